What follows belongs to an exercise in optimizing a design on an open flow for small area; a production flow would make more cautious choices. Function was checked by simulation only, so behaviour that the tests miss may differ from the original. The runs stand in the order in which they began. Some may have run side by side, so a run need not build on the results above it, and the first need not be the original design. Some runs may be left out. An edit can pass the tests and still lose a function that they never use. Power and IR drop assume default switching activity.

==> flow/design.v <==
module arbiter5(
	input	wire		clk,
	input	wire		rst_n,
	input	wire[4:0]	grant,
	output	wire[4:0]	arbitration
	);
	reg	prio4_3;	reg	prio4_2;	reg	prio4_1;	reg	prio4_0;
	reg	prio3_2;	reg	prio3_1;	reg	prio3_0;
	reg	prio2_1;	reg	prio2_0;
	reg	prio1_0;
	assign arbitration[4] = grant[4]& (~grant[3] | prio4_3) & (~grant[2] | prio4_2) &(~grant[1] | prio4_1)& (~grant[0] | prio4_0);
	assign arbitration[3] = grant[3]& (~grant[4] | ~prio4_3) & (~grant[2] | prio3_2) &(~grant[1] | prio3_1)& (~grant[0] | prio3_0);
	assign arbitration[2] = grant[2]& (~grant[4] | ~prio4_2) & (~grant[3] | ~prio3_2) &(~grant[1] | prio2_1)& (~grant[0] | prio2_0);
	assign arbitration[1] = grant[1]& (~grant[4] | ~prio4_1) & (~grant[3] | ~prio3_1) &(~grant[2] | ~prio2_1)& (~grant[0] | prio1_0);
	assign arbitration[0] = grant[0]& (~grant[4] | ~prio4_0) & (~grant[3] | ~prio3_0) &(~grant[2] | ~prio2_0)& (~grant[1] | ~prio1_0);
	always @(posedge clk or negedge rst_n) begin
		if (!rst_n) begin
			prio4_3		<=	1;
			prio4_2		<=	1;
			prio4_1		<=	1;
			prio4_0		<=	1;
			prio3_2		<=	1;
			prio3_1		<=	1;
			prio3_0		<=	1;
			prio2_1		<=	1;
			prio2_0		<=	1;
			prio1_0		<=	1;
		end
		else begin
			case(arbitration)
				5'b10000:begin
					prio4_3		<=	0;
					prio4_2		<=	0;
					prio4_1		<=	0;
					prio4_0		<=	0;
					prio3_2		<=	prio3_2;
					prio3_1		<=	prio3_1;
					prio3_0		<=	prio3_0;
					prio2_1		<=	prio2_1;
					prio2_0		<=	prio2_0;
					prio1_0		<=	prio1_0;
				end
				5'b01000:begin
					prio4_3		<=	1;
					prio4_2		<=	prio4_2;
					prio4_1		<=	prio4_1;
					prio4_0		<=	prio4_0;
					prio3_2		<=	0;
					prio3_1		<=	0;
					prio3_0		<=	0;
					prio2_1		<=	prio2_1;
					prio2_0		<=	prio2_0;
					prio1_0		<=	prio1_0;
				end
				5'b00100:begin
					prio4_3		<=	prio4_3;
					prio4_2		<=	1;
					prio4_1		<=	prio4_1;
					prio4_0		<=	prio4_0;
					prio3_2		<=	1;
					prio3_1		<=	prio3_1;
					prio3_0		<=	prio3_0;
					prio2_1		<=	0;
					prio2_0		<=	0;
					prio1_0		<=	prio1_0;
				end
				5'b00010:begin
					prio4_3		<=	prio4_3;
					prio4_2		<=	prio4_2;
					prio4_1		<=	1;
					prio4_0		<=	prio4_0;
					prio3_2		<=	prio3_2;
					prio3_1		<=	1;
					prio3_0		<=	prio3_0;
					prio2_1		<=	1;
					prio2_0		<=	prio2_0;
					prio1_0		<=	0;
				end
				5'b00001:begin
					prio4_3		<=	prio4_3;
					prio4_2		<=	prio4_2;
					prio4_1		<=	prio4_1;
					prio4_0		<=	1;
					prio3_2		<=	prio3_2;
					prio3_1		<=	prio3_1;
					prio3_0		<=	1;
					prio2_1		<=	prio2_1;
					prio2_0		<=	1;
					prio1_0		<=	1;
				end
				default: begin
					prio4_3		<=	prio4_3;
					prio4_2		<=	prio4_2;
					prio4_1		<=	prio4_1;
					prio4_0		<=	prio4_0;
					prio3_2		<=	prio3_2;
					prio3_1		<=	prio3_1;
					prio3_0		<=	prio3_0;
					prio2_1		<=	prio2_1;
					prio2_0		<=	prio2_0;
					prio1_0		<=	prio1_0;
				end
			endcase
		end
	end
endmodule
module fifo_sub #(
  parameter DEPTH = 8, 
  parameter WIDTH = 3,
  parameter DATASIZE=40
  ) (
  input wire[DATASIZE-1:0] wdata,
  output reg full,
  input wire wr_en,
  input wire rd_en,
  output reg[DATASIZE-1:0] rdata,
  output reg empty_n,
  output reg[WIDTH:0] count,  
  input wire fifo_clk,
  input wire rst_n
  );
  reg[DATASIZE-1:0] fifo[DEPTH-1:0];
  reg[WIDTH:0] r_ptr;
  reg[WIDTH:0] w_ptr;
  always@(posedge fifo_clk, negedge rst_n) begin
    if(!rst_n)
      r_ptr <= {(WIDTH+1){1'b0}};
    else if(empty_n && rd_en)
      r_ptr <= r_ptr+1'b1;
    else
      r_ptr <= r_ptr;
  end    
  always@(posedge fifo_clk, negedge rst_n) begin
    if(!rst_n)
      rdata <= 40'd0;
     else if(rd_en && !wr_en && !empty_n)
      rdata <= rdata;
    else if(wr_en && ((rd_en && w_ptr == r_ptr + 1'b1) ||(!empty_n && w_ptr == r_ptr)))
      rdata <= wdata;
    else if(rd_en)
      rdata <= fifo[r_ptr[WIDTH-1:0]+1'b1];
    else
      rdata <= rdata;
  end
  always@(posedge fifo_clk) begin
    if(rst_n && !full && wr_en)
      fifo[w_ptr[WIDTH-1:0]] <= wdata;
  end
  always@(posedge fifo_clk, negedge rst_n) begin
    if(!rst_n)
      w_ptr <= {(WIDTH+1){1'b0}};
    else if(!full & wr_en)
      w_ptr <= w_ptr+1'b1;
    else
      w_ptr <= w_ptr;
  end
  wire full_pre;
  wire full_hold;
  wire[WIDTH:0] r_ptr_add;
  wire[WIDTH:0] w_ptr_add;
  assign w_ptr_add = w_ptr +1'b1;
  assign r_ptr_add = r_ptr + 1'b1;
  assign full_pre = (!rd_en && w_ptr_add[WIDTH-1:0] == r_ptr[WIDTH-1:0] && w_ptr_add[WIDTH]^r_ptr[WIDTH]) || (rd_en && w_ptr[WIDTH-1:0] == r_ptr[WIDTH-1:0] && w_ptr[WIDTH]^r_ptr[WIDTH]);
  assign full_hold =(!rd_en && w_ptr[WIDTH-1:0] == r_ptr[WIDTH-1:0] && w_ptr[WIDTH]^r_ptr[WIDTH]) || (rd_en && w_ptr[WIDTH-1:0] == r_ptr_add[WIDTH-1:0] && w_ptr[WIDTH]^r_ptr_add[WIDTH]);
  always@(posedge fifo_clk, negedge rst_n) begin
    if(!rst_n)
      empty_n <= 1'b0;
    else if(rd_en && !wr_en && w_ptr == r_ptr_add)
      empty_n <= 1'b0;
    else if(!empty_n && !wr_en && w_ptr == r_ptr)
      empty_n <= 1'b0;
    else
      empty_n <= 1'b1;
  end
  always@(posedge fifo_clk, negedge rst_n) begin
    if(!rst_n)
      full <= 1'b0;
    else if(wr_en && full_pre)
      full <= 1'b1;
    else if(full && full_hold)
      full <=1'b1;
    else
      full <= 1'b0;
  end
  always@(posedge fifo_clk, negedge rst_n) begin
    if(!rst_n)begin
      count <= 4'b0;
    end
    else begin
        case({wr_en,rd_en})
          2'b10:begin
            if (count!=3'b100) begin
              count <= count +1;
            end
            else begin
              count <= count;
            end
          end
          2'b01:begin
            if(count!=3'b000)begin
              count <= count - 1;
            end
            else begin
              count <= count;
            end
          end
          default:begin
            count   <= count;
          end
        endcase
    end
  end
endmodule
module fifo_11#(
  parameter DEPTH=8,
  parameter WIDTH=3,
  parameter DATASIZE=40
  )(
  output wire[DATASIZE-1:0] N_data_out,
  output wire N_valid_out,
  output wire N_full_out,
  output wire[WIDTH:0] N_pressure_out,
  input wire[DATASIZE-1:0] N_data_in,
  input wire N_valid_in,
  input wire fifo_ready_N,
  output wire[DATASIZE-1:0] E_data_out,
  output wire E_valid_out,
  output wire E_full_out,
  output wire[WIDTH:0] E_pressure_out,
  input wire[DATASIZE-1:0] E_data_in,
  input wire E_valid_in,
  input wire fifo_ready_E,
  output wire[DATASIZE-1:0] S_data_out,
  output wire S_valid_out,
  output wire S_full_out,
  output wire[WIDTH:0] S_pressure_out,
  input wire[DATASIZE-1:0] S_data_in,
  input wire S_valid_in,
  input wire fifo_ready_S,
  output wire[DATASIZE-1:0] W_data_out,
  output wire W_valid_out,
  output wire W_full_out,
  output wire[WIDTH:0] W_pressure_out,
  input wire[DATASIZE-1:0] W_data_in,
  input wire W_valid_in,
  input wire fifo_ready_W,
  output wire[DATASIZE-1:0] L_data_out,
  output wire L_valid_out,
  output wire L_full_out,
  output wire[WIDTH:0] L_pressure_out,
  input wire[DATASIZE-1:0] L_data_in,
  input wire L_valid_in,
  input wire fifo_ready_L,
  input wire fifo_clk,
  input wire rst_n
  );
  fifo_sub #(
    .DEPTH(DEPTH),
    .WIDTH(WIDTH),
    .DATASIZE(DATASIZE)
    ) fifo_N_11 (
    .wdata(N_data_in),
    .full(N_full_out),
    .wr_en(N_valid_in),
    .rd_en(fifo_ready_N),
    .empty_n(N_valid_out),
    .rdata(N_data_out),
    .count(N_pressure_out),
    .fifo_clk(fifo_clk),
    .rst_n(rst_n)
    );
  fifo_sub #(
    .DEPTH(DEPTH),
    .WIDTH(WIDTH),
    .DATASIZE(DATASIZE)
    ) fifo_E_11 (
    .wdata(E_data_in),
    .full(E_full_out),
    .wr_en(E_valid_in),
    .rd_en(fifo_ready_E),
    .empty_n(E_valid_out),
    .rdata(E_data_out),
    .count(E_pressure_out),
    .fifo_clk(fifo_clk),
    .rst_n(rst_n)
    );
  fifo_sub #(
    .DEPTH(DEPTH),
    .WIDTH(WIDTH),
    .DATASIZE(DATASIZE)
    ) fifo_S_11 (
    .wdata(S_data_in),
    .full(S_full_out),
    .wr_en(S_valid_in),
    .rd_en(fifo_ready_S),
    .empty_n(S_valid_out),
    .rdata(S_data_out),
    .count(S_pressure_out),
    .fifo_clk(fifo_clk),
    .rst_n(rst_n)
    );
  fifo_sub #(
    .DEPTH(DEPTH),
    .WIDTH(WIDTH),
    .DATASIZE(DATASIZE)
    ) fifo_W_11 (
    .wdata(W_data_in),
    .full(W_full_out),
    .wr_en(W_valid_in),
    .rd_en(fifo_ready_W),
    .empty_n(W_valid_out),
    .rdata(W_data_out),
    .count(W_pressure_out),
    .fifo_clk(fifo_clk),
    .rst_n(rst_n)
    );
  fifo_sub #(
    .DEPTH(DEPTH),
    .WIDTH(WIDTH),
    .DATASIZE(DATASIZE)
    ) fifo_L_11 (
    .wdata(L_data_in),
    .full(L_full_out),
    .wr_en(L_valid_in),
    .rd_en(fifo_ready_L),
    .empty_n(L_valid_out),
    .rdata(L_data_out),
    .count(L_pressure_out),
    .fifo_clk(fifo_clk),
    .rst_n(rst_n)
    );
endmodule
module rc_11_sub#(
  parameter DEPTH=8,
  parameter WIDTH=3,
  parameter DATASIZE=40   
  )(
  output reg[DATASIZE-1:0] data_out,
  output reg[3:0] direction_out,
  input wire[DATASIZE-1:0] data_in,
  input wire valid_in,
  input wire rc_ready,
  input wire[WIDTH:0] N_pressure_in,
  input wire[WIDTH:0] E_pressure_in,
  input wire[WIDTH:0] S_pressure_in,
  input wire[WIDTH:0] W_pressure_in,
  input wire rc_clk,
  input wire rst_n
  );
  wire[3:0] dst;
  assign dst=data_in[35:32];
  reg[3:0] direction;
  always @ (*) begin
    case (dst)
      4'b0000:
        if (W_pressure_in<=N_pressure_in)
          direction=4'b1000;
        else
          direction=4'b0100;
      4'b0001:direction=4'b0100;
      4'b0010:
        if (E_pressure_in<=N_pressure_in)
          direction=4'b0010;
        else
          direction=4'b0100;
      4'b0100:direction=4'b1000;
      4'b0101:direction=4'b0000;
      4'b0110:direction=4'b0010;
      4'b1000:
        if (W_pressure_in<=S_pressure_in)
          direction=4'b1000;
        else
          direction=4'b0001;
      4'b1001:direction=4'b0001;
      4'b1010:
        if (E_pressure_in<=S_pressure_in)
          direction=4'b0010;
        else
          direction=4'b0001;
      default:direction=4'b1111;
      endcase
    end
  always@(posedge rc_clk, negedge rst_n) begin
    if(!rst_n)
      data_out<=40'b0;
    else if (rc_ready)
      data_out<=data_in;
    else
      data_out<=data_out;
  end
  always@(posedge rc_clk, negedge rst_n) begin
    if(!rst_n)
      direction_out<=4'b1111;
    else if(!valid_in & rc_ready)
      direction_out<=4'b1111;
    else if(!rc_ready)
      direction_out<=direction_out;
    else
      direction_out<=direction;
  end
endmodule
module rc_11#(
  parameter DEPTH=8,
  parameter WIDTH=3,
  parameter DATASIZE=40
  )(
  output wire[DATASIZE-1:0] data_out_1,
  output wire[3:0] direction_out_1,
  input wire[DATASIZE-1:0] N_data_in,
  input wire N_valid_in,
  input wire[WIDTH:0] N_pressure_in,
  input wire rc_ready_N,
  output wire[DATASIZE-1:0] data_out_2,
  output wire[3:0] direction_out_2,
  input wire[DATASIZE-1:0] E_data_in,
  input wire E_valid_in,
  input wire[WIDTH:0] E_pressure_in,
  input wire rc_ready_E,
  output wire[DATASIZE-1:0] data_out_3,
  output wire[3:0] direction_out_3,
  input wire[DATASIZE-1:0] W_data_in,
  input wire W_valid_in,
  input wire[WIDTH:0] W_pressure_in,
  input wire rc_ready_W,
  output wire[DATASIZE-1:0] data_out_4,
  output wire[3:0] direction_out_4,
  input wire[DATASIZE-1:0] S_data_in,
  input wire S_valid_in,
  input wire[WIDTH:0] S_pressure_in,
  input wire rc_ready_S,
  output wire[DATASIZE-1:0] data_out_5,
  output wire[3:0] direction_out_5,
  input wire[DATASIZE-1:0] L_data_in,
  input wire L_valid_in,
  input wire rc_ready_L,
  input wire rc_clk,
  input wire rst_n
  );
rc_11_sub #(
    .DEPTH(DEPTH),
    .WIDTH(WIDTH),
    .DATASIZE(DATASIZE)
    ) rc_11_N (
    .data_out(data_out_1),
    .direction_out(direction_out_1),
    .data_in(N_data_in),
    .valid_in(N_valid_in),
    .rc_ready(rc_ready_N),
    .N_pressure_in(N_pressure_in),
    .E_pressure_in(E_pressure_in),
    .S_pressure_in(S_pressure_in),
    .W_pressure_in(W_pressure_in),
    .rc_clk(rc_clk),
    .rst_n(rst_n)
    );
    rc_11_sub #(
    .DEPTH(DEPTH),
    .WIDTH(WIDTH),
    .DATASIZE(DATASIZE)
    ) rc_11_E (
    .data_out(data_out_2),
    .direction_out(direction_out_2),
    .data_in(E_data_in),
    .valid_in(E_valid_in),
    .rc_ready(rc_ready_E),
    .N_pressure_in(N_pressure_in),
    .E_pressure_in(E_pressure_in),
    .S_pressure_in(S_pressure_in),
    .W_pressure_in(W_pressure_in),
    .rc_clk(rc_clk),
    .rst_n(rst_n)
    );
    rc_11_sub #(
    .DEPTH(DEPTH),
    .WIDTH(WIDTH),
    .DATASIZE(DATASIZE)
    ) rc_11_W (
    .data_out(data_out_3),
    .direction_out(direction_out_3),
    .data_in(W_data_in),
    .valid_in(W_valid_in),
    .rc_ready(rc_ready_W),
    .N_pressure_in(N_pressure_in),
    .E_pressure_in(E_pressure_in),
    .S_pressure_in(S_pressure_in),
    .W_pressure_in(W_pressure_in),
    .rc_clk(rc_clk),
    .rst_n(rst_n)
    );
    rc_11_sub #(
    .DEPTH(DEPTH),
    .WIDTH(WIDTH),
    .DATASIZE(DATASIZE)
    ) rc_11_S (
    .data_out(data_out_4),
    .direction_out(direction_out_4),
    .data_in(S_data_in),
    .valid_in(S_valid_in),
    .rc_ready(rc_ready_S),
    .N_pressure_in(N_pressure_in),
    .E_pressure_in(E_pressure_in),
    .S_pressure_in(S_pressure_in),
    .W_pressure_in(W_pressure_in),
    .rc_clk(rc_clk),
    .rst_n(rst_n)
    );
    rc_11_sub #(
    .DEPTH(DEPTH),
    .WIDTH(WIDTH),
    .DATASIZE(DATASIZE)
    ) rc_11_L (
    .data_out(data_out_5),
    .direction_out(direction_out_5),
    .data_in(L_data_in),
    .valid_in(L_valid_in),
    .rc_ready(rc_ready_L),
    .N_pressure_in(N_pressure_in),
    .E_pressure_in(E_pressure_in),
    .S_pressure_in(S_pressure_in),
    .W_pressure_in(W_pressure_in),
    .rc_clk(rc_clk),
    .rst_n(rst_n)
    );
endmodule
module switch_alloc11#(
  parameter DEPTH=8,
  parameter WIDTH=3,
  parameter DATASIZE=40   
  )(
  input	wire	clk,
  input	wire	rst_n,
	input	wire[3:0]	L_label,
	input	wire[3:0]	N_label,
	input	wire[3:0]	E_label,
	input	wire[3:0]	S_label,
	input	wire[3:0]	W_label,
	input	wire[DATASIZE-1:0]	L_data_in,
	input	wire[DATASIZE-1:0]	E_data_in,
	input	wire[DATASIZE-1:0]	S_data_in,
	input	wire[DATASIZE-1:0]	W_data_in,
	input	wire[DATASIZE-1:0]	N_data_in,
	input	wire	N_full,
	input	wire	S_full,
	input	wire	E_full,
	input	wire	W_full,
	input 	wire[4:0]		L_arb_res,
	input		wire[4:0]		E_arb_res,
	input		wire[4:0]		S_arb_res,
	input 	wire[4:0]		W_arb_res,
	input 	wire[4:0]		N_arb_res,
	output	wire	[4:0]	grant_L,
	output	wire	[4:0]	grant_N,
	output	wire	[4:0]	grant_S,
	output	wire	[4:0]	grant_W,
	output	wire	[4:0]	grant_E,
	output	wire	N_ready,
	output	wire	S_ready,
	output	wire	E_ready,
	output	wire	W_ready,
	output	wire	L_ready,
	output	reg		L_data_valid,
	output	reg		E_data_valid,
	output	reg		S_data_valid,
	output	reg		W_data_valid,
	output	reg		N_data_valid,
	output	reg[DATASIZE-1:0]	L_data_out,
	output	reg[DATASIZE-1:0]	E_data_out,
	output	reg[DATASIZE-1:0]	S_data_out,
	output	reg[DATASIZE-1:0]	W_data_out,
	output	reg[DATASIZE-1:0]	N_data_out
	);
	wire	L_label_valid;
	wire	N_label_valid;
	wire	S_label_valid;
	wire	W_label_valid;
	wire	E_label_valid;
	assign  L_label_valid	= 	~(&L_label);
	assign  N_label_valid	= 	~(&N_label);
	assign  S_label_valid	= 	~(&S_label);
	assign  W_label_valid	= 	~(&W_label);
	assign  E_label_valid	= 	~(&E_label);
	assign grant_W = {L_label[3]&L_label_valid, W_label[3]&W_label_valid, N_label[3]&N_label_valid, E_label[3]&E_label_valid, S_label[3]&S_label_valid};	 
	assign grant_N = {L_label[2]&L_label_valid,W_label[2]&W_label_valid,N_label[2]&N_label_valid,E_label[2]&E_label_valid,S_label[2]&S_label_valid};	 
	assign grant_E = {L_label[1]&L_label_valid,W_label[1]&W_label_valid,N_label[1]&N_label_valid,E_label[1]&E_label_valid,S_label[1]&S_label_valid};	 
	assign grant_S = {L_label[0]&L_label_valid,W_label[0]&W_label_valid,N_label[0]&N_label_valid,E_label[0]&E_label_valid,S_label[0]&S_label_valid};	 
	assign grant_L = {~(|L_label),~(|W_label),~(|N_label),~(|E_label),~(|S_label)};	 
	reg[DATASIZE-1:0]	L_data_src;
	reg[DATASIZE-1:0]	E_data_src;
	reg[DATASIZE-1:0]	S_data_src;
	reg[DATASIZE-1:0]	W_data_src;
	reg[DATASIZE-1:0]	N_data_src;
	reg	L_port_valid;
	reg	N_port_valid;
	reg	E_port_valid;
	reg	W_port_valid;
	reg	S_port_valid;
	assign 	 L_ready =  ~L_label_valid | L_arb_res[4] | (W_arb_res[4] & ~W_full)| (E_arb_res[4] & ~E_full)| (N_arb_res[4] & ~N_full)| (S_arb_res[4] & ~S_full);
	assign 	 W_ready =  ~W_label_valid | L_arb_res[3] | (W_arb_res[3] & ~W_full)| (E_arb_res[3] & ~E_full)| (N_arb_res[3] & ~N_full)| (S_arb_res[3] & ~S_full);
	assign 	 N_ready =  ~N_label_valid | L_arb_res[2] | (W_arb_res[2] & ~W_full)| (E_arb_res[2] & ~E_full)| (N_arb_res[2] & ~N_full)| (S_arb_res[2] & ~S_full);
	assign 	 E_ready =  ~E_label_valid | L_arb_res[1] | (W_arb_res[1] & ~W_full)| (E_arb_res[1] & ~E_full)| (N_arb_res[1] & ~N_full)| (S_arb_res[1] & ~S_full);
	assign 	 S_ready =  ~S_label_valid | L_arb_res[0] | (W_arb_res[0] & ~W_full)| (E_arb_res[0] & ~E_full)| (N_arb_res[0] & ~N_full)| (S_arb_res[0] & ~S_full);
	always @(*) begin
		case(L_arb_res)
			5'b00001:begin
				L_data_src = S_data_in;
				L_port_valid = 1;
			end
			5'b00010:begin
				L_data_src= E_data_in;
				L_port_valid=1;
			end
			5'b00100:begin
				L_data_src=N_data_in;
				L_port_valid=1;
			end
			5'b01000:begin
				L_data_src=W_data_in;
				L_port_valid=1;
			end
			5'b10000:begin
				L_data_src=L_data_in;
				L_port_valid=1;
			end
			default:begin
				L_data_src	=	'hdeadface;
				L_port_valid=0;
			end
			endcase
	end
			always @(*) begin
		case(W_arb_res)
			5'b00001:begin
				W_data_src=S_data_in;
				W_port_valid=1;
			end
			5'b00010:begin
				W_data_src=E_data_in;
				W_port_valid=1;
			end
			5'b00100:begin
				W_data_src=N_data_in;
				W_port_valid=1;
			end
			5'b01000:begin
				W_data_src=W_data_in;
				W_port_valid=1;
			end
			5'b10000:begin
				W_data_src=L_data_in;
				W_port_valid=1;
			end
			default:begin
				W_data_src=	'hdeadface;
				W_port_valid=0;
			end
			endcase
	end
		always @(*) begin
		case(N_arb_res)
			5'b00001:begin
				N_data_src=S_data_in;
				N_port_valid=1;
			end
			5'b00010:begin
				N_data_src=E_data_in;
				N_port_valid=1;
			end
			5'b00100:begin
				N_data_src=N_data_in;
				N_port_valid=1;
			end
			5'b01000:begin
				N_data_src=W_data_in;
				N_port_valid=1;
			end
			5'b10000:begin
				N_data_src=L_data_in;
				N_port_valid=1;
			end
			default:begin
				N_data_src= 'hdeadface;
				N_port_valid=0;
			end
			endcase
	end
		always @(*) begin
		case(E_arb_res)
			5'b00001:begin
				E_data_src=S_data_in;
				E_port_valid=1;
			end
			5'b00010:begin
				E_data_src=E_data_in;
				E_port_valid=1;
			end
			5'b00100:begin
				E_data_src=N_data_in;
				E_port_valid=1;
			end
			5'b01000:begin
				E_data_src=W_data_in;
				E_port_valid=1;
			end
			5'b10000:begin
				E_data_src=L_data_in;
				E_port_valid=1;
			end
			default:begin
				E_data_src=	'hdeadface;
				E_port_valid=0;
			end
			endcase
	end
		always @(*) begin
		case(S_arb_res)
			5'b00001:begin
				S_data_src=S_data_in;
				S_port_valid=1;
			end
			5'b00010:begin
				S_data_src=E_data_in;
				S_port_valid=1;
			end
			5'b00100:begin
				S_data_src=N_data_in;
				S_port_valid=1;
			end
			5'b01000:begin
				S_data_src=W_data_in;
				S_port_valid=1;
			end
			5'b10000:begin
				S_data_src=L_data_in;
				S_port_valid=1;
			end
			default:begin
				S_data_src=	'hdeadface;
				S_port_valid=0;
			end
		endcase
		end
		always @(posedge clk or negedge rst_n) begin
			if (!rst_n) begin
					L_data_valid	<=		0;
					L_data_out	<=		0;
			end
			else begin
					L_data_valid	<=		L_port_valid;
					L_data_out	<=		L_data_src;
			end
		end
		always @(posedge clk or negedge rst_n) begin
			if (!rst_n) begin
					W_data_valid	<=		0;
					W_data_out	<=		0;
			end
			else if(!W_full)begin
					W_data_valid		<=		W_port_valid;
					W_data_out			<=		W_data_src;
			end
			else begin
					W_data_valid		<=		W_data_valid;
					W_data_out			<=		W_data_out;
			end
		end
		always @(posedge clk or negedge rst_n) begin
			if (!rst_n) begin
					E_data_valid	<=		0;
					E_data_out	<=		0;
			end
			else if(!E_full)begin
					E_data_valid		<=		E_port_valid;
					E_data_out			<=		E_data_src;
			end
			else begin
					E_data_valid		<=		E_data_valid;
					E_data_out			<=		E_data_out;
			end
		end
		always @(posedge clk or negedge rst_n) begin
			if (!rst_n) begin
					N_data_valid	<=		0;
					N_data_out	<=		0;
			end
			else if(!N_full)begin
					N_data_valid		<=		N_port_valid;
					N_data_out			<=		N_data_src;
			end
			else begin
					N_data_valid		<=		N_data_valid;
					N_data_out			<=		N_data_out;
			end
		end
		always @(posedge clk or negedge rst_n) begin
			if (!rst_n) begin
					S_data_valid	<=		0;
					S_data_out	<=		0;
			end
			else if(!S_full)begin
					S_data_valid		<=		S_port_valid;
					S_data_out			<=		S_data_src;
			end
			else begin
					S_data_valid		<=		S_data_valid;
					S_data_out			<=		S_data_out;
			end
		end
endmodule
module	SA11#(
  parameter DEPTH=8,
  parameter WIDTH=3,
  parameter DATASIZE=40   
  )(
  	input	wire	clk,
  	input	wire	rst_n,
  	input	wire[3:0]	L_label,
		input	wire[3:0]	N_label,
		input	wire[3:0]	E_label,
		input	wire[3:0]	S_label,
		input	wire[3:0]	W_label,
	input	wire[DATASIZE-1:0]	L_data_in,
	input	wire[DATASIZE-1:0]	E_data_in,
	input	wire[DATASIZE-1:0]	S_data_in,
	input	wire[DATASIZE-1:0]	W_data_in,
	input	wire[DATASIZE-1:0]	N_data_in,
	input	wire	N_full,
	input	wire	S_full,
	input	wire	E_full,
	input	wire	W_full,
	output	wire	N_ready,
	output	wire	S_ready,
	output	wire	E_ready,
	output	wire	W_ready,
	output	wire	L_ready,
	output	wire	L_data_valid,
	output	wire	E_data_valid,
	output	wire	S_data_valid,
	output	wire	W_data_valid,
	output	wire	N_data_valid,
	output	wire[DATASIZE-1:0]	L_data_out,
	output	wire[DATASIZE-1:0]	E_data_out,
	output	wire[DATASIZE-1:0]	S_data_out,
	output	wire[DATASIZE-1:0]	W_data_out,
	output	wire[DATASIZE-1:0]	N_data_out
  );
  wire[4:0]		L_arb_res;
	wire[4:0]		E_arb_res;
	wire[4:0]		S_arb_res;
	wire[4:0]		W_arb_res;
	wire[4:0]		N_arb_res;
	wire[4:0]		grant_L;
	wire[4:0]		grant_N;
	wire[4:0]		grant_S;
	wire[4:0]		grant_W;
	wire[4:0]		grant_E;
  	arbiter5 arbiterL(
		.clk(clk),
		.rst_n(rst_n),
		.grant(grant_L),
		.arbitration(L_arb_res)
		);
  	arbiter5 arbiterW(
		.clk(clk),
		.rst_n(rst_n),
		.grant(grant_W),
		.arbitration(W_arb_res)
		);
  	arbiter5 arbiterN(
		.clk(clk),
		.rst_n(rst_n),
		.grant(grant_N),
		.arbitration(N_arb_res)
		);
  	arbiter5 arbiterE(
		.clk(clk),
		.rst_n(rst_n),
		.grant(grant_E),
		.arbitration(E_arb_res)
		);
  	arbiter5 arbiterS(
		.clk(clk),
		.rst_n(rst_n),
		.grant(grant_S),
		.arbitration(S_arb_res)
		);
  	switch_alloc11	#(
    	.DEPTH(DEPTH),
    	.WIDTH(WIDTH),
    	.DATASIZE(DATASIZE)
    	) switch_alloc(
    	.clk(clk),
  		.rst_n(rst_n),
		.L_label(L_label),
		.N_label(N_label),
		.E_label(E_label),
		.S_label(S_label),
		.W_label(W_label),
		.L_data_in(L_data_in),
		.W_data_in(W_data_in),
		.N_data_in(N_data_in),
		.E_data_in(E_data_in),
		.S_data_in(S_data_in),
		.N_full(N_full),
		.S_full(S_full),
		.E_full(E_full),
		.W_full(W_full),
		.L_arb_res(L_arb_res),
		.E_arb_res(E_arb_res),
		.S_arb_res(S_arb_res),
		.W_arb_res(W_arb_res),
		.N_arb_res(N_arb_res),
		.grant_L(grant_L),
		.grant_N(grant_N),
		.grant_S(grant_S),
		.grant_W(grant_W),
		.grant_E(grant_E),
		.N_ready(N_ready),
		.L_ready(L_ready),
		.E_ready(E_ready),
		.S_ready(S_ready),
		.W_ready(W_ready),
		.L_data_valid(L_data_valid),
		.W_data_valid(W_data_valid),
		.N_data_valid(N_data_valid),
		.E_data_valid(E_data_valid),
		.S_data_valid(S_data_valid),
		.L_data_out(L_data_out),
		.W_data_out(W_data_out),
		.N_data_out(N_data_out),
		.E_data_out(E_data_out),
		.S_data_out(S_data_out)
    );
endmodule
module router11#(
  parameter DEPTH=4,
  parameter WIDTH=2,
  parameter DATASIZE=40   
  )(
	input 	wire	clk,
	input 	wire	rst_n,
  output  wire  full,
	input	wire	[DATASIZE-1:0]	L_data_in,
	input	wire	[DATASIZE-1:0]	W_data_in,
	input	wire	[DATASIZE-1:0]	N_data_in,
	input	wire	[DATASIZE-1:0]	E_data_in,
	input	wire	[DATASIZE-1:0]	S_data_in,
	output	wire	[DATASIZE-1:0]	L_data_out,
	output	wire	[DATASIZE-1:0]	W_data_out,
	output	wire	[DATASIZE-1:0]	N_data_out,
	output	wire	[DATASIZE-1:0]	E_data_out,
	output	wire	[DATASIZE-1:0]	S_data_out,
	input	wire	L_valid_in,
	input	wire	W_valid_in,
	input	wire	N_valid_in,
	input	wire	E_valid_in,
	input	wire	S_valid_in,
	output	wire	L_valid_out,
	output	wire	W_valid_out,
	output	wire	N_valid_out,
	output	wire	E_valid_out,
	output	wire	S_valid_out,
	input	wire[WIDTH:0]	W_prussure_in,
	input	wire[WIDTH:0]	N_prussure_in,
	input	wire[WIDTH:0]	E_prussure_in,
	input	wire[WIDTH:0]	S_prussure_in,
	output	wire[WIDTH:0]	W_prussure_out,
	output	wire[WIDTH:0]	N_prussure_out,
	output	wire[WIDTH:0]	E_prussure_out,
	output	wire[WIDTH:0]	S_prussure_out,
  output  wire[WIDTH:0] L_prussure_out,
	input	wire	W_full_in,
	input	wire	N_full_in,
	input	wire	E_full_in,
	input	wire	S_full_in,
	output	wire	W_full_out,
	output	wire	N_full_out,
	output	wire	E_full_out,
	output	wire	S_full_out
);
  wire	[DATASIZE-1:0]  L_data_out_fifo;
  wire	[DATASIZE-1:0]  W_data_out_fifo;
  wire	[DATASIZE-1:0]  N_data_out_fifo;
  wire	[DATASIZE-1:0]  E_data_out_fifo;
  wire	[DATASIZE-1:0]  S_data_out_fifo;
  wire	L_valid_out_fifo;
  wire	W_valid_out_fifo;
  wire	N_valid_out_fifo;
  wire	E_valid_out_fifo;
  wire	S_valid_out_fifo;
  wire  L_ready;
  wire  W_ready;
  wire  N_ready;
  wire  E_ready;
  wire  S_ready;
  fifo_11	#(
      .DEPTH(DEPTH),
      .WIDTH(WIDTH),
      .DATASIZE(DATASIZE)
      ) fifo(
  		.N_data_out(N_data_out_fifo),
  		.N_valid_out(N_valid_out_fifo),
  		.N_full_out(N_full_out),
  		.N_pressure_out(N_prussure_out),
  		.N_data_in(N_data_in),
  		.N_valid_in(N_valid_in),
  		.fifo_ready_N(N_ready),
      .E_data_out(E_data_out_fifo),
      .E_valid_out(E_valid_out_fifo),
      .E_full_out(E_full_out),
      .E_pressure_out(E_prussure_out),
      .E_data_in(E_data_in),
      .E_valid_in(E_valid_in),
      .fifo_ready_E(E_ready),
      .S_data_out(S_data_out_fifo),
      .S_valid_out(S_valid_out_fifo),
      .S_full_out(S_full_out),
      .S_pressure_out(S_prussure_out),
      .S_data_in(S_data_in),
      .S_valid_in(S_valid_in),
      .fifo_ready_S(S_ready),
      .W_data_out(W_data_out_fifo),
      .W_valid_out(W_valid_out_fifo),
      .W_full_out(W_full_out),
      .W_pressure_out(W_prussure_out),
      .W_data_in(W_data_in),
      .W_valid_in(W_valid_in),
      .fifo_ready_W(W_ready),
      .L_data_out(L_data_out_fifo),
      .L_valid_out(L_valid_out_fifo),
      .L_full_out(full),
      .L_pressure_out(L_prussure_out),
      .L_data_in(L_data_in),
      .L_valid_in(L_valid_in),
      .fifo_ready_L(L_ready),
      .fifo_clk(clk),
      .rst_n(rst_n)
  );
    wire[3:0] L_label;
    wire[3:0] N_label;
    wire[3:0] E_label;
    wire[3:0] S_label;
    wire[3:0] W_label;
    wire  [DATASIZE-1:0]  L_data_out_rc;
    wire  [DATASIZE-1:0]  W_data_out_rc;
    wire  [DATASIZE-1:0]  N_data_out_rc;
    wire  [DATASIZE-1:0]  E_data_out_rc;
    wire  [DATASIZE-1:0]  S_data_out_rc;
   rc_11#(
      .DEPTH(DEPTH),
      .WIDTH(WIDTH),
      .DATASIZE(DATASIZE)
      ) RC(
      .data_out_1(N_data_out_rc),
      .direction_out_1(N_label),
      .N_data_in(N_data_out_fifo),
      .N_valid_in(N_valid_out_fifo),
      .N_pressure_in(N_prussure_in),
      .rc_ready_N(N_ready),
      .data_out_2(E_data_out_rc),
      .direction_out_2(E_label),
      .E_data_in(E_data_out_fifo),
      .E_valid_in(E_valid_out_fifo),
      .E_pressure_in(E_prussure_in),
      .rc_ready_E(E_ready),
      .data_out_3(W_data_out_rc),
      .direction_out_3(W_label),
      .W_data_in(W_data_out_fifo),
      .W_valid_in(W_valid_out_fifo),
      .W_pressure_in(W_prussure_in),
      .rc_ready_W(W_ready),
      .data_out_4(S_data_out_rc),
      .direction_out_4(S_label),
      .S_data_in(S_data_out_fifo),
      .S_valid_in(S_valid_out_fifo),
      .S_pressure_in(S_prussure_in),
      .rc_ready_S(S_ready),
      .data_out_5(L_data_out_rc),
      .direction_out_5(L_label),
      .L_data_in(L_data_out_fifo),
      .L_valid_in(L_valid_out_fifo),
      .rc_ready_L(L_ready),
      .rc_clk(clk),
      .rst_n(rst_n)
  );
   SA11#(
      .DEPTH(DEPTH),
      .WIDTH(WIDTH),
      .DATASIZE(DATASIZE)
  ) SA(
    .clk(clk),
    .rst_n(rst_n),
    .L_label(L_label),
    .W_label(W_label),
    .N_label(N_label),
    .E_label(E_label),
    .S_label(S_label),
    .L_data_in(L_data_out_rc),
    .W_data_in(W_data_out_rc),
    .N_data_in(N_data_out_rc),
    .E_data_in(E_data_out_rc),
    .S_data_in(S_data_out_rc),
    .N_full(N_full_in),
    .S_full(S_full_in),
    .E_full(E_full_in),
    .W_full(W_full_in),
    .N_ready(N_ready),
    .W_ready(W_ready),
    .E_ready(E_ready),
    .S_ready(S_ready),
    .L_ready(L_ready),
    .L_data_valid(L_valid_out),
    .W_data_valid(W_valid_out),
    .N_data_valid(N_valid_out),
    .E_data_valid(E_valid_out),
    .S_data_valid(S_valid_out),
    .L_data_out(L_data_out),
    .E_data_out(E_data_out),
    .S_data_out(S_data_out),
    .W_data_out(W_data_out),
    .N_data_out(N_data_out)
  );
endmodule
==> flow/run.sh <==
#!/bin/bash
# synth_recipe.tcl (not shown) runs the flow's synth.tcl, then flattens the netlist and writes it again
# the make line also repeats each setting of config.mk as NAME=value (left out here)
make -C /OpenROAD-flow-scripts/flow DESIGN_CONFIG=/design/flow/config.mk WORK_HOME=/design/flow/orfs CLKGATE_MAP_FILE= SYNTH_SCRIPT=/design/flow/synth_recipe.tcl finish
==> flow/config.mk <==
export PLATFORM = sky130hd
export DESIGN_NAME = router11
export DESIGN_NICKNAME = router11
export VERILOG_FILES = /design/flow/design.v
export SDC_FILE = /design/flow/constraint.sdc
export NUM_CORES = 4
export LEC_CHECK = 0
export CAP_MARGIN = 20
export CELL_PAD_IN_SITES_DETAIL_PLACEMENT = 1
export CELL_PAD_IN_SITES_GLOBAL_PLACEMENT = 2
export CORE_MARGIN = 2
export CORE_UTILIZATION = 35
export PLACE_DENSITY = 0.45
export SLEW_MARGIN = 20
==> flow/constraint.sdc <==
create_clock -name core_clock -period 5.0 [get_ports {clk}]
set_input_delay 1.0000 -clock core_clock [delete_from_list [all_inputs] [get_ports {clk}]]
set_output_delay 1.0000 -clock core_clock [all_outputs]
set_load 0.01 [all_outputs]
==> results of run 1 <==
## cell usage in the layout (no fill, tap or decap), types with 23 or more instances in the layout
cell type | synthesis | routed
dfstp_2 | 70 | 70
a31oi_1 | 117 | 115
clkinv_2 | 0 | 23
o21a_1 | 31 | 31
a32oi_1 | 130 | 130
buf_12 | 0 | 27
clkbuf_1 | 251 | 58
mux2_1 | 24 | 24
nand3_1 | 114 | 111
xnor2_1 | 45 | 45
nor2_1 | 156 | 156
mux2_2 | 282 | 282
dfrtp_1 | 660 | 655
a22oi_1 | 206 | 204
buf_4 | 2 | 117
inv_1 | 199 | 199
o21ai_0 | 47 | 47
edfxtp_1 | 800 | 800
clkbuf_16 | 0 | 183
clkdlybuf4s50_1 | 0 | 442
mux4_2 | 200 | 200
a222oi_1 | 203 | 203
and3_2 | 0 | 24
clkbuf_8 | 0 | 34
nand2_1 | 578 | 577
a21o_1 | 28 | 28
ha_1 | 42 | 39
## kinds of logic after synthesis
logic type	synth area share, %
AO/OA/AOI/OAI	11.0
XOR/XNOR	0.894
adder cells (fa/ha/maj)	0.800
buffers and inverters	3.30
flip-flops	64.5
multiplexers	12.9
AND/OR/NAND/NOR	6.51
## worst paths after layout
| kind | to | cells after the start |
|---|---|---|
| worst max-delay path | SA.switch_alloc.W_data_out[25] | 8 |
| worst min-delay path | fifo.fifo_L_11.rdata[35] | 1 |
| worst max register to register | SA.switch_alloc.W_data_out[25] | 8 |
| worst min register to register | RC.rc_11_N.data_out[21] | 2 |
| max in group asynchronous | fifo.fifo_E_11.rdata[7] | 3 |
| min in group core_clock | RC.rc_11_N.data_out[21] | 2 |
## worst max-delay path, delay by kind of cell (launching register included)
kind                   cells  cell delay, ns
and+or+nand+nor            4            1.35
buffers and inverters      2            1.01
DFF                        1            0.69
AOI/OAI and AO/OA          2            0.62
## report_power, final
part,total (mW),switching (mW),internal (mW)
sequential,23.8,6.27,17.5
clock,13.2,5.42,7.76
combinational,30.5,17.3,13.2
total,67.5,28.9,38.5
## sequential cells by signal (all words and copies together), names as in the netlist, 160 cells and up
signal and count:
fifo.fifo_E_11.fifo 160, fifo.fifo_N_11.fifo 160, fifo.fifo_S_11.fifo 160, fifo.fifo_W_11.fifo 160, fifo.fifo_L_11.fifo 160
## synth_stat cells, types with 8 or more instances
cell,count
mux2i_1,20
a311oi_1,9
mux2_2,282
a222oi_1,203
dfstp_2,70
nand3_1,114
o21bai_1,21
o22ai_1,11
nand2_1,578
nor2_1,156
a21oi_1,18
buf_1,28
mux4_2,200
o21a_1,31
buf_2,59
nand2b_1,9
edfxtp_1,800
a22oi_1,206
mux2_4,22
dfrtp_1,660
xnor2_1,45
and3_1,38
nor3_1,22
ha_1,42
nor2b_1,13
mux2_1,24
a31oi_1,117
clkbuf_1,251
a21o_1,28
or3_1,12
o21ai_0,47
o311a_1,14
and4_1,8
inv_1,199
a32oi_1,130
xor2_1,22
## cell type report
| type | count | area (um^2) | share of cell area (%) |
|---|---|---|---|
| Multi-Input combinational cell | 2540 | 21400 | 26.9 |
| Clock inverter | 58 | 636 | 0.800 |
| Antenna cell | 4 | 10.0 | 0.0126 |
| Inverter | 203 | 762 | 0.959 |
| Timing Repair Buffer | 591 | 5880 | 7.40 |
| Clock buffer | 275 | 5270 | 6.63 |
| Tap cell | 2480 | 3100 | 3.91 |
| Sequential cell | 1530 | 42400 | 53.4 |
## layer usage
layer / vias up / global-route usage [%] / part of all wire [%]
li1: 18800 / - / -
met1: 23800 / 37.1 / 42
met2: 1588 / 45.9 / 49
met3: 361 / 4.43 / 5.5
met4: 0 / 9.35 / 3.5
met5: - / 0 / 0
==> impl_metrics.tcl, run 1 <==
set metrics [dict create \
    r2r_start "RC.rc_11_L.direction_out[2]" \
    wirelength_um 267000 \
    hold_buffers 0 \
    pin_count 448 \
    synth_edf_count 800 \
    grt_usage_pct 27.8 \
    fin_area_um2 79400 \
    setup_viol 0 \
    ctsHtreeMaxLevel 4 \
    cts-root-buf "clkbuf_16" \
    rsz0062_at_grt "false" \
    worstMarginPinSlew_ns 0.975 \
    cellLeakagePower_nw 29.5 \
    synthTopCellsByArea "edfxtp_1 37%, dfrtp_1 25%, mux4_2 6.9%, mux2_2 4.8%, nand2_1 3.3%" \
    grt_max_degree 110 \
    fin_setup_tns_ns 0 \
    pre_cts_ws_ns 0.828 \
    drt_iter0_markers 4911 \
    clockBufferDepth 3 \
    area_growth_pct 21.0 \
    crit_type "register to register" \
    regToRegSetupSlack_ns 1.09 \
    core_um2 186000 \
    cts_setup_buffers 0 \
    crit_required_ns 5.67 \
    clk_pin_slew_worst_paths_ns 0.06 \
    ys_warn_count 4 \
    first_pass_iters 14 \
    status "complete, no violations" \
    dp_cells 7344 \
    synth_seq_cells 1530 \
    ir_drop_uv 901 \
    maxCapViolCount 0 \
    setup_ws_ns 1.09 \
    synth.largest_area_cell "edfxtp_1" \
    syn-instance-count 4617 \
    p_per_area_nw_per_um2 849 \
    row_count 158 \
    fin_nets 5307 \
    grt_pass1_wl_um 376000 \
    grt_pass1_vias 46200 \
    cts_resized 0 \
    place_congestion 0.917 \
    cts_sinks 1530 \
    crit_path_cell_trace "nand3_1 > nand3_1 > and4_2 > buf_4 > nor4_1 > a21oi_4 > buf_4 > a32oi_1" \
    slew_headroom_pct 35.0 \
    max_stage_delay_ns 0.71 \
    synth_top_area_share_pct 36.6 \
    crit_slowest_cell "and4_2" \
    clk_latency_ns 0.83 \
    crit_fanout 24 \
    synthFlopType "edfxtp_1" \
    finalPower_mw 67.5 \
    dr_total_vias 44500 \
    die-area_um2 191000 \
    die_w_um 437 \
    fin_crit_sh_pct 78.1 \
    routed_via_density 5.79 \
    fillerInstances 18700 \
    drc 0 \
    hold_ws_ns 0.154 \
    synthArstFlopShare_pct 47.7 \
    postSynthAreaPerCell_um2 14.2 \
    antenna_found_initial 11 \
    max_freq_mhz 256 \
    place_area_um2 73500 \
    skew_ns 0.0296 \
    worstHoldPathType "input pin to asynchronous set/reset pin" \
    fin_util_pct 42.7 \
    crit_path_end_kind "register" \
    hpwl_um 182000 \
    ys_types 74 \
    start_kind "register" \
    hold_violations 0 \
    syn_area_um2 65700 \
    stdcell_count 7681 \
    grt-ovfl-total 0 \
    cts_buffers 176 \
    finalMaxSlewViolations 0 \
    start_util_pct 35.3 \
    cts_tree "built" \
    startpoint "RC.rc_11_L.direction_out[2]" \
    arrival_ns 4.57 \
    die_h_um 437 \
    wire_per_inst_um 34.8 \
    portBuffers 447 \
    period_needed_ns 3.91 \
    ant_nets 0 \
    drive_gt1_share_pct 20.5 \
    yosysSeqAreaShare_pct 64.5 \
]
==> inputs of run 2 (changes only) <==
--- a/flow/design.v
+++ b/flow/design.v
@@ -114,5 +114,5 @@
   input wire wr_en,
   input wire rd_en,
-  output reg[DATASIZE-1:0] rdata,
+  output wire[DATASIZE-1:0] rdata,
   output reg empty_n,
   output reg[WIDTH:0] count,  
@@ -128,21 +128,8 @@
     else if(empty_n && rd_en)
       r_ptr <= r_ptr+1'b1;
-    else
-      r_ptr <= r_ptr;
-  end    
-  always@(posedge fifo_clk, negedge rst_n) begin
-    if(!rst_n)
-      rdata <= 40'd0;
-     else if(rd_en && !wr_en && !empty_n)
-      rdata <= rdata;
-    else if(wr_en && ((rd_en && w_ptr == r_ptr + 1'b1) ||(!empty_n && w_ptr == r_ptr)))
-      rdata <= wdata;
-    else if(rd_en)
-      rdata <= fifo[r_ptr[WIDTH-1:0]+1'b1];
-    else
-      rdata <= rdata;
   end
+  assign rdata = fifo[r_ptr[WIDTH-1:0]];
   always@(posedge fifo_clk) begin
-    if(rst_n && !full && wr_en)
+    if(!full && wr_en)
       fifo[w_ptr[WIDTH-1:0]] <= wdata;
   end
@@ -381,8 +368,6 @@
       endcase
     end
-  always@(posedge rc_clk, negedge rst_n) begin
-    if(!rst_n)
-      data_out<=40'b0;
-    else if (rc_ready)
+  always@(posedge rc_clk) begin
+    if (rc_ready)
       data_out<=data_in;
     else
@@ -601,209 +586,48 @@
 	assign 	 S_ready =  ~S_label_valid | L_arb_res[0] | (W_arb_res[0] & ~W_full)| (E_arb_res[0] & ~E_full)| (N_arb_res[0] & ~N_full)| (S_arb_res[0] & ~S_full);
 	always @(*) begin
-		case(L_arb_res)
-			5'b00001:begin
-				L_data_src = S_data_in;
-				L_port_valid = 1;
-			end
-			5'b00010:begin
-				L_data_src= E_data_in;
-				L_port_valid=1;
-			end
-			5'b00100:begin
-				L_data_src=N_data_in;
-				L_port_valid=1;
-			end
-			5'b01000:begin
-				L_data_src=W_data_in;
-				L_port_valid=1;
-			end
-			5'b10000:begin
-				L_data_src=L_data_in;
-				L_port_valid=1;
-			end
-			default:begin
-				L_data_src	=	'hdeadface;
-				L_port_valid=0;
-			end
-			endcase
+		L_data_src = ({DATASIZE{L_arb_res[0]}} & S_data_in) | ({DATASIZE{L_arb_res[1]}} & E_data_in) | ({DATASIZE{L_arb_res[2]}} & N_data_in) | ({DATASIZE{L_arb_res[3]}} & W_data_in) | ({DATASIZE{L_arb_res[4]}} & L_data_in);
+		L_port_valid = |L_arb_res;
+	end
+	always @(*) begin
+		W_data_src = ({DATASIZE{W_arb_res[0]}} & S_data_in) | ({DATASIZE{W_arb_res[1]}} & E_data_in) | ({DATASIZE{W_arb_res[2]}} & N_data_in) | ({DATASIZE{W_arb_res[3]}} & W_data_in) | ({DATASIZE{W_arb_res[4]}} & L_data_in);
+		W_port_valid = |W_arb_res;
+	end
+	always @(*) begin
+		N_data_src = ({DATASIZE{N_arb_res[0]}} & S_data_in) | ({DATASIZE{N_arb_res[1]}} & E_data_in) | ({DATASIZE{N_arb_res[2]}} & N_data_in) | ({DATASIZE{N_arb_res[3]}} & W_data_in) | ({DATASIZE{N_arb_res[4]}} & L_data_in);
+		N_port_valid = |N_arb_res;
+	end
+	always @(*) begin
+		E_data_src = ({DATASIZE{E_arb_res[0]}} & S_data_in) | ({DATASIZE{E_arb_res[1]}} & E_data_in) | ({DATASIZE{E_arb_res[2]}} & N_data_in) | ({DATASIZE{E_arb_res[3]}} & W_data_in) | ({DATASIZE{E_arb_res[4]}} & L_data_in);
+		E_port_valid = |E_arb_res;
+	end
+	always @(*) begin
+		S_data_src = ({DATASIZE{S_arb_res[0]}} & S_data_in) | ({DATASIZE{S_arb_res[1]}} & E_data_in) | ({DATASIZE{S_arb_res[2]}} & N_data_in) | ({DATASIZE{S_arb_res[3]}} & W_data_in) | ({DATASIZE{S_arb_res[4]}} & L_data_in);
+		S_port_valid = |S_arb_res;
+	end
+	always @(posedge clk or negedge rst_n) begin
+		if (!rst_n) L_data_valid <= 0;
+		else L_data_valid <= L_port_valid;
+	end
+	always @(posedge clk) L_data_out <= L_data_src;
+	always @(posedge clk or negedge rst_n) begin
+		if (!rst_n) W_data_valid <= 0;
+		else if (!W_full) W_data_valid <= W_port_valid;
 	end
-			always @(*) begin
-		case(W_arb_res)
-			5'b00001:begin
-				W_data_src=S_data_in;
-				W_port_valid=1;
-			end
-			5'b00010:begin
-				W_data_src=E_data_in;
-				W_port_valid=1;
-			end
-			5'b00100:begin
-				W_data_src=N_data_in;
-				W_port_valid=1;
-			end
-			5'b01000:begin
-				W_data_src=W_data_in;
-				W_port_valid=1;
-			end
-			5'b10000:begin
-				W_data_src=L_data_in;
-				W_port_valid=1;
-			end
-			default:begin
-				W_data_src=	'hdeadface;
-				W_port_valid=0;
-			end
-			endcase
+	always @(posedge clk) if (!W_full) W_data_out <= W_data_src;
+	always @(posedge clk or negedge rst_n) begin
+		if (!rst_n) E_data_valid <= 0;
+		else if (!E_full) E_data_valid <= E_port_valid;
 	end
-		always @(*) begin
-		case(N_arb_res)
-			5'b00001:begin
-				N_data_src=S_data_in;
-				N_port_valid=1;
-			end
-			5'b00010:begin
-				N_data_src=E_data_in;
-				N_port_valid=1;
-			end
-			5'b00100:begin
-				N_data_src=N_data_in;
-				N_port_valid=1;
-			end
-			5'b01000:begin
-				N_data_src=W_data_in;
-				N_port_valid=1;
-			end
-			5'b10000:begin
-				N_data_src=L_data_in;
-				N_port_valid=1;
-			end
-			default:begin
-				N_data_src= 'hdeadface;
-				N_port_valid=0;
-			end
-			endcase
+	always @(posedge clk) if (!E_full) E_data_out <= E_data_src;
+	always @(posedge clk or negedge rst_n) begin
+		if (!rst_n) N_data_valid <= 0;
+		else if (!N_full) N_data_valid <= N_port_valid;
 	end
-		always @(*) begin
-		case(E_arb_res)
-			5'b00001:begin
-				E_data_src=S_data_in;
-				E_port_valid=1;
-			end
-			5'b00010:begin
-				E_data_src=E_data_in;
-				E_port_valid=1;
-			end
-			5'b00100:begin
-				E_data_src=N_data_in;
-				E_port_valid=1;
-			end
-			5'b01000:begin
-				E_data_src=W_data_in;
-				E_port_valid=1;
-			end
-			5'b10000:begin
-				E_data_src=L_data_in;
-				E_port_valid=1;
-			end
-			default:begin
-				E_data_src=	'hdeadface;
-				E_port_valid=0;
-			end
-			endcase
+	always @(posedge clk) if (!N_full) N_data_out <= N_data_src;
+	always @(posedge clk or negedge rst_n) begin
+		if (!rst_n) S_data_valid <= 0;
+		else if (!S_full) S_data_valid <= S_port_valid;
 	end
-		always @(*) begin
-		case(S_arb_res)
-			5'b00001:begin
-				S_data_src=S_data_in;
-				S_port_valid=1;
-			end
-			5'b00010:begin
-				S_data_src=E_data_in;
-				S_port_valid=1;
-			end
-			5'b00100:begin
-				S_data_src=N_data_in;
-				S_port_valid=1;
-			end
-			5'b01000:begin
-				S_data_src=W_data_in;
-				S_port_valid=1;
-			end
-			5'b10000:begin
-				S_data_src=L_data_in;
-				S_port_valid=1;
-			end
-			default:begin
-				S_data_src=	'hdeadface;
-				S_port_valid=0;
-			end
-		endcase
-		end
-		always @(posedge clk or negedge rst_n) begin
-			if (!rst_n) begin
-					L_data_valid	<=		0;
-					L_data_out	<=		0;
-			end
-			else begin
-					L_data_valid	<=		L_port_valid;
-					L_data_out	<=		L_data_src;
-			end
-		end
-		always @(posedge clk or negedge rst_n) begin
-			if (!rst_n) begin
-					W_data_valid	<=		0;
-					W_data_out	<=		0;
-			end
-			else if(!W_full)begin
-					W_data_valid		<=		W_port_valid;
-					W_data_out			<=		W_data_src;
-			end
-			else begin
-					W_data_valid		<=		W_data_valid;
-					W_data_out			<=		W_data_out;
-			end
-		end
-		always @(posedge clk or negedge rst_n) begin
-			if (!rst_n) begin
-					E_data_valid	<=		0;
-					E_data_out	<=		0;
-			end
-			else if(!E_full)begin
-					E_data_valid		<=		E_port_valid;
-					E_data_out			<=		E_data_src;
-			end
-			else begin
-					E_data_valid		<=		E_data_valid;
-					E_data_out			<=		E_data_out;
-			end
-		end
-		always @(posedge clk or negedge rst_n) begin
-			if (!rst_n) begin
-					N_data_valid	<=		0;
-					N_data_out	<=		0;
-			end
-			else if(!N_full)begin
-					N_data_valid		<=		N_port_valid;
-					N_data_out			<=		N_data_src;
-			end
-			else begin
-					N_data_valid		<=		N_data_valid;
-					N_data_out			<=		N_data_out;
-			end
-		end
-		always @(posedge clk or negedge rst_n) begin
-			if (!rst_n) begin
-					S_data_valid	<=		0;
-					S_data_out	<=		0;
-			end
-			else if(!S_full)begin
-					S_data_valid		<=		S_port_valid;
-					S_data_out			<=		S_data_src;
-			end
-			else begin
-					S_data_valid		<=		S_data_valid;
-					S_data_out			<=		S_data_out;
-			end
-		end
+	always @(posedge clk) if (!S_full) S_data_out <= S_data_src;
 endmodule
 module	SA11#(
==> impl_metrics.tcl, run 2 <==
set metrics [dict create \
    status "complete, no violations" \
    first_pass_iters 14 \
    row_count 143 \
    synth_edf_count 1160 \
    yosysMostFrequentCell "edfxtp_1" \
    synth_top_area_share_pct 64.9 \
    area_growth_pct 22.2 \
    ys_types 81 \
    drt_iter0_markers 4820 \
    worstHoldPathType "input pin to asynchronous set/reset pin" \
    crit_type "register to register" \
    portBuffers 447 \
    fin_util_pct 43.1 \
    cts_resized 0 \
    synthArstFlopShare_pct 9.77 \
    ant_nets 0 \
    grt_usage_pct 25.9 \
    core_um2 152000 \
    dp_cells 5434 \
    crit_slowest_cell "nand4b_1" \
    slew_headroom_pct 34.4 \
    cts_buffers 152 \
    cts_tree "built" \
    pwr-share-seq_pct 41.8 \
    cp_top_family "simple AND/OR/NAND/NOR gates" \
    grt_max_degree 58 \
    die_w_um 396 \
    finalMaxSlewViolations 0 \
    clockBufferDepth 3 \
    start_util_pct 35.3 \
    setup_viol 0 \
    grt_pass1_vias 34600 \
    skew_ns 0.0274 \
    pin_count 448 \
    power_switching_mw 21.7 \
    fin_setup_tns_ns 0 \
    drc 0 \
    wirelength_um 204000 \
    drive_gt1_share_pct 18.0 \
    cellLeakagePower_nw 22.5 \
    cts_setup_buffers 0 \
    fin_nets 3823 \
    antenna_found_initial 13 \
    die_h_um 396 \
    arrival_ns 4.74 \
    start_kind "register" \
    clk_latency_ns 0.79 \
    max_freq_mhz 244 \
    cts_sinks 1330 \
    combPwrFrac_pct 37.6 \
    path_buf_inv 0 \
    power.share.clock_pct 20.6 \
    fin_crit_sh_pct 81.9 \
    cts-root-buf "clkbuf_16" \
    wire_per_inst_um 35.8 \
    clk_pin_slew_worst_paths_ns 0.06 \
    hold_violations 0 \
    place_congestion 0.890 \
    synth_seq_cells 1330 \
    syn_area_um2 53700 \
    period_needed_ns 4.10 \
    rsz0062_at_grt "false" \
    p_per_area_nw_per_um2 814 \
    hold_buffers 0 \
    postSynthAreaPerCell_um2 17.5 \
    swShare_pct 40.7 \
    final_cell_mix "1,160 x edfxtp_1, 446 x clkdlybuf4s50_1, 253 x nand2_1" \
    stdcell_count 5714 \
    dr_total_vias 33200 \
    ir_drop_uv 487 \
    ctsHtreeMaxLevel 4 \
    crit_path_cell_trace "nand3_1 > nand2_1 > and4b_2 > a222oi_1 > nand4b_1 > nand2b_1 > xnor2_1 > ha_1 > or3_1 > mux4_2" \
    max_stage_delay_ns 0.72 \
    maxCapViolCount 0 \
    routed_via_density 5.82 \
    fillerInstances 14600 \
    grt_pass1_wl_um 284000 \
    syn-instance-count 3072 \
    worstMarginPinSlew_ns 0.984 \
    ys_warn_count 4 \
    synthTopCellsByArea "edfxtp_1 65%, mux4_2 8.6%, a222oi_1 3.8%, dfstp_2 3.4%, a22oi_1 2.8%" \
    synth_commonest_cells "1,160 x edfxtp_1, 254 x nand2_1, 205 x a222oi_1, 204 x mux4_2, 202 x a22oi_1" \
    hpwl_um 142000 \
    synth.largest_area_cell "edfxtp_1" \
    final_common_cell "edfxtp_1" \
    crit_fanout 10 \
    grt-ovfl-total 0 \
    yosysSeqAreaShare_pct 72.6 \
    synthFlopType "edfxtp_1" \
    crit_path_end_kind "register" \
    crit_required_ns 5.64 \
    die-area_um2 157000 \
    internal-power_mw 31.6 \
    regToRegSetupSlack_ns 0.90 \
]
run 2: cell count changes after synthesis, sizes merged, moves of 119 or more:
cell	previous run	this run
clkbuf	251	132
dfrtp	660	60
edfxtp	800	1160
inv	200	71
mux2	328	9
nand2	579	255
run 2: layout make-up:
| cell class | count | area, um^2 | area share [%] |
|---|---|---|---|
| Clock inverter | 72 | 678 | 1.03 |
| Tap cell | 2030 | 2540 | 3.87 |
| Sequential cell | 1330 | 39000 | 59.4 |
| Multi-Input combinational cell | 1465 | 13700 | 20.9 |
| Inverter | 73 | 274 | 0.418 |
| Antenna cell | 2 | 5.00 | 0.00763 |
| Clock buffer | 206 | 4240 | 6.47 |
| Timing Repair Buffer | 536 | 5160 | 7.86 |
run 2: path summary, 6_finish.rpt:
| kind | startpoint | end | cells after the start |
|---|---|---|---|
| max | RC.rc_11_N.direction_out[0] | fifo.fifo_N_11.count[2] | 10 |
| min | rst_n | fifo.fifo_E_11.w_ptr[1] | 1 |
| max reg2reg | RC.rc_11_N.direction_out[0] | fifo.fifo_N_11.count[2] | 10 |
| min reg2reg | fifo.fifo_E_11.w_ptr[2] | fifo.fifo_E_11.w_ptr[2] | 1 |
| max in group asynchronous | rst_n | fifo.fifo_N_11.r_ptr[0] | 2 |
| min in group core_clock | fifo.fifo_E_11.w_ptr[2] | fifo.fifo_E_11.w_ptr[2] | 1 |
run 2: metal layers:
metal | vias to the layer above | part of all wire [%] | track usage, %
li1 | 13700 | - | -
met1 | 17600 | 42 | 35.4
met2 | 1595 | 49 | 42.8
met3 | 291 | 6.7 | 4.54
met4 | 4 | 2.6 | 6.80
met5 | - | 0.012 | 0
run 2: through the flow:
step / cell area [um^2] / power [mW] / worst slack, ns / hold slack, ns
3_5_place_dp: 60700 / 42.5 / 0.397 / 0.479
4_1_cts: 65600 / 53.7 / 0.927 / 0.157
3_3_place_gp: 60700 / 42.1 / 0.367 / 0.477
5_1_grt: 65600 / 55.6 / 0.796 / 0.179
2_1_floorplan: 53700 / 31.3 / 0.895 / 0.444
6_report: 65600 / 53.4 / 0.903 / 0.187
run 2: kinds of logic after synthesis:
logic type      after synthesis  share of synthesized area [%]
simple gates                501                           4.44
mux                         232                           9.11
buf+inv                     277                           2.09
fa+ha+maj                    42                          0.979
flops                      1330                           72.6
xor+xnor                     66                           1.08
compound gates              624                           9.72
run 2: power groups by stage:
| stage | combinational, mW | sequential (mW) | clock [mW] |
|---|---|---|---|
| floorplan | 11.6 | 19.7 | 0 |
| global placement | 19.8 | 22.4 | 0 |
| detailed placement | 20.0 | 22.5 | 0 |
| CTS | 20.1 | 22.4 | 11.3 |
| global route | 21.3 | 22.7 | 11.7 |
| finish | 20.1 | 22.3 | 11.0 |
==> inputs of run 3 (changes only) <==
==> flow/design.v (replaced) <==
module arbiter5(
  input  wire      clk,
  input  wire      rst_n,
  input  wire[4:0] grant,
  output wire[4:0] arbitration
  );
  reg np4_3, np4_2, np4_1, np4_0, np3_2, np3_1, np3_0, np2_1, np2_0, np1_0;
  assign arbitration[4] = grant[4] & (~grant[3] | ~np4_3) & (~grant[2] | ~np4_2) & (~grant[1] | ~np4_1) & (~grant[0] | ~np4_0);
  assign arbitration[3] = grant[3] & (~grant[4] |  np4_3) & (~grant[2] | ~np3_2) & (~grant[1] | ~np3_1) & (~grant[0] | ~np3_0);
  assign arbitration[2] = grant[2] & (~grant[4] |  np4_2) & (~grant[3] |  np3_2) & (~grant[1] | ~np2_1) & (~grant[0] | ~np2_0);
  assign arbitration[1] = grant[1] & (~grant[4] |  np4_1) & (~grant[3] |  np3_1) & (~grant[2] |  np2_1) & (~grant[0] | ~np1_0);
  assign arbitration[0] = grant[0] & (~grant[4] |  np4_0) & (~grant[3] |  np3_0) & (~grant[2] |  np2_0) & (~grant[1] |  np1_0);
  always @(posedge clk or negedge rst_n) begin
    if (!rst_n) begin
      np4_3 <= 1'b0; np4_2 <= 1'b0; np4_1 <= 1'b0; np4_0 <= 1'b0;
      np3_2 <= 1'b0; np3_1 <= 1'b0; np3_0 <= 1'b0;
      np2_1 <= 1'b0; np2_0 <= 1'b0;
      np1_0 <= 1'b0;
    end else begin
      np4_3 <= (np4_3 | arbitration[4]) & ~arbitration[3];
      np4_2 <= (np4_2 | arbitration[4]) & ~arbitration[2];
      np4_1 <= (np4_1 | arbitration[4]) & ~arbitration[1];
      np4_0 <= (np4_0 | arbitration[4]) & ~arbitration[0];
      np3_2 <= (np3_2 | arbitration[3]) & ~arbitration[2];
      np3_1 <= (np3_1 | arbitration[3]) & ~arbitration[1];
      np3_0 <= (np3_0 | arbitration[3]) & ~arbitration[0];
      np2_1 <= (np2_1 | arbitration[2]) & ~arbitration[1];
      np2_0 <= (np2_0 | arbitration[2]) & ~arbitration[0];
      np1_0 <= (np1_0 | arbitration[1]) & ~arbitration[0];
    end
  end
endmodule
module fifo_sub #(
  parameter DEPTH = 8,
  parameter WIDTH = 3,
  parameter DATASIZE=40
  ) (
  input  wire[DATASIZE-1:0] wdata,
  output reg  full,
  input  wire wr_en,
  input  wire rd_en,
  output wire empty_n,
  output reg[WIDTH:0] count,
  output wire[3:0] head_dst,    
  output reg[DATASIZE-1:0] rc_data,
  input  wire fifo_clk,
  input  wire rst_n
  );
  reg[1:0] r_ptr;
  reg[1:0] w_ptr;
  wire[1:0] w_ptr_add = {w_ptr[0], ~w_ptr[1]};
  wire[1:0] r_ptr_add = {r_ptr[0], ~r_ptr[1]};
  wire ptr_eq = (w_ptr == r_ptr);
  wire diff_full = ptr_eq & full;            
  wire diff_almost = (w_ptr_add == r_ptr);   
  wire wr = wr_en & ~full;
  assign empty_n = ~ptr_eq | full;
  always@(posedge fifo_clk, negedge rst_n) begin
    if(!rst_n) begin
      r_ptr <= 2'b00;
      w_ptr <= 2'b00;
      full <= 1'b0;
    end else begin
      if(empty_n && rd_en)
        r_ptr <= r_ptr_add;
      if(wr)
        w_ptr <= w_ptr_add;
      full <= (diff_full & (wr_en | ~rd_en)) | (diff_almost & wr_en & ~rd_en);
    end
  end
  always@(posedge fifo_clk, negedge rst_n) begin
    if(!rst_n)
      count <= {(WIDTH+1){1'b0}};
    else if(wr_en & ~rd_en & (count != DEPTH))
      count <= count + 1'b1;
    else if(~wr_en & rd_en & (count != 0))
      count <= count - 1'b1;
  end
  function [1:0] jcode;
    input integer n;
    jcode = (n == 0) ? 2'b00 : (n == 1) ? 2'b01 : (n == 2) ? 2'b11 : 2'b10;
  endfunction
  reg[DEPTH*DATASIZE-1:0] fifo;
  wire[DEPTH-1:0] rsel;
  genvar k;
  generate
    for (k = 0; k < DEPTH; k = k + 1) begin : entry
      wire we = wr & (w_ptr == jcode(k));
      wire[DATASIZE-1:0] nxt;
      ao_mux #(.N(2), .W(DATASIZE)) upd (.sel({we, ~we}), .in({wdata, fifo[k*DATASIZE +: DATASIZE]}), .out(nxt));
      always @(posedge fifo_clk)
        fifo[k*DATASIZE +: DATASIZE] <= nxt;
      assign rsel[k] = (r_ptr == jcode(k));
    end
  endgenerate
  wire[DATASIZE-1:0] rc_nxt;
  ao_mux #(.N(DEPTH+1), .W(DATASIZE)) rcmux (
    .sel({~rd_en, rsel & {DEPTH{rd_en}}}),
    .in({rc_data, fifo}),
    .out(rc_nxt));
  always @(posedge fifo_clk)
    rc_data <= rc_nxt;
  assign head_dst = rc_nxt[35:32];
endmodule
module fifo_11#(
  parameter DEPTH=8,
  parameter WIDTH=3,
  parameter DATASIZE=40
  )(
  output wire[DATASIZE-1:0] N_data_out,
  output wire[3:0] N_dst,
  output wire N_valid_out,
  output wire N_full_out,
  output wire[WIDTH:0] N_pressure_out,
  input  wire[DATASIZE-1:0] N_data_in,
  input  wire N_valid_in,
  input  wire fifo_ready_N,
  output wire[DATASIZE-1:0] E_data_out,
  output wire[3:0] E_dst,
  output wire E_valid_out,
  output wire E_full_out,
  output wire[WIDTH:0] E_pressure_out,
  input  wire[DATASIZE-1:0] E_data_in,
  input  wire E_valid_in,
  input  wire fifo_ready_E,
  output wire[DATASIZE-1:0] S_data_out,
  output wire[3:0] S_dst,
  output wire S_valid_out,
  output wire S_full_out,
  output wire[WIDTH:0] S_pressure_out,
  input  wire[DATASIZE-1:0] S_data_in,
  input  wire S_valid_in,
  input  wire fifo_ready_S,
  output wire[DATASIZE-1:0] W_data_out,
  output wire[3:0] W_dst,
  output wire W_valid_out,
  output wire W_full_out,
  output wire[WIDTH:0] W_pressure_out,
  input  wire[DATASIZE-1:0] W_data_in,
  input  wire W_valid_in,
  input  wire fifo_ready_W,
  output wire[DATASIZE-1:0] L_data_out,
  output wire[3:0] L_dst,
  output wire L_valid_out,
  output wire L_full_out,
  output wire[WIDTH:0] L_pressure_out,
  input  wire[DATASIZE-1:0] L_data_in,
  input  wire L_valid_in,
  input  wire fifo_ready_L,
  input  wire fifo_clk,
  input  wire rst_n
  );
  fifo_sub #(.DEPTH(DEPTH), .WIDTH(WIDTH), .DATASIZE(DATASIZE)) fifo_N_11 (
    .wdata(N_data_in), .full(N_full_out), .wr_en(N_valid_in), .rd_en(fifo_ready_N),
    .empty_n(N_valid_out), .count(N_pressure_out), .head_dst(N_dst), .rc_data(N_data_out),
    .fifo_clk(fifo_clk), .rst_n(rst_n));
  fifo_sub #(.DEPTH(DEPTH), .WIDTH(WIDTH), .DATASIZE(DATASIZE)) fifo_E_11 (
    .wdata(E_data_in), .full(E_full_out), .wr_en(E_valid_in), .rd_en(fifo_ready_E),
    .empty_n(E_valid_out), .count(E_pressure_out), .head_dst(E_dst), .rc_data(E_data_out),
    .fifo_clk(fifo_clk), .rst_n(rst_n));
  fifo_sub #(.DEPTH(DEPTH), .WIDTH(WIDTH), .DATASIZE(DATASIZE)) fifo_S_11 (
    .wdata(S_data_in), .full(S_full_out), .wr_en(S_valid_in), .rd_en(fifo_ready_S),
    .empty_n(S_valid_out), .count(S_pressure_out), .head_dst(S_dst), .rc_data(S_data_out),
    .fifo_clk(fifo_clk), .rst_n(rst_n));
  fifo_sub #(.DEPTH(DEPTH), .WIDTH(WIDTH), .DATASIZE(DATASIZE)) fifo_W_11 (
    .wdata(W_data_in), .full(W_full_out), .wr_en(W_valid_in), .rd_en(fifo_ready_W),
    .empty_n(W_valid_out), .count(W_pressure_out), .head_dst(W_dst), .rc_data(W_data_out),
    .fifo_clk(fifo_clk), .rst_n(rst_n));
  fifo_sub #(.DEPTH(DEPTH), .WIDTH(WIDTH), .DATASIZE(DATASIZE)) fifo_L_11 (
    .wdata(L_data_in), .full(L_full_out), .wr_en(L_valid_in), .rd_en(fifo_ready_L),
    .empty_n(L_valid_out), .count(L_pressure_out), .head_dst(L_dst), .rc_data(L_data_out),
    .fifo_clk(fifo_clk), .rst_n(rst_n));
endmodule
module rc_11_sub(
  output reg[4:0] req,
  input  wire[3:0] head_dst,
  input  wire[3:0] flit_dst,
  input  wire valid_in,
  input  wire rc_ready,
  input  wire w_le_n,    
  input  wire e_le_n,    
  input  wire w_le_s,    
  input  wire e_le_s,    
  input  wire rc_clk,
  input  wire rst_n
  );
  reg valid;
  always@(posedge rc_clk, negedge rst_n) begin
    if(!rst_n)
      valid <= 1'b0;
    else if(rc_ready)
      valid <= valid_in;
  end
  wire horiz_in = head_dst[1] ? (head_dst[3] ? e_le_s : e_le_n)
                              : (head_dst[3] ? w_le_s : w_le_n);
  reg horiz;
  always@(posedge rc_clk) begin
    if(rc_ready)
      horiz <= horiz_in;
  end
  always @(*) begin
    case (flit_dst)
      4'b0000: req = horiz ? 5'b10000 : 5'b01000;
      4'b0001: req = 5'b01000;
      4'b0010: req = horiz ? 5'b00100 : 5'b01000;
      4'b0100: req = 5'b10000;
      4'b0101: req = 5'b00001;
      4'b0110: req = 5'b00100;
      4'b1000: req = horiz ? 5'b10000 : 5'b00010;
      4'b1001: req = 5'b00010;
      4'b1010: req = horiz ? 5'b00100 : 5'b00010;
      default: req = 5'b00000;
    endcase
    if (!valid)
      req = 5'b00000;
  end
endmodule
module rc_11#(
  parameter DEPTH=8,
  parameter WIDTH=3,
  parameter DATASIZE=40
  )(
  output wire[4:0] req_out_1,
  input  wire[3:0] N_dst,
  input  wire[3:0] N_flit_dst,
  input  wire N_valid_in,
  input  wire[WIDTH:0] N_pressure_in,
  input  wire rc_ready_N,
  output wire[4:0] req_out_2,
  input  wire[3:0] E_dst,
  input  wire[3:0] E_flit_dst,
  input  wire E_valid_in,
  input  wire[WIDTH:0] E_pressure_in,
  input  wire rc_ready_E,
  output wire[4:0] req_out_3,
  input  wire[3:0] W_dst,
  input  wire[3:0] W_flit_dst,
  input  wire W_valid_in,
  input  wire[WIDTH:0] W_pressure_in,
  input  wire rc_ready_W,
  output wire[4:0] req_out_4,
  input  wire[3:0] S_dst,
  input  wire[3:0] S_flit_dst,
  input  wire S_valid_in,
  input  wire[WIDTH:0] S_pressure_in,
  input  wire rc_ready_S,
  output wire[4:0] req_out_5,
  input  wire[3:0] L_dst,
  input  wire[3:0] L_flit_dst,
  input  wire L_valid_in,
  input  wire rc_ready_L,
  input  wire rc_clk,
  input  wire rst_n
  );
  function le3;
    input [2:0] a;
    input [2:0] b;
    begin
      le3 = ~((a[2] & ~b[2]) |
              (~(a[2] ^ b[2]) & ((a[1] & ~b[1]) |
                                 (~(a[1] ^ b[1]) & a[0] & ~b[0]))));
    end
  endfunction
  wire w_le_n = le3(W_pressure_in, N_pressure_in);
  wire e_le_n = le3(E_pressure_in, N_pressure_in);
  wire w_le_s = le3(W_pressure_in, S_pressure_in);
  wire e_le_s = le3(E_pressure_in, S_pressure_in);
  rc_11_sub rc_11_N (.req(req_out_1), .head_dst(N_dst), .flit_dst(N_flit_dst), .valid_in(N_valid_in), .rc_ready(rc_ready_N),
    .w_le_n(w_le_n), .e_le_n(e_le_n), .w_le_s(w_le_s), .e_le_s(e_le_s), .rc_clk(rc_clk), .rst_n(rst_n));
  rc_11_sub rc_11_E (.req(req_out_2), .head_dst(E_dst), .flit_dst(E_flit_dst), .valid_in(E_valid_in), .rc_ready(rc_ready_E),
    .w_le_n(w_le_n), .e_le_n(e_le_n), .w_le_s(w_le_s), .e_le_s(e_le_s), .rc_clk(rc_clk), .rst_n(rst_n));
  rc_11_sub rc_11_W (.req(req_out_3), .head_dst(W_dst), .flit_dst(W_flit_dst), .valid_in(W_valid_in), .rc_ready(rc_ready_W),
    .w_le_n(w_le_n), .e_le_n(e_le_n), .w_le_s(w_le_s), .e_le_s(e_le_s), .rc_clk(rc_clk), .rst_n(rst_n));
  rc_11_sub rc_11_S (.req(req_out_4), .head_dst(S_dst), .flit_dst(S_flit_dst), .valid_in(S_valid_in), .rc_ready(rc_ready_S),
    .w_le_n(w_le_n), .e_le_n(e_le_n), .w_le_s(w_le_s), .e_le_s(e_le_s), .rc_clk(rc_clk), .rst_n(rst_n));
  rc_11_sub rc_11_L (.req(req_out_5), .head_dst(L_dst), .flit_dst(L_flit_dst), .valid_in(L_valid_in), .rc_ready(rc_ready_L),
    .w_le_n(w_le_n), .e_le_n(e_le_n), .w_le_s(w_le_s), .e_le_s(e_le_s), .rc_clk(rc_clk), .rst_n(rst_n));
endmodule
module ao_grp #(
  parameter N = 2,
  parameter W = 40
  )(
  input  wire[N-1:0]   sel,
  input  wire[N*W-1:0] in,
  output reg[W-1:0]    out
  );
  integer i;
  always @(*) begin
    out = {W{1'b0}};
    for (i = 0; i < N; i = i + 1)
      out = out | ({W{sel[i]}} & in[i*W +: W]);
  end
endmodule
module aoi_grp #(
  parameter N = 3,
  parameter W = 40
  )(
  input  wire[N-1:0]   sel,
  input  wire[N*W-1:0] in,
  output reg[W-1:0]    out_n
  );
  integer i;
  always @(*) begin
    out_n = {W{1'b0}};
    for (i = 0; i < N; i = i + 1)
      out_n = out_n | ({W{sel[i]}} & in[i*W +: W]);
    out_n = ~out_n;
  end
endmodule
module ao_mux #(
  parameter N = 2,
  parameter W = 40
  )(
  input  wire[N-1:0]   sel,
  input  wire[N*W-1:0] in,
  output wire[W-1:0]   out
  );
  generate
    if (N <= 2) begin : g_small
      ao_grp #(.N(N), .W(W)) g0 (.sel(sel), .in(in), .out(out));
    end else begin : g_grouped
      localparam NA = 3;
      localparam NB = N - 3;
      wire[W-1:0] a_n, b_n;
      aoi_grp #(.N(NA), .W(W)) ga (.sel(sel[NA-1:0]), .in(in[NA*W-1:0]), .out_n(a_n));
      aoi_grp #(.N(NB), .W(W)) gb (.sel(sel[N-1:NA]), .in(in[N*W-1:NA*W]), .out_n(b_n));
      assign out = ~(a_n & b_n);
    end
  endgenerate
endmodule
module switch_alloc11#(
  parameter DEPTH=8,
  parameter WIDTH=3,
  parameter DATASIZE=40
  )(
  input  wire clk,
  input  wire rst_n,
  input  wire[4:0] L_req,
  input  wire[4:0] N_req,
  input  wire[4:0] E_req,
  input  wire[4:0] S_req,
  input  wire[4:0] W_req,
  input  wire[DATASIZE-1:0] L_data_in,
  input  wire[DATASIZE-1:0] E_data_in,
  input  wire[DATASIZE-1:0] S_data_in,
  input  wire[DATASIZE-1:0] W_data_in,
  input  wire[DATASIZE-1:0] N_data_in,
  input  wire N_full,
  input  wire S_full,
  input  wire E_full,
  input  wire W_full,
  input  wire[4:0] L_arb_res,
  input  wire[4:0] E_arb_res,
  input  wire[4:0] S_arb_res,
  input  wire[4:0] W_arb_res,
  input  wire[4:0] N_arb_res,
  output wire[4:0] grant_L,
  output wire[4:0] grant_N,
  output wire[4:0] grant_S,
  output wire[4:0] grant_W,
  output wire[4:0] grant_E,
  output wire N_ready,
  output wire S_ready,
  output wire E_ready,
  output wire W_ready,
  output wire L_ready,
  output reg  L_data_valid,
  output reg  E_data_valid,
  output reg  S_data_valid,
  output reg  W_data_valid,
  output reg  N_data_valid,
  output wire[DATASIZE-1:0] L_data_out,
  output wire[DATASIZE-1:0] E_data_out,
  output wire[DATASIZE-1:0] S_data_out,
  output wire[DATASIZE-1:0] W_data_out,
  output wire[DATASIZE-1:0] N_data_out
  );
  wire L_label_valid = |L_req;
  wire N_label_valid = |N_req;
  wire S_label_valid = |S_req;
  wire W_label_valid = |W_req;
  wire E_label_valid = |E_req;
  assign grant_W = {L_req[4], W_req[4], N_req[4], E_req[4], S_req[4]};
  assign grant_N = {L_req[3], W_req[3], N_req[3], E_req[3], S_req[3]};
  assign grant_E = {L_req[2], W_req[2], N_req[2], E_req[2], S_req[2]};
  assign grant_S = {L_req[1], W_req[1], N_req[1], E_req[1], S_req[1]};
  assign grant_L = {L_req[0], W_req[0], N_req[0], E_req[0], S_req[0]};
  assign L_ready = ~L_label_valid | L_arb_res[4] | (W_arb_res[4] & ~W_full) | (E_arb_res[4] & ~E_full) | (N_arb_res[4] & ~N_full) | (S_arb_res[4] & ~S_full);
  assign W_ready = ~W_label_valid | L_arb_res[3] | (W_arb_res[3] & ~W_full) | (E_arb_res[3] & ~E_full) | (N_arb_res[3] & ~N_full) | (S_arb_res[3] & ~S_full);
  assign N_ready = ~N_label_valid | L_arb_res[2] | (W_arb_res[2] & ~W_full) | (E_arb_res[2] & ~E_full) | (N_arb_res[2] & ~N_full) | (S_arb_res[2] & ~S_full);
  assign E_ready = ~E_label_valid | L_arb_res[1] | (W_arb_res[1] & ~W_full) | (E_arb_res[1] & ~E_full) | (N_arb_res[1] & ~N_full) | (S_arb_res[1] & ~S_full);
  assign S_ready = ~S_label_valid | L_arb_res[0] | (W_arb_res[0] & ~W_full) | (E_arb_res[0] & ~E_full) | (N_arb_res[0] & ~N_full) | (S_arb_res[0] & ~S_full);
  always @(posedge clk or negedge rst_n) begin
    if (!rst_n) begin
      L_data_valid <= 1'b0;
      W_data_valid <= 1'b0;
      N_data_valid <= 1'b0;
      E_data_valid <= 1'b0;
      S_data_valid <= 1'b0;
    end else begin
      L_data_valid <= |L_arb_res;
      if (!W_full) W_data_valid <= |W_arb_res;
      if (!N_full) N_data_valid <= |N_arb_res;
      if (!E_full) E_data_valid <= |E_arb_res;
      if (!S_full) S_data_valid <= |S_arb_res;
    end
  end
  localparam DW = DATASIZE - 2;    
  localparam DL = DATASIZE - 4;    
  function [DW-1:0] drop_lo;
    input [DATASIZE-1:0] f;
    drop_lo = {f[DATASIZE-1:34], f[31:0]};
  endfunction
  function [DW-1:0] drop_hi;
    input [DATASIZE-1:0] f;
    drop_hi = {f[DATASIZE-1:36], f[33:0]};
  endfunction
  function [DL-1:0] drop_dst;
    input [DATASIZE-1:0] f;
    drop_dst = {f[DATASIZE-1:36], f[31:0]};
  endfunction
  wire[5*DW-1:0] srcs_lo = {drop_lo(L_data_in), drop_lo(W_data_in), drop_lo(N_data_in), drop_lo(E_data_in), drop_lo(S_data_in)};
  wire[5*DW-1:0] srcs_hi = {drop_hi(L_data_in), drop_hi(W_data_in), drop_hi(N_data_in), drop_hi(E_data_in), drop_hi(S_data_in)};
  wire[5*DL-1:0] srcs_l  = {drop_dst(L_data_in), drop_dst(W_data_in), drop_dst(N_data_in), drop_dst(E_data_in), drop_dst(S_data_in)};
  reg[DL-1:0] L_q;
  reg[DW-1:0] W_q, N_q, E_q, S_q;
  wire[DL-1:0] L_nxt;
  wire[DW-1:0] W_nxt, N_nxt, E_nxt, S_nxt;
  ao_mux #(.N(5), .W(DL)) mux_L (.sel(L_arb_res), .in(srcs_l), .out(L_nxt));
  ao_mux #(.N(6), .W(DW)) mux_W (.sel({W_full, W_arb_res & {5{~W_full}}}), .in({W_q, srcs_lo}), .out(W_nxt));
  ao_mux #(.N(6), .W(DW)) mux_N (.sel({N_full, N_arb_res & {5{~N_full}}}), .in({N_q, srcs_hi}), .out(N_nxt));
  ao_mux #(.N(6), .W(DW)) mux_E (.sel({E_full, E_arb_res & {5{~E_full}}}), .in({E_q, srcs_lo}), .out(E_nxt));
  ao_mux #(.N(6), .W(DW)) mux_S (.sel({S_full, S_arb_res & {5{~S_full}}}), .in({S_q, srcs_hi}), .out(S_nxt));
  always @(posedge clk) begin
    L_q <= L_nxt;
    W_q <= W_nxt;
    N_q <= N_nxt;
    E_q <= E_nxt;
    S_q <= S_nxt;
  end
  assign L_data_out = {L_q[DL-1:32], 4'b0101, L_q[31:0]};
  assign W_data_out = {W_q[DW-1:32], 2'b00, W_q[31:0]};
  assign E_data_out = {E_q[DW-1:32], 2'b10, E_q[31:0]};
  assign N_data_out = {N_q[DW-1:34], 2'b00, N_q[33:0]};
  assign S_data_out = {S_q[DW-1:34], 2'b10, S_q[33:0]};
endmodule
module	SA11#(
  parameter DEPTH=8,
  parameter WIDTH=3,
  parameter DATASIZE=40   
  )(
  	input	wire	clk,
  	input	wire	rst_n,
  	input	wire[4:0]	L_req,
		input	wire[4:0]	N_req,
		input	wire[4:0]	E_req,
		input	wire[4:0]	S_req,
		input	wire[4:0]	W_req,
	input	wire[DATASIZE-1:0]	L_data_in,
	input	wire[DATASIZE-1:0]	E_data_in,
	input	wire[DATASIZE-1:0]	S_data_in,
	input	wire[DATASIZE-1:0]	W_data_in,
	input	wire[DATASIZE-1:0]	N_data_in,
	input	wire	N_full,
	input	wire	S_full,
	input	wire	E_full,
	input	wire	W_full,
	output	wire	N_ready,
	output	wire	S_ready,
	output	wire	E_ready,
	output	wire	W_ready,
	output	wire	L_ready,
	output	wire	L_data_valid,
	output	wire	E_data_valid,
	output	wire	S_data_valid,
	output	wire	W_data_valid,
	output	wire	N_data_valid,
	output	wire[DATASIZE-1:0]	L_data_out,
	output	wire[DATASIZE-1:0]	E_data_out,
	output	wire[DATASIZE-1:0]	S_data_out,
	output	wire[DATASIZE-1:0]	W_data_out,
	output	wire[DATASIZE-1:0]	N_data_out
  );
  wire[4:0]		L_arb_res;
	wire[4:0]		E_arb_res;
	wire[4:0]		S_arb_res;
	wire[4:0]		W_arb_res;
	wire[4:0]		N_arb_res;
	wire[4:0]		grant_L;
	wire[4:0]		grant_N;
	wire[4:0]		grant_S;
	wire[4:0]		grant_W;
	wire[4:0]		grant_E;
  	arbiter5 arbiterL(
		.clk(clk),
		.rst_n(rst_n),
		.grant(grant_L),
		.arbitration(L_arb_res)
		);
  	arbiter5 arbiterW(
		.clk(clk),
		.rst_n(rst_n),
		.grant(grant_W),
		.arbitration(W_arb_res)
		);
  	arbiter5 arbiterN(
		.clk(clk),
		.rst_n(rst_n),
		.grant(grant_N),
		.arbitration(N_arb_res)
		);
  	arbiter5 arbiterE(
		.clk(clk),
		.rst_n(rst_n),
		.grant(grant_E),
		.arbitration(E_arb_res)
		);
  	arbiter5 arbiterS(
		.clk(clk),
		.rst_n(rst_n),
		.grant(grant_S),
		.arbitration(S_arb_res)
		);
  	switch_alloc11	#(
    	.DEPTH(DEPTH),
    	.WIDTH(WIDTH),
    	.DATASIZE(DATASIZE)
    	) switch_alloc(
    	.clk(clk),
  		.rst_n(rst_n),
		.L_req(L_req),
		.N_req(N_req),
		.E_req(E_req),
		.S_req(S_req),
		.W_req(W_req),
		.L_data_in(L_data_in),
		.W_data_in(W_data_in),
		.N_data_in(N_data_in),
		.E_data_in(E_data_in),
		.S_data_in(S_data_in),
		.N_full(N_full),
		.S_full(S_full),
		.E_full(E_full),
		.W_full(W_full),
		.L_arb_res(L_arb_res),
		.E_arb_res(E_arb_res),
		.S_arb_res(S_arb_res),
		.W_arb_res(W_arb_res),
		.N_arb_res(N_arb_res),
		.grant_L(grant_L),
		.grant_N(grant_N),
		.grant_S(grant_S),
		.grant_W(grant_W),
		.grant_E(grant_E),
		.N_ready(N_ready),
		.L_ready(L_ready),
		.E_ready(E_ready),
		.S_ready(S_ready),
		.W_ready(W_ready),
		.L_data_valid(L_data_valid),
		.W_data_valid(W_data_valid),
		.N_data_valid(N_data_valid),
		.E_data_valid(E_data_valid),
		.S_data_valid(S_data_valid),
		.L_data_out(L_data_out),
		.W_data_out(W_data_out),
		.N_data_out(N_data_out),
		.E_data_out(E_data_out),
		.S_data_out(S_data_out)
    );
endmodule
module router11#(
  parameter DEPTH=4,
  parameter WIDTH=2,
  parameter DATASIZE=40   
  )(
	input 	wire	clk,
	input 	wire	rst_n,
  output  wire  full,
	input	wire	[DATASIZE-1:0]	L_data_in,
	input	wire	[DATASIZE-1:0]	W_data_in,
	input	wire	[DATASIZE-1:0]	N_data_in,
	input	wire	[DATASIZE-1:0]	E_data_in,
	input	wire	[DATASIZE-1:0]	S_data_in,
	output	wire	[DATASIZE-1:0]	L_data_out,
	output	wire	[DATASIZE-1:0]	W_data_out,
	output	wire	[DATASIZE-1:0]	N_data_out,
	output	wire	[DATASIZE-1:0]	E_data_out,
	output	wire	[DATASIZE-1:0]	S_data_out,
	input	wire	L_valid_in,
	input	wire	W_valid_in,
	input	wire	N_valid_in,
	input	wire	E_valid_in,
	input	wire	S_valid_in,
	output	wire	L_valid_out,
	output	wire	W_valid_out,
	output	wire	N_valid_out,
	output	wire	E_valid_out,
	output	wire	S_valid_out,
	input	wire[WIDTH:0]	W_prussure_in,
	input	wire[WIDTH:0]	N_prussure_in,
	input	wire[WIDTH:0]	E_prussure_in,
	input	wire[WIDTH:0]	S_prussure_in,
	output	wire[WIDTH:0]	W_prussure_out,
	output	wire[WIDTH:0]	N_prussure_out,
	output	wire[WIDTH:0]	E_prussure_out,
	output	wire[WIDTH:0]	S_prussure_out,
  output  wire[WIDTH:0] L_prussure_out,
	input	wire	W_full_in,
	input	wire	N_full_in,
	input	wire	E_full_in,
	input	wire	S_full_in,
	output	wire	W_full_out,
	output	wire	N_full_out,
	output	wire	E_full_out,
	output	wire	S_full_out
);
  wire [DATASIZE-1:0] L_rc_data, W_rc_data, N_rc_data, E_rc_data, S_rc_data;
  wire [3:0] L_dst, W_dst, N_dst, E_dst, S_dst;
  wire L_valid_out_fifo, W_valid_out_fifo, N_valid_out_fifo, E_valid_out_fifo, S_valid_out_fifo;
  wire L_ready, W_ready, N_ready, E_ready, S_ready;
  wire [4:0] L_req, W_req, N_req, E_req, S_req;
  fifo_11 #(.DEPTH(DEPTH), .WIDTH(WIDTH), .DATASIZE(DATASIZE)) fifo (
    .N_data_out(N_rc_data), .N_dst(N_dst), .N_valid_out(N_valid_out_fifo), .N_full_out(N_full_out),
    .N_pressure_out(N_prussure_out), .N_data_in(N_data_in), .N_valid_in(N_valid_in), .fifo_ready_N(N_ready),
    .E_data_out(E_rc_data), .E_dst(E_dst), .E_valid_out(E_valid_out_fifo), .E_full_out(E_full_out),
    .E_pressure_out(E_prussure_out), .E_data_in(E_data_in), .E_valid_in(E_valid_in), .fifo_ready_E(E_ready),
    .S_data_out(S_rc_data), .S_dst(S_dst), .S_valid_out(S_valid_out_fifo), .S_full_out(S_full_out),
    .S_pressure_out(S_prussure_out), .S_data_in(S_data_in), .S_valid_in(S_valid_in), .fifo_ready_S(S_ready),
    .W_data_out(W_rc_data), .W_dst(W_dst), .W_valid_out(W_valid_out_fifo), .W_full_out(W_full_out),
    .W_pressure_out(W_prussure_out), .W_data_in(W_data_in), .W_valid_in(W_valid_in), .fifo_ready_W(W_ready),
    .L_data_out(L_rc_data), .L_dst(L_dst), .L_valid_out(L_valid_out_fifo), .L_full_out(full),
    .L_pressure_out(L_prussure_out), .L_data_in(L_data_in), .L_valid_in(L_valid_in), .fifo_ready_L(L_ready),
    .fifo_clk(clk), .rst_n(rst_n));
  rc_11 #(.DEPTH(DEPTH), .WIDTH(WIDTH), .DATASIZE(DATASIZE)) RC (
    .req_out_1(N_req), .N_dst(N_dst), .N_flit_dst(N_rc_data[35:32]), .N_valid_in(N_valid_out_fifo), .N_pressure_in(N_prussure_in), .rc_ready_N(N_ready),
    .req_out_2(E_req), .E_dst(E_dst), .E_flit_dst(E_rc_data[35:32]), .E_valid_in(E_valid_out_fifo), .E_pressure_in(E_prussure_in), .rc_ready_E(E_ready),
    .req_out_3(W_req), .W_dst(W_dst), .W_flit_dst(W_rc_data[35:32]), .W_valid_in(W_valid_out_fifo), .W_pressure_in(W_prussure_in), .rc_ready_W(W_ready),
    .req_out_4(S_req), .S_dst(S_dst), .S_flit_dst(S_rc_data[35:32]), .S_valid_in(S_valid_out_fifo), .S_pressure_in(S_prussure_in), .rc_ready_S(S_ready),
    .req_out_5(L_req), .L_dst(L_dst), .L_flit_dst(L_rc_data[35:32]), .L_valid_in(L_valid_out_fifo), .rc_ready_L(L_ready),
    .rc_clk(clk), .rst_n(rst_n));
  SA11 #(.DEPTH(DEPTH), .WIDTH(WIDTH), .DATASIZE(DATASIZE)) SA (
    .clk(clk), .rst_n(rst_n),
    .L_req(L_req), .W_req(W_req), .N_req(N_req), .E_req(E_req), .S_req(S_req),
    .L_data_in(L_rc_data), .W_data_in(W_rc_data), .N_data_in(N_rc_data), .E_data_in(E_rc_data), .S_data_in(S_rc_data),
    .N_full(N_full_in), .S_full(S_full_in), .E_full(E_full_in), .W_full(W_full_in),
    .N_ready(N_ready), .W_ready(W_ready), .E_ready(E_ready), .S_ready(S_ready), .L_ready(L_ready),
    .L_data_valid(L_valid_out), .W_data_valid(W_valid_out), .N_data_valid(N_valid_out), .E_data_valid(E_valid_out), .S_data_valid(S_valid_out),
    .L_data_out(L_data_out), .E_data_out(E_data_out), .S_data_out(S_data_out), .W_data_out(W_data_out), .N_data_out(N_data_out));
endmodule
==> flow/flow/run.sh (new file) <==
#!/bin/bash
# Layout flow: the standard ORFS flow (standard.sh, unchanged synthesis), with
#  - small (buf_1) port buffers instead of the default buffer cell,
#  - clock tree built from clkbuf_8 sink clusters of up to 15 registers
#    (80 um diameter), without dummy loads.
# The make run's full output goes to standard_flow.log in the work folder
# (each step also keeps its own log under orfs/logs).
set -euo pipefail
export BUFFER_PORTS_ARGS="-buffer_cell sky130_fd_sc_hd__buf_1"
export CTS_ARGS="-sink_clustering_enable -repair_clock_nets -dont_use_dummy_load -sink_clustering_size 15 -sink_clustering_max_diameter 80 -buf_list sky130_fd_sc_hd__clkbuf_8"
bash standard.sh finish > standard_flow.log 2>&1
==> flow/standard.sh (new file) <==
#!/bin/bash
# synth_recipe.tcl (not shown) runs the flow's synth.tcl, then flattens the netlist and writes it again
# the make line also repeats each setting of config.mk as NAME=value (left out here)
make -C /OpenROAD-flow-scripts/flow DESIGN_CONFIG=/design/flow/config.mk WORK_HOME=/design/flow/orfs CLKGATE_MAP_FILE= SYNTH_SCRIPT=/design/flow/synth_recipe.tcl "${@:-finish}"
--- a/flow/config.mk
+++ b/flow/config.mk
@@ -9,6 +9,7 @@
 export CELL_PAD_IN_SITES_DETAIL_PLACEMENT = 1
 export CELL_PAD_IN_SITES_GLOBAL_PLACEMENT = 2
-export CORE_MARGIN = 2
-export CORE_UTILIZATION = 35
+export CORE_AREA = 2.3 2.72 393.3 391.68
+export DIE_AREA = 0 0 395.675 395.675
 export PLACE_DENSITY = 0.45
 export SLEW_MARGIN = 20
+export SYNTH_HIERARCHICAL = 1
removed: flow/run.sh
==> impl_metrics.tcl, run 3 <==
set metrics [dict create \
    top_layer "met5" \
    place_congestion 0.867 \
    fin_crit_sh_pct 92.7 \
    crit_slowest_cell "nor3b_2" \
    period_needed_ns 4.63 \
    routed_via_density 6.27 \
    fin_nets 4913 \
    start_kind "register" \
    grt_usage_pct 29.2 \
    cts_tree "built" \
    portBuffers 435 \
    synth_commonest_cells "1,188 x dfxtp_1, 800 x a22o_1, 540 x a222oi_1, 458 x nand2_1, 210 x a22oi_1" \
    ir_drop_uv 458 \
    syn_area_um2 50600 \
    p_per_area_nw_per_um2 847 \
    cpMostUsedCell "buf_4" \
    crit_path_cell_trace "nor2_1 > a2111oi_1 > buf_4 > and4_4 > and2_1 > nor2b_4 > nor4_1 > o211ai_1 > inv_2 > nor3b_2 > buf_4 > a222oi_1 > nand2_1 > mux4_2" \
    grt_pass1_vias 41500 \
    ant_nets 0 \
    final_common_cell "dfxtp_1" \
    drt_iter0_markers 5483 \
    arrival_ns 5.18 \
    grt-ovfl-total 0 \
    yosysMostFrequentCell "dfxtp_1" \
    status "complete, no violations" \
    maxCapViolCount 0 \
    hpwl_um 160000 \
    cts_setup_buffers 0 \
    synthFlopType "dfxtp_1" \
    cts_sinks 1293 \
    crit_fanout 30 \
    max_stage_delay_ns 0.74 \
    crit_required_ns 5.55 \
    synthAdderAreaFrac_pct 0.395 \
    drive_gt1_share_pct 9.65 \
    slew_headroom_pct 26.3 \
    synth_top_family_by_area "compound AO/OA/AOI/OAI gates" \
    cellLeakagePower_nw 21.4 \
    pin_count 448 \
    worstMarginPinSlew_ns 1.10 \
    regToRegSetupSlack_ns 0.37 \
    synthXorXnorAreaFrac_pct 0.346 \
    synth_edf_count 5 \
    synth_seq_cells 1293 \
    r2r_end "RC.rc_11_N.horiz" \
    synthMuxAreaShare_pct 0.581 \
    wire_per_inst_um 35.3 \
    fin_setup_tns_ns 0 \
    skew_ns 0.0939 \
    synth_top_area_share_pct 47.0 \
    clockBufferDepth 3 \
    hold_violations 0 \
    crit_type "register to register" \
    yosysSeqAreaShare_pct 52.2 \
    dr_wl_met2_um 107000 \
    synthArstFlopShare_pct 7.73 \
    synthTopCellsByArea "dfxtp_1 47%, a22o_1 14%, a222oi_1 11%, dfrtp_1 4.9%, buf_6 3.9%" \
    worstHoldPathType "input pin to asynchronous set/reset pin" \
    row_count 143 \
    grt_pass1_wl_um 334000 \
    setup_viol 0 \
    ys_types 67 \
    ys_warn_count 17 \
    grt_max_degree 101 \
    clk_latency_ns 0.86 \
    wirelength_um 237000 \
    max_freq_mhz 216 \
    clk_pin_slew_worst_paths_ns 0.10 \
    drt-met1-wl_um 107000 \
    start_util_pct 33.3 \
    die-area_um2 157000 \
    r2r_start "fifo.fifo_N_11.rc_data[34]" \
    area_growth_pct 7.38 \
    die_w_um 396 \
    cts_buffers 103 \
    drc 0 \
    hold_buffers 0 \
    ctsHtreeMaxLevel 3 \
    cts-root-buf "clkbuf_8" \
    finalPower_mw 46.1 \
    fillerInstances 16800 \
    dr_total_vias 42100 \
    synth.largest_area_cell "dfxtp_1" \
    cts_resized 0 \
    crit_path_end_kind "register" \
    rsz0062_at_grt "false" \
    reg2reg_depth 14 \
    postSynthAreaPerCell_um2 11.4 \
    yosys.area_share.simple_pct 7.33 \
    met3_wirelength_um 16900 \
    finalMaxSlewViolations 0 \
    core_um2 152000 \
    antenna_found_initial 24 \
    syn-instance-count 4430 \
    synth_compound_area_share_pct 31.9 \
    final_cell_mix "1,188 x dfxtp_1, 800 x a22o_1, 540 x a222oi_1" \
    die_h_um 396 \
    first_pass_iters 14 \
]
-- run 3: cell types whose count changed in the layout (fill, tap and decap cells not counted), sizes merged, moves of 70 or more --
cell	before	now
edfxtp	1160	5
dfstp	70	0
mux4	204	5
clkdlybuf4s50	446	0
clkbuf	206	107
nand2	255	458
buf	90	581
dfxtp	40	1188
a222oi	205	540
a22o	5	800
-- run 3: kinds of logic after synthesis --
group / after synthesis
AO/OA/AOI/OAI: 1814
XOR/XNOR: 20
adder cells (fa/ha/maj): 13
buffers and inverters: 511
flip-flops: 1293
multiplexers: 20
other: 2
AND/OR/NAND/NOR: 757
-- run 3: final cells by class --
class,instances,area [um^2],share of cell area (%)
diodes,8,20.0,0.0368
clock buffers,103,1420,2.61
inverters,58,218,0.400
multi-input cells,2636,20900,38.4
flip-flops and latches,1293,26400,48.6
well taps,2030,2540,4.67
repair buffers,585,2860,5.25
-- run 3: worst max path at each step --
stage | depth (start not counted) | endpoint | from
3_3_place_gp | 15 | RC.rc_11_E.horiz | fifo.fifo_L_11.rc_data[32]
2_1_floorplan | 16 | RC.rc_11_S.horiz | fifo.fifo_L_11.rc_data[32]
5_1_grt | 15 | RC.rc_11_E.horiz | fifo.fifo_L_11.rc_data[32]
4_1_cts | 16 | RC.rc_11_E.horiz | fifo.fifo_L_11.rc_data[34]
3_5_place_dp | 15 | RC.rc_11_E.horiz | fifo.fifo_L_11.rc_data[32]
6_report | 14 | RC.rc_11_N.horiz | fifo.fifo_N_11.rc_data[34]
-- run 3: per-module statistics from Yosys (local to each module, per instance), excerpt --
| module | times used | cell area, um^2 | flip-flops and latches | cells |
|---|---|---|---|---|
| arbiter5 | 5 | 566 | 10 | 57 |
| rc_11_sub | 5 | 184 | 2 | 14 |
-- run 3: through the flow --
stage	instance area [um^2]	worst slack (ns)	std cells	util, %	hold WS, ns
2_1_floorplan	50700	1.10	4440	-	0.447
3_3_place_gp	52900	0.372	6602	34.8	0.449
3_5_place_dp	52900	0.380	6602	34.8	0.454
4_1_cts	54400	0.356	6705	35.7	0.173
5_1_grt	54400	0.0349	6706	35.7	0.195
6_report	54400	0.367	6713	35.8	0.176
-- run 3: critical path: cells and delay by family (launching register included) --
| family | cells | cell delay, ns |
|---|---|---|
| AND/OR/NAND/NOR | 7 | 1.68 |
| flip-flops | 1 | 0.63 |
| AO/OA/AOI/OAI | 3 | 0.85 |
| buffers and inverters | 3 | 0.92 |
| multiplexers | 1 | 0.30 |
-- run 3: layer usage --
metal	global-route usage, %	vias up
li1	-	18300
met1	41.0	22000
met2	45.8	1554
met3	5.10	271
met4	8.11	18
met5	0	-
-- run 3: power breakdown --
group	switching (mW)	internal [mW]
Sequential	5.43	15.4
Combinational	11.6	8.17
Clock	3.62	1.84
==> inputs of run 4 (changes only) <==
==> flow/flow/run.sh (replaced) <==
#!/bin/bash
# Layout flow: the standard ORFS flow (standard.sh, unchanged synthesis), with
#  - small (buf_1) port buffers instead of the default buffer cell,
#  - clock tree built from clkbuf_8 sink clusters of up to 14 registers
#    (50 um diameter), without dummy loads.
# The make run's full output goes to standard_flow.log in the work folder
# (each step also keeps its own log under orfs/logs).
set -euo pipefail
export BUFFER_PORTS_ARGS="-buffer_cell sky130_fd_sc_hd__buf_1"
export CTS_ARGS="-sink_clustering_enable -repair_clock_nets -dont_use_dummy_load -sink_clustering_size 14 -sink_clustering_max_diameter 50 -buf_list sky130_fd_sc_hd__clkbuf_8"
bash standard.sh finish > standard_flow.log 2>&1
==> impl_metrics.tcl, run 4 <==
set metrics [dict create \
    crit_required_ns 5.60 \
    synthArstFlopShare_pct 7.73 \
    antenna_found_initial 22 \
    dr_total_vias 42500 \
    postSynthAreaPerCell_um2 11.4 \
    fin_util_pct 36.4 \
    clockBufferDepth 3 \
    portBuffers 435 \
    synthFlopType "dfxtp_1" \
    p_per_area_nw_per_um2 859 \
    synth_top_area_share_pct 47.0 \
    ant_nets 0 \
    fin_nets 4978 \
    hpwl_um 160000 \
    skew_ns 0.107 \
    first_pass_iters 14 \
    grt_pass1_wl_um 335000 \
    synth_edf_count 5 \
    fin_setup_tns_ns 0 \
    period_needed_ns 4.66 \
    routed_via_density 6.26 \
    syn_area_um2 50600 \
    cellLeakagePower_nw 21.8 \
    ys_warn_count 17 \
    crit_type "register to register" \
    final_cell_mix "1,188 x dfxtp_1, 800 x a22o_1, 540 x a222oi_1" \
    grt_pass1_vias 41900 \
    hold_violations 0 \
    arrival_ns 5.25 \
    start_util_pct 33.3 \
    status "complete, no violations" \
    pin_count 448 \
    wire_per_inst_um 35.0 \
    cts_tree "built" \
    grt_max_degree 101 \
    grt-ovfl-total 0 \
    rsz0062_at_grt "false" \
    die_h_um 396 \
    fin_crit_sh_pct 93.2 \
    place_congestion 0.867 \
    synth.largest_area_cell "dfxtp_1" \
    row_count 143 \
    die_w_um 396 \
    cts-root-buf "clkbuf_8" \
    crit_path_end_kind "register" \
    synthTopCellsByArea "dfxtp_1 47%, a22o_1 14%, a222oi_1 11%, dfrtp_1 4.9%, buf_6 3.9%" \
    synth_seq_cells 1293 \
    yosysSeqAreaShare_pct 52.2 \
    cts_sinks 1293 \
    cts_resized 0 \
    cts_setup_buffers 0 \
    ys_types 67 \
    drc 0 \
    core_um2 152000 \
    maxCapViolCount 0 \
    grt_usage_pct 29.3 \
    drt_iter0_markers 5505 \
    slew_headroom_pct 27.3 \
    finalMaxSlewViolations 0 \
    yosysMostFrequentCell "dfxtp_1" \
    final_common_cell "dfxtp_1" \
    setup_viol 0 \
    worstHoldPathType "input pin to asynchronous set/reset pin" \
    cts_buffers 168 \
    clk_latency_ns 0.91 \
    max_freq_mhz 215 \
    die-area_um2 157000 \
    hold_buffers 0 \
    drive_gt1_share_pct 10.9 \
    start_kind "register" \
    syn-instance-count 4430 \
    clk_pin_slew_worst_paths_ns 0.07 \
    area_growth_pct 9.18 \
    worstMarginPinSlew_ns 1.09 \
    ir_drop_uv 430 \
    wirelength_um 237000 \
    synth_commonest_cells "1,188 x dfxtp_1, 800 x a22o_1, 540 x a222oi_1, 458 x nand2_1, 210 x a22oi_1" \
    crit_fanout 30 \
    ctsHtreeMaxLevel 4 \
]
-- run 4: cell counts after synthesis --
Identical to the previous run, type by type.
-- run 4: where the power goes --
part           leakage [nW]  total (mW)  switching, mW  internal (mW)
Combinational          9.47        19.8           11.6           8.17
Clock                  1.21        6.83           3.86           2.96
Sequential             11.2        20.9           5.45           15.4
Total                  21.8        47.5           21.0           26.5
-- run 4: final cells by class --
| cell class | instances | area, um^2 |
|---|---|---|
| Antenna cell | 13 | 32.5 |
| Tap cell | 2030 | 2540 |
| Timing Repair Buffer | 585 | 2860 |
| Fill cell | 16800 | 96800 |
| Clock buffer | 168 | 2310 |
| Multi-Input combinational cell | 2636 | 20900 |
| Inverter | 58 | 218 |
| Sequential cell | 1293 | 26400 |
-- run 4: logic make-up (layout without fill, tap and decap cells) --
kind of cell / count (synthesis) / in the layout / share of synthesized area, %
buffers and inverters: 511 / 811 / 7.18
AND/OR/NAND/NOR: 757 / 757 / 7.33
other: 2 / 25 / 0.0148
XOR/XNOR: 20 / 20 / 0.346
multiplexers: 20 / 20 / 0.581
flip-flops: 1293 / 1293 / 52.2
AO/OA/AOI/OAI: 1814 / 1814 / 31.9
adder cells (fa/ha/maj): 13 / 13 / 0.395
-- run 4: stage by stage --
stage / total power [mW] / hold WS (ns) / cells / setup slack, ns / area, um^2
CTS: 47.7 / 0.153 / 6770 / 0.385 / 55300
global placement: 40.5 / 0.449 / 6602 / 0.372 / 52900
detailed placement: 40.7 / 0.454 / 6602 / 0.380 / 52900
finish: 47.5 / 0.140 / 6783 / 0.341 / 55300
floorplan: 32.6 / 0.447 / 4440 / 1.10 / 50700
global route: 50.3 / 0.165 / 6773 / 0.0753 / 55300
-- run 4: worst paths after layout --
check	startpoint	end	slack, ns	cells after the start
max reg2reg	fifo.fifo_N_11.rc_data[34]	RC.rc_11_N.horiz	0.34	14
min in group core_clock	N_data_in[17]	fifo.fifo_N_11.fifo[137]	0.43	2
max in group asynchronous	rst_n	fifo.fifo_E_11.w_ptr[1]	4.07	2
min reg2reg	fifo.fifo_W_11.fifo[109]	fifo.fifo_W_11.rc_data[29]	0.46	2
min	rst_n	fifo.fifo_W_11.count[0]	0.14	2
max	fifo.fifo_N_11.rc_data[34]	RC.rc_11_N.horiz	0.34	14
-- run 4: critical path, cell delays in order (launching register included) --
cell,delay [ns]
dfxtp_1,0.63
nor2_1,0.13
a2111oi_1,0.37
buf_4,0.26
and4_4,0.25
and2_1,0.19
nor2b_4,0.17
nor4_1,0.09
o211ai_1,0.24
inv_2,0.12
nor3b_2,0.75
buf_4,0.55
a222oi_1,0.18
nand2_1,0.15
mux4_2,0.29
-- run 4: per-module statistics from Yosys (local to each module, per instance), excerpt --
module | cells inside | flops+latches | cell area (um^2) | copies in the design
arbiter5 | 57 | 10 | 566 | 5
rc_11_sub | 14 | 2 | 184 | 5
-- run 4: layer usage --
layer / up-vias / track usage [%] / routed length (um)
met5: - / 0 / 43
met3: 279 / 5.54 / 17000
met2: 1691 / 46.1 / 107000
met1: 22000 / 41.1 / 107000
li1: 18400 / - / -
met4: 6 / 7.62 / 5930

-- afterwards: timing with drivers on the ports --
The flow's constraints put no driver on any port. The routed layouts listed below were extracted and timed again, unchanged, in two steps.
Step 1 assumes that a clkbuf_16 drives the clock port and a buf_2 every other input.
Step 2 times the ports against the registers' clock, not the clock port: input delays grow and output delays shrink by t, the midpoint of the rising clock arrivals with the driver on.
Three values: ideal ports, drivers, drivers and shift; two values: the first two.
| run | shift t [ns] | setup slack, ns | hold slack, ns |
|---|---|---|---|
| run 1 | 0.917 | 1.094 / 1.094 / 0.837 | 0.154 / 0.109 / 0.463 |
| run 2 | 0.857 | 0.903 / 0.903 / 0.393 | 0.187 / 0.158 / 0.481 |
| run 3 | 0.891 | 0.367 / 0.367 / 0.367 | 0.176 / 0.119 / 0.477 |
| run 4 | 0.944 | 0.341 / 0.341 / 0.341 | 0.140 / 0.083 / 0.460 |
After both steps every run listed still meets setup and hold. For run 2, which loses most, drivers alone change the setup slack by 0.000 ns; drivers and shift together by -0.510 ns.
